Source: an optimization exercise on an open RTL-to-GDS flow (aim: small area and a short achievable clock period). Production flows keep margins and buffers that such runs may drop. RTL that was checked went through simulation tests only; none was proved equivalent to the original. Runs are listed by start time; runs that overlapped did not see each other's results, and the first one shown may already differ from the original design. The series may have gaps, and a smaller design here may also do less where the tests do not look. For run 8, only the layout was checked, not whether the RTL still works. Power figures rest on the tool's default switching activity, not on a simulated workload.

<file path="design/flow/constraint.sdc">
create_clock -name core_clock -period 4.5 [get_ports {CLK}]
set_input_delay 0.9000 -clock core_clock [delete_from_list [all_inputs] [get_ports {CLK}]]
set_output_delay 0.9000 -clock core_clock [all_outputs]
set_load 0.01 [all_outputs]
</file>
<file path="design/flow/design.v">
`default_nettype none
module mc_fifo_top (input  wire        CLK,
                    input  wire        RST,
                    input  wire        enq,
                    input  wire [2:0]  enq_idx,
                    input  wire        deq,
                    input  wire [2:0]  deq_idx,
                    input  wire [31:0] din,
                    output wire [31:0] dot,
                    output wire [7:0]  emp,
                    output wire [7:0]  full);
  MULTI_CHANNEL_FIFO #(.C_LOG(3), .FIFO_SIZE(3), .FIFO_WIDTH(32))
  u_fifo (.CLK(CLK), .RST(RST),
          .enq(enq), .enq_idx(enq_idx),
          .deq(deq), .deq_idx(deq_idx),
          .din(din), .dot(dot), .emp(emp), .full(full));
endmodule
`default_nettype wire

`default_nettype none
module BFIFO #(parameter                    FIFO_SIZE  =  4,   
               parameter                    FIFO_WIDTH = 32)   
              (input  wire                  CLK, 
               input  wire                  RST, 
               input  wire                  enq, 
               input  wire                  deq, 
               input  wire [FIFO_WIDTH-1:0] din, 
               output reg  [FIFO_WIDTH-1:0] dot, 
               output wire                  emp, 
               output wire                  full, 
               output reg  [FIFO_SIZE:0]    cnt);
  reg [FIFO_SIZE-1:0]  head, tail;
  reg [FIFO_WIDTH-1:0] mem [(1<<FIFO_SIZE)-1:0];
  assign emp  = (cnt==0);
  assign full = (cnt==(1<<FIFO_SIZE));
  always @(posedge CLK) dot <= mem[head];
  always @(posedge CLK) begin
    if (RST) {cnt, head, tail} <= 0;
    else begin
      case ({enq, deq})
        2'b01: begin                 head<=head+1;               cnt<=cnt-1; end
        2'b10: begin mem[tail]<=din;               tail<=tail+1; cnt<=cnt+1; end
        2'b11: begin mem[tail]<=din; head<=head+1; tail<=tail+1;             end
      endcase
    end
  end
endmodule
module MULTI_CHANNEL_FIFO #(parameter                    C_LOG      = 2,   
                            parameter                    FIFO_SIZE  = 2,   
                            parameter                    FIFO_WIDTH = 32)
                           (input  wire                  CLK,
                            input  wire                  RST,
                            input  wire                  enq,
                            input  wire [C_LOG-1:0]      enq_idx,
                            input  wire                  deq,
                            input  wire [C_LOG-1:0]      deq_idx,
                            input  wire [FIFO_WIDTH-1:0] din,
                            output reg  [FIFO_WIDTH-1:0] dot,
                            output wire [(1<<C_LOG)-1:0] emp,
                            output wire [(1<<C_LOG)-1:0] full);
  (* mem2reg *) reg [FIFO_SIZE:0] head_list [(1<<C_LOG)-1:0];
  (* mem2reg *) reg [FIFO_SIZE:0] tail_list [(1<<C_LOG)-1:0];
  reg [FIFO_WIDTH-1:0] mem [(1<<(C_LOG+FIFO_SIZE))-1:0];
  genvar i;
  generate
    for (i=0; i<(1<<C_LOG); i=i+1) begin: channels
      assign emp[i]  = (head_list[i] == tail_list[i]);
      assign full[i] = (head_list[i] == {~tail_list[i][FIFO_SIZE], tail_list[i][FIFO_SIZE-1:0]});
    end
  endgenerate
  wire [(C_LOG+FIFO_SIZE)-1:0] raddr = {deq_idx, head_list[deq_idx][FIFO_SIZE-1:0]};
  wire [(C_LOG+FIFO_SIZE)-1:0] waddr = {enq_idx, tail_list[enq_idx][FIFO_SIZE-1:0]};
  always @(posedge CLK) dot <= mem[raddr];
  integer p;
  always @(posedge CLK) begin
    if (RST) begin
      for (p=0; p<(1<<C_LOG); p=p+1) begin
        head_list[p] <= 0; 
        tail_list[p] <= 0;
      end
    end else begin
      case ({enq, deq})
        2'b01: begin 
          head_list[deq_idx] <= head_list[deq_idx] + 1;
        end
        2'b10: begin 
          mem[waddr]         <= din;
          tail_list[enq_idx] <= tail_list[enq_idx] + 1; 
        end
        2'b11: begin 
          mem[waddr]         <= din; 
          head_list[deq_idx] <= head_list[deq_idx] + 1; 
          tail_list[enq_idx] <= tail_list[enq_idx] + 1; 
        end
      endcase
    end
  end
endmodule
module DFIFO #(parameter                    FIFO_SIZE  =  4,   
               parameter                    FIFO_WIDTH = 32)   
              (input  wire                  CLK, 
               input  wire                  RST, 
               input  wire                  enq, 
               input  wire                  deq, 
               input  wire [FIFO_WIDTH-1:0] din, 
               output wire [FIFO_WIDTH-1:0] dot, 
               output wire                  emp, 
               output wire                  full, 
               output reg  [FIFO_SIZE:0]    cnt);
  reg [FIFO_SIZE-1:0]  head, tail;
  reg [FIFO_WIDTH-1:0] mem [(1<<FIFO_SIZE)-1:0];
  assign emp  = (cnt==0);
  assign full = (cnt==(1<<FIFO_SIZE));
  assign dot  = mem[head];
  always @(posedge CLK) begin
    if (RST) {cnt, head, tail} <= 0;
    else begin
      case ({enq, deq})
        2'b01: begin                 head<=head+1;               cnt<=cnt-1; end
        2'b10: begin mem[tail]<=din;               tail<=tail+1; cnt<=cnt+1; end
        2'b11: begin mem[tail]<=din; head<=head+1; tail<=tail+1;             end
      endcase
    end
  end
endmodule
module SRL_FIFO #(parameter                    FIFO_SIZE  = 4,    
                  parameter                    FIFO_WIDTH = 32)   
                 (input  wire                  CLK,
                  input  wire                  RST,
                  input  wire                  enq,
                  input  wire                  deq,
                  input  wire [FIFO_WIDTH-1:0] din,
                  output wire [FIFO_WIDTH-1:0] dot,
                  output wire                  emp,
                  output wire                  full,
                  output reg  [FIFO_SIZE:0]    cnt);
  reg  [FIFO_SIZE-1:0]  head;
  reg  [FIFO_WIDTH-1:0] mem [(1<<FIFO_SIZE)-1:0];
  assign emp  = (cnt==0);
  assign full = (cnt==(1<<FIFO_SIZE));
  assign dot  = mem[head];
  always @(posedge CLK) begin
    if (RST) begin
      cnt  <= 0;
      head <= {(FIFO_SIZE){1'b1}};
    end else begin
      case ({enq, deq})
        2'b01: begin cnt <= cnt - 1; head <= head - 1; end
        2'b10: begin cnt <= cnt + 1; head <= head + 1; end
      endcase
    end
  end
  integer i;
  always @(posedge CLK) begin
    if (enq) begin
      mem[0] <= din;
      for (i=1; i<(1<<FIFO_SIZE); i=i+1) mem[i] <= mem[i-1];
    end
  end
endmodule
`default_nettype wire
</file>
<file path="design/flow/run.sh">
#!/bin/bash
# synth_recipe.tcl (not shown) runs the flow's synth.tcl, then flattens the netlist and writes it again
# the make line also repeats each setting of config.mk as NAME=value (left out here)
make -C /OpenROAD-flow-scripts/flow DESIGN_CONFIG=/design/flow/config.mk WORK_HOME=/design/flow/orfs CLKGATE_MAP_FILE= SYNTH_SCRIPT=/design/flow/synth_recipe.tcl finish
</file>
<file path="design/flow/config.mk">
export PLATFORM = sky130hd
export DESIGN_NAME = mc_fifo_top
export DESIGN_NICKNAME = mc_fifo_top
export VERILOG_FILES = /design/flow/design.v
export SDC_FILE = /design/flow/constraint.sdc
export NUM_CORES = 4
export LEC_CHECK = 0
export CAP_MARGIN = 20
export CORE_MARGIN = 2
export CORE_UTILIZATION = 40
export PLACE_DENSITY = 0.6
export SLEW_MARGIN = 20
</file>
==> flow_summary.toml, run 1 <==
[setup_path]
path_cells = "clkdlybuf4s50_1, or2_2, buf_4, o32ai_1, o31a_2, nor2_4, buf_12, a221oi_1, nor3_1, buf_4, o2111ai_1, o31a_1"
critPathArrivalTime_ns = 4.78
worstPathMaxFanout = 21
crit_path_top_delay_cell = "a221oi_1"
slowest_delay_ns = 0.62
cp-end-kind = "flip-flop"
cp_top_family = "compound AO/OA/AOI/OAI gates"
critPathLaunchType = "input port"
cpMostUsedCell = "buf_4"
crit_type = "in -> reg"
path_buf_inv = 4
cp.required_ns = 5.30

[drt]
drtIter0Drc = 6365
ant_nets = 0
wl_um = 253000
drc = 0
avgViaCountPerCell = 5.80
vias = 50700
dr.pass1.iters = 8
avgRoutedWirePerCell_um = 28.9

[sta]
fin_crit_sh_pct = 88.5
report.final.slew_viol_count = 0
fin_crit_ns = 3.98
fmax_mhz = 251
rsz0062_at_grt = "no"
setup_viol = 0
hold_viol_final = 0
holdWs_ns = 0.428
worst_pin_slew_ns = 1.10
finClkSkew_ns = 0.0729
max-slew-margin-rel_pct = 26.9

[logic_synthesis]
syn-cell-area_um2 = 84500
synth_area_per_cell_um2 = 15.8
synth_edf_count = 2048
synth-async-reset-ratio_pct = 0
ys_warn_count = 1
syn_inst = 5361
yosysSeqAreaShare_pct = 75.1
synth_cell_types = 72
synth_ff_type = "edfxtp_1"
ys_seq_elements = 2144

[cts]
cts_num_sinks = 2144
root_buffer = "clkbuf_16"
cts_resized = 0
cts_buffer_depth = 3
hold_buffers = 0
clk_pin_slew_worst_paths_ns = 0.06
clkLatencyLatePin_ns = 0.88
htree_levels = 4
cts_tree = "built"
cts_buffers = 213
cts_setup_buffers = 0

[final_layout]
n_fill_cell = 17800
seqCellArea_um2 = 63400
final_cell_area_um2 = 99800
drive_gt1_share_pct = 16.8
syn_to_final_growth_pct = 18.1
final_cell_mix = "edfxtp_1, nand2_1, mux2i_1"
layout_commonest_cell = "edfxtp_1"
final_nets = 5792
multi_input_comb_area_um2 = 19900

[global_routing]
grt_usage_pct = 23.1
grt_first_pass_wirelength_um = 361000
overflow = 0
grt_pass1_vias = 49000
grt_max_degree = 68
antenna_found_initial = 13

[power]
p_leak_nw = 33.3
power_mw = 42.5
vdd_drop_max_mv = 0.405
p_sw_share_pct = 22.9
p_int_mw = 32.8
comb_power_share_pct = 7.2
p_per_area_nw_per_um2 = 426
power_frac_seq_pct = 51.8
pwr-share-clk_pct = 41.0
power.switching_mw = 9.75

[die]
die_area_um2 = 215000
io_pins = 90
start_util_pct = 40.3
fp.dieW_um = 464
std_cell_rows = 168
coreArea_um2 = 210000
die_h_um = 464

[flow_run]
drv_cap = 0

[placed_design]
portBuffers = 89
dp_hpwl_um = 153000
place.gp.congestion = 0.842
placed_cell_area_um2 = 92900

[hold_path]
hold_class = "in -> reg"

[run_status]
status = "complete, no violations"
power by group through the flow:
| stage | registers, mW | clock network (mW) | logic, mW |
|---|---|---|---|
| floorplan | 22.4 | 0 | 1.51 |
| global placement | 22.5 | 0 | 3.00 |
| detailed placement | 22.5 | 0 | 3.04 |
| CTS | 22.1 | 17.7 | 3.04 |
| global route | 22.0 | 18.5 | 3.25 |
| finish | 22.1 | 17.4 | 3.05 |
state kept, by name, summed over array words and instances, names as in the netlist:
name              cells
u_fifo.head_list     32
u_fifo.mem         2048
u_fifo.dot           32
u_fifo.tail_list     32
cell families after synthesis:
family	Yosys count	synth area share, %
buf+inv	375	2.01
xor+xnor	37	0.384
fa+ha+maj	2	0.0296
mux	594	8.98
flops	2144	75.1
compound gates	701	6.00
simple gates	1508	7.53
stage by stage:
stage	setup slack, ns	util, %	instances	TNS (ns)
final	0.516	47.6	8743	0
after global placement	-0.300	44.3	8337	-3.30
after CTS	0.635	47.5	8741	0
after global routing	0.485	47.6	8742	0
after detailed placement	-0.276	44.3	8338	-3.91
after floorplan	-0.00756	-	5361	-1.21
final cells by class:
class / instances / share of cell area (%)
sequential: 2144 / 63.5
clock buffer: 266 / 5.65
timing repair buffer: 519 / 5.92
antenna: 2 / 0.00501
multi-input combinational: 2842 / 20.0
inverter: 28 / 0.129
tap: 2805 / 3.52
clock inverter: 137 / 1.24
synthesized netlist by cell type (all sizes together) (13+ instances only):
master | instances | area share (%)
nor2 | 158 | 0.72
buf | 201 | 1.2
a2111oi | 63 | 0.65
nand2 | 885 | 3.9
a21oi | 166 | 0.98
o2111ai | 48 | 0.50
a211oi | 79 | 0.70
o211a | 26 | 0.31
edfxtp | 2048 | 73
nand2b | 16 | 0.12
o31a | 13 | 0.13
a22oi | 13 | 0.12
a311oi | 15 | 0.16
nor3 | 19 | 0.11
o21ai | 54 | 0.32
a32oi | 37 | 0.38
clkbuf | 146 | 0.65
dfxtp | 96 | 2.3
nand3 | 369 | 2.2
nor2b | 18 | 0.13
mux4 | 130 | 3.5
inv | 28 | 0.13
mux2i | 453 | 5.4
nand4 | 16 | 0.12
o211ai | 18 | 0.16
xnor2 | 27 | 0.28
o22ai | 15 | 0.11
a31oi | 57 | 0.42
a221oi | 28 | 0.30
path summary, 6_finish.rpt:
path,cells past startpoint,endpoint,slack [ns],start
hold / removal,1,u_fifo.mem[27][20],0.43,din[20]
setup reg to reg,10,u_fifo.dot[2],0.75,u_fifo.head_list[2][1]
hold reg to reg,2,u_fifo.head_list[4][1],0.51,u_fifo.head_list[4][1]
setup / recovery,12,u_fifo.dot[2],0.52,deq_idx[0]
per-layer routing:
layer	vias up	wire length (um)	GRT usage, %
li1	21600	-	-
met1	26300	102000	31.4
met2	2326	121000	37.6
met3	438	20700	4.20
met4	8	8470	7.63
met5	-	84	0
==> inputs of run 2 (changes only) <==
==> design/flow/design.v (replaced) <==
`default_nettype none
module mc_fifo_top (input  wire        CLK,
                    input  wire        RST,
                    input  wire        enq,
                    input  wire [2:0]  enq_idx,
                    input  wire        deq,
                    input  wire [2:0]  deq_idx,
                    input  wire [31:0] din,
                    output wire [31:0] dot,
                    output wire [7:0]  emp,
                    output wire [7:0]  full);
  MULTI_CHANNEL_FIFO #(.C_LOG(3), .FIFO_SIZE(3), .FIFO_WIDTH(32))
  u_fifo (.CLK(CLK), .RST(RST),
          .enq(enq), .enq_idx(enq_idx),
          .deq(deq), .deq_idx(deq_idx),
          .din(din), .dot(dot), .emp(emp), .full(full));
endmodule
`default_nettype wire

`default_nettype none
module MULTI_CHANNEL_FIFO #(parameter                    C_LOG      = 2,   
                            parameter                    FIFO_SIZE  = 2,   
                            parameter                    FIFO_WIDTH = 32)
                           (input  wire                  CLK,
                            input  wire                  RST,
                            input  wire                  enq,
                            input  wire [C_LOG-1:0]      enq_idx,
                            input  wire                  deq,
                            input  wire [C_LOG-1:0]      deq_idx,
                            input  wire [FIFO_WIDTH-1:0] din,
                            output wire [FIFO_WIDTH-1:0] dot,
                            output wire [(1<<C_LOG)-1:0] emp,
                            output wire [(1<<C_LOG)-1:0] full);
  localparam NCH = 1 << C_LOG;
  localparam DEP = 1 << FIFO_SIZE;
  localparam W   = FIFO_WIDTH;
  reg ph;
  always @(posedge CLK) ph <= RST ? 1'b0 : ~ph;
  wire [W-1:0] dinx = din ^ {W{ph}};
  reg  [NCH*DEP*W-1:0] mem;    
  reg  [NCH*DEP-1:0]   occ;    
  reg  [W-1:0] rd;
  wire [W-1:0] head [0:NCH-1];
  genvar c, k;
  generate
    for (c = 0; c < NCH; c = c + 1) begin: ch
      wire pop  = deq & (deq_idx == c);
      wire push = enq & (enq_idx == c);
      assign emp[c]  = ~occ[c*DEP];
      assign full[c] = occ[c*DEP+DEP-1];
      assign head[c] = mem[(c*DEP)*W +: W] & {W{deq_idx == c}};
      for (k = 0; k < DEP; k = k + 1) begin: pos
        wire occ_k  = occ[c*DEP+k];
        wire occ_up = (k == DEP-1) ? 1'b0 : occ[c*DEP+k+1];
        wire occ_dn = (k == 0)     ? 1'b1 : occ[c*DEP+k-1];
        wire nx = pop & occ_up;
        wire hd = ~pop & occ_k;
        wire wr = ~(nx | hd);
        wire [W-1:0] q  = mem[(c*DEP+k)*W +: W];
        wire [W-1:0] qn = (k == DEP-1) ? {W{1'b0}} : mem[(c*DEP+k+1)*W +: W];
        wire [W-1:0] d;
        AOI222_BANK #(.W(W)) u_sel (.s0(nx), .a0(qn), .s1(wr), .a1(dinx), .s2(hd), .a2(q), .y(d));
        always @(posedge CLK) mem[(c*DEP+k)*W +: W] <= d;
        always @(posedge CLK) begin
          if (RST)               occ[c*DEP+k] <= 1'b0;
          else if (push & ~pop)  occ[c*DEP+k] <= occ_dn;
          else if (pop & ~push)  occ[c*DEP+k] <= occ_up;
        end
      end
    end
  endgenerate
  integer i;
  reg [W-1:0] sel;
  always @* begin
    sel = {W{1'b0}};
    for (i = 0; i < NCH; i = i + 1) sel = sel | head[i];
  end
  reg ph_d;
  always @(posedge CLK) begin
    rd   <= sel;
    ph_d <= ph;
  end
  assign dot = rd ^ {W{ph_d}};
endmodule
module AOI222_BANK #(parameter W = 32)
                    (input  wire         s0,
                     input  wire [W-1:0] a0,
                     input  wire         s1,
                     input  wire [W-1:0] a1,
                     input  wire         s2,
                     input  wire [W-1:0] a2,
                     output wire [W-1:0] y);
  assign y = ~(({W{s0}} & a0) | ({W{s1}} & a1) | ({W{s2}} & a2));
endmodule
`default_nettype wire
--- a/design/flow/config.mk
+++ b/design/flow/config.mk
@@ -10,3 +10,5 @@
 export CORE_UTILIZATION = 40
 export PLACE_DENSITY = 0.6
 export SLEW_MARGIN = 20
+export SYNTH_HIERARCHICAL = 1
+export SYNTH_MINIMUM_KEEP_SIZE = 0
==> flow_summary.toml, run 2 <==
[run_status]
status = "complete, no violations"

[sta]
hold_viol_final = 0
fin_crit_sh_pct = 82.2
report.final.slew_viol_count = 0
worst_slack_ns = 0.799
fmax_mhz = 270
setup_viol = 0
worst_pin_slew_ns = 1.18
rsz0062_at_grt = "no"
setup_tns_ns = 0
holdWs_ns = 0.435
fin_crit_ns = 3.70
finClkSkew_ns = 0.0244
max-slew-margin-rel_pct = 21.0

[drt]
vias = 58100
avgRoutedWirePerCell_um = 29.1
ant_nets = 0
avgViaCountPerCell = 7.02
wl_um = 241000
drtIter0Drc = 18500
dr.pass1.iters = 22
drc = 0

[cts]
htree_levels = 4
hold_buffers = 0
root_buffer = "clkbuf_16"
cts_tree = "built"
cts_resized = 0
cts_buffer_depth = 3
cts_num_sinks = 2146
cts_buffers = 198
clkLatencyLatePin_ns = 0.82
cts_setup_buffers = 0
clk_pin_slew_worst_paths_ns = 0.06

[die]
coreArea_um2 = 186000
die_h_um = 436
fp.dieW_um = 436
io_pins = 90
die_area_um2 = 190000
std_cell_rows = 158
start_util_pct = 40.3

[logic_synthesis]
post-synth-top-count-cell = "dfxtp_1"
yosysSeqAreaShare_pct = 57.5
yosys.area.top_type_share_pct = 57.5
syn-cell-area_um2 = 74800
synth-async-reset-ratio_pct = 0
synthTopCellsByCount = "dfxtp_1, a222oi_1, buf_6"
synth.area.top_cells = "dfxtp_1, a222oi_1, buf_6"
synth_area_per_cell_um2 = 13.8
synth_top_area_cell = "dfxtp_1"
synth_cell_types = 29
synth_ff_type = "dfxtp_1"
synth_edf_count = 0
syn_inst = 5428
ys_warn_count = 7
ys_seq_elements = 2146

[hold_path]
hold_class = "reg -> reg"

[setup_path]
crit_path_top_delay_cell = "dfxtp_2"
critPathLaunchType = "flip-flop"
worstPathMaxFanout = 32
crit_type = "reg -> out"
cp_top_family = "flip-flops"
path_buf_inv = 1
cp-end-kind = "primary output"
critPathArrivalTime_ns = 2.80
cp.required_ns = 3.60
path_cells = "xor2_1, clkdlybuf4s50_1"
slowest_delay_ns = 1.09

[power]
p_per_area_nw_per_um2 = 566
vdd_drop_max_mv = 0.321
p_leak_nw = 30.6
power_mw = 47.7

[final_layout]
regMostFlops = "u_fifo.mem"
largest_registers = "u_fifo.mem (2048), u_fifo.occ (64), u_fifo.rd (32)"
final_cell_mix = "dfxtp_1, a222oi_1, conb_1"
final_nets = 5672
drive_gt1_share_pct = 13.2
layout_commonest_cell = "dfxtp_1"
multi_input_comb_area_um2 = 28000
n_fill_cell = 16300
syn_to_final_growth_pct = 12.7
finalNonFillerCells = 8267
final_cell_area_um2 = 84300
largest_reg_flops = 2048
seqCellArea_um2 = 43000
utilization_pct = 45.4

[placed_design]
place.gp.congestion = 1.07
portBuffers = 89
dp_hpwl_um = 139000
placed_cell_area_um2 = 77400
dp_slack_ns = 0.892
place_inst = 7901

[global_routing]
grt_pass1_vias = 50900
antenna_found_initial = 5
grt_max_degree = 66
grt_first_pass_wirelength_um = 353000
overflow = 0
grt_usage_pct = 23.7

[flow_run]
drv_cap = 0
run 2: changes by cell type in the layout (fill, tap and decap cells not counted), moves of 74 or more:
cell	before	now
a21oi_1	166	8
a222oi_1	0	2048
and2_1	1	84
buf_12	152	35
buf_4	301	227
conb_1	0	296
dfxtp_1	96	2144
edfxtp_1	2048	0
mux2i_1	453	48
mux4_2	130	18
nand2_1	884	14
nand3_1	369	0
nor2_1	87	7
run 2: cell type report:
| class | count | share of cell area (%) |
|---|---|---|
| clock buffers | 287 | 6.94 |
| multi-input cells | 2902 | 33.3 |
| diodes | 3 | 0.00891 |
| repair buffers | 350 | 3.89 |
| inverters | 24 | 0.107 |
| flip-flops and latches | 2146 | 51.0 |
| well taps | 2480 | 3.68 |
| clock inverters | 75 | 1.13 |
run 2: worst register-to-register path, delay by kind of cell (launching register included):
family | cells | cell delay [ns]
flops | 1 | 0.73
compound gates | 1 | 0.25
xor+xnor | 1 | 0.79
buf+inv | 2 | 0.84
run 2: per-layer routing:
metal / part of all wire (%) / global-route usage (%)
met5: 0 / 0
met3: 12 / 4.22
met4: 5.2 / 12.1
met1: 44 / 37.2
met2: 39 / 30.2
run 2: final timing paths:
check / from / end / slack [ns] / depth (start not counted)
worst max-delay path: u_fifo.ph_d / dot[20] / 0.80 / 2
worst min-delay path: u_fifo.mem[19] / u_fifo.mem[19] / 0.43 / 1
worst max register to register: u_fifo.ph / u_fifo.mem[1121] / 1.74 / 4
worst min register to register: u_fifo.mem[19] / u_fifo.mem[19] / 0.43 / 1
run 2: logic make-up after synthesis:
kind of cell,share of synthesized area (%)
compound gates,28.0
xor+xnor,0.750
fa+ha+maj,0.134
buf+inv,7.75
flops,57.5
mux,4.03
other cells,0.00502
simple gates,1.82
run 2: report_power, final:
group	switching, mW	leakage [nW]	internal [mW]
Combinational	3.17	9.19	2.48
Clock	7.28	3.36	10.3
Sequential	2.42	18.1	22.1
==> inputs of run 3 (changes only) <==
--- a/design/flow/design.v
+++ b/design/flow/design.v
@@ -28,7 +28,7 @@
                             input  wire                  deq,
                             input  wire [C_LOG-1:0]      deq_idx,
                             input  wire [FIFO_WIDTH-1:0] din,
-                            output wire [FIFO_WIDTH-1:0] dot,
+                            output reg  [FIFO_WIDTH-1:0] dot,
                             output wire [(1<<C_LOG)-1:0] emp,
                             output wire [(1<<C_LOG)-1:0] full);
   localparam NCH = 1 << C_LOG;
@@ -39,48 +39,43 @@
   wire [W-1:0] dinx = din ^ {W{ph}};
   reg  [NCH*DEP*W-1:0] mem;    
   reg  [NCH*DEP-1:0]   occ;    
-  reg  [W-1:0] rd;
-  wire [W-1:0] head [0:NCH-1];
+  wire [NCH-1:0]   rsel;       
+  wire [NCH*W-1:0] heads;      
   genvar c, k;
   generate
     for (c = 0; c < NCH; c = c + 1) begin: ch
       wire pop  = deq & (deq_idx == c);
       wire push = enq & (enq_idx == c);
-      assign emp[c]  = ~occ[c*DEP];
+      assign emp[c]  = occ[c*DEP];
       assign full[c] = occ[c*DEP+DEP-1];
-      assign head[c] = mem[(c*DEP)*W +: W] & {W{deq_idx == c}};
+      assign rsel[c] = (deq_idx == c);
+      assign heads[c*W +: W] = mem[(c*DEP)*W +: W];
       for (k = 0; k < DEP; k = k + 1) begin: pos
-        wire occ_k  = occ[c*DEP+k];
-        wire occ_up = (k == DEP-1) ? 1'b0 : occ[c*DEP+k+1];
-        wire occ_dn = (k == 0)     ? 1'b1 : occ[c*DEP+k-1];
+        wire occ_k  = (k == 0)     ? ~occ[c*DEP] : occ[c*DEP+k];
+        wire occ_up = (k == DEP-1) ? 1'b0 : (k == DEP-2) ? occ[c*DEP+k+1] : occ[c*DEP+k+1];
+        wire occ_dn = (k == 0)     ? 1'b1 : (k == 1) ? ~occ[c*DEP] : occ[c*DEP+k-1];
         wire nx = pop & occ_up;
         wire hd = ~pop & occ_k;
         wire wr = ~(nx | hd);
-        wire [W-1:0] q  = mem[(c*DEP+k)*W +: W];
-        wire [W-1:0] qn = (k == DEP-1) ? {W{1'b0}} : mem[(c*DEP+k+1)*W +: W];
+        wire [W-1:0] q = mem[(c*DEP+k)*W +: W];
         wire [W-1:0] d;
-        AOI222_BANK #(.W(W)) u_sel (.s0(nx), .a0(qn), .s1(wr), .a1(dinx), .s2(hd), .a2(q), .y(d));
+        if (k == DEP-1) begin: last
+          AOI22_BANK #(.W(W)) u_sel (.s0(wr), .a0(dinx), .s1(hd), .a1(q), .y(d));
+        end else begin: mid
+          AOI222_BANK #(.W(W)) u_sel (.s0(nx), .a0(mem[(c*DEP+k+1)*W +: W]),
+                                      .s1(wr), .a1(dinx), .s2(hd), .a2(q), .y(d));
+        end
         always @(posedge CLK) mem[(c*DEP+k)*W +: W] <= d;
-        always @(posedge CLK) begin
-          if (RST)               occ[c*DEP+k] <= 1'b0;
-          else if (push & ~pop)  occ[c*DEP+k] <= occ_dn;
-          else if (pop & ~push)  occ[c*DEP+k] <= occ_up;
-        end
+        wire occ_nx = RST                ? 1'b0   :
+                      (push & ~pop)      ? occ_dn :
+                      (pop & ~push)      ? occ_up : occ_k;
+        always @(posedge CLK) occ[c*DEP+k] <= (k == 0) ? ~occ_nx : occ_nx;
       end
     end
   endgenerate
-  integer i;
-  reg [W-1:0] sel;
-  always @* begin
-    sel = {W{1'b0}};
-    for (i = 0; i < NCH; i = i + 1) sel = sel | head[i];
-  end
-  reg ph_d;
-  always @(posedge CLK) begin
-    rd   <= sel;
-    ph_d <= ph;
-  end
-  assign dot = rd ^ {W{ph_d}};
+  wire [W-1:0] rdata;
+  AO8_BANK #(.W(W)) u_rd (.s(rsel), .a(heads), .y(rdata));
+  always @(posedge CLK) dot <= rdata ^ {W{ph}};
 endmodule
 module AOI222_BANK #(parameter W = 32)
                     (input  wire         s0,
@@ -92,4 +87,21 @@
                      output wire [W-1:0] y);
   assign y = ~(({W{s0}} & a0) | ({W{s1}} & a1) | ({W{s2}} & a2));
 endmodule
+module AOI22_BANK #(parameter W = 32)
+                   (input  wire         s0,
+                    input  wire [W-1:0] a0,
+                    input  wire         s1,
+                    input  wire [W-1:0] a1,
+                    output wire [W-1:0] y);
+  assign y = ~(({W{s0}} & a0) | ({W{s1}} & a1));
+endmodule
+module AO8_BANK #(parameter W = 32)
+                 (input  wire [7:0]     s,
+                  input  wire [8*W-1:0] a,
+                  output wire [W-1:0]   y);
+  assign y = ({W{s[0]}} & a[0*W +: W]) | ({W{s[1]}} & a[1*W +: W]) |
+             ({W{s[2]}} & a[2*W +: W]) | ({W{s[3]}} & a[3*W +: W]) |
+             ({W{s[4]}} & a[4*W +: W]) | ({W{s[5]}} & a[5*W +: W]) |
+             ({W{s[6]}} & a[6*W +: W]) | ({W{s[7]}} & a[7*W +: W]);
+endmodule
 `default_nettype wire
--- a/design/flow/config.mk
+++ b/design/flow/config.mk
@@ -6,9 +6,12 @@
 export NUM_CORES = 4
 export LEC_CHECK = 0
 export CAP_MARGIN = 20
+export CELL_PAD_IN_SITES_DETAIL_PLACEMENT = 1
+export CELL_PAD_IN_SITES_GLOBAL_PLACEMENT = 2
 export CORE_MARGIN = 2
 export CORE_UTILIZATION = 40
-export PLACE_DENSITY = 0.6
+export PLACE_DENSITY = 0.5
+export SETUP_SLACK_MARGIN = 2.2
 export SLEW_MARGIN = 20
 export SYNTH_HIERARCHICAL = 1
 export SYNTH_MINIMUM_KEEP_SIZE = 0
==> flow_summary.toml, run 3 <==
[cts]
cts_tree = "built"
root_buffer = "clkbuf_16"
htree_levels = 4
clkLatencyLatePin_ns = 0.87
cts_buffers = 225
cts_buffer_depth = 3
cts_num_sinks = 2145
clk_pin_slew_worst_paths_ns = 0.06

[setup_path]
ff2ff_setup_slack_ns = 2.26
cp_num_cells = 1
cp_top_family = "flip-flops"
path_buf_inv = 1
r2r_start = "u_fifo.ph"
rr_endpoint = "u_fifo.mem[108]"
crit_type = "reg -> out"
crit_path_top_delay_cell = "dfxtp_4"
cp.required_ns = 3.60
cp-end-kind = "primary output"
crit_path_end = "dot[30]"
critPathLaunchType = "flip-flop"
reg2reg_depth = 5
startpoint = "u_fifo.dot[30]"
critPathArrivalTime_ns = 1.40
worstPathMaxFanout = 1
slowest_delay_ns = 0.41
path_cells = "buf_6"

[die]
die_area_um2 = 186000
die_h_um = 431
fp.dieW_um = 431
coreArea_um2 = 181000
std_cell_rows = 156
start_util_pct = 40.3
io_pins = 90

[final_layout]
largest_registers = "u_fifo.mem (2048), u_fifo.occ (64), u_fifo.dot (32)"
syn_to_final_growth_pct = 13.8
drive_gt1_share_pct = 16.5
final_cell_mix = "dfxtp_1, a222oi_1, a22oi_1"
regMostFlops = "u_fifo.mem"
final_nets = 5542
largest_reg_flops = 2048
layout_commonest_cell = "dfxtp_1"
n_fill_cell = 18000

[logic_synthesis]
yosys.area.top_type_share_pct = 58.9
synth_mux_area_share_pct = 1.15
synth_cell_types = 40
synth-async-reset-ratio_pct = 0
yosysSeqAreaShare_pct = 58.9
synth_compound_area_share_pct = 29.0
synth_ff_type = "dfxtp_1"
ys_seq_elements = 2145
syn_inst = 5505
synth_edf_count = 0
post-synth-top-count-cell = "dfxtp_1"
synth_top_area_cell = "dfxtp_1"
synthTopCellsByCount = "dfxtp_1, a222oi_1, a22oi_1"
synth_area_per_cell_um2 = 13.2
ys_warn_count = 7
syn-cell-area_um2 = 72900
synth_top_family_by_area = "compound AO/OA/AOI/OAI gates"
synth_xor_area_share_pct = 0.769
synth.area.top_cells = "dfxtp_1, a222oi_1, buf_6"
synthSimpleGateAreaFrac_pct = 2.33
synthAdderAreaFrac_pct = 0.275

[drt]
drc = 0
avgRoutedWirePerCell_um = 35.2
wl_um = 283000
avgViaCountPerCell = 7.21
dr.pass1.iters = 13
vias = 57900
ant_nets = 0
drtIter0Drc = 13700

[sta]
fmax_mhz = 436
setup_viol = 0
report.final.slew_viol_count = 0
fin_crit_sh_pct = 51.0
max-slew-margin-rel_pct = 30.7
setup_tns_ns = 0
finClkSkew_ns = 0.0228
worst_pin_slew_ns = 1.04
hold_viol_final = 0
rsz0062_at_grt = "yes"
fin_crit_ns = 2.30

[placed_design]
portBuffers = 89
dp_hpwl_um = 161000
place.gp.congestion = 0.861

[power]
vdd_drop_max_mv = 0.354
power_mw = 46.8
p_leak_nw = 30.6
p_per_area_nw_per_um2 = 564

[global_routing]
overflow = 0
grt_max_degree = 66
grt_usage_pct = 28.8
grt_first_pass_wirelength_um = 403000
grt_pass1_vias = 55400
antenna_found_initial = 5

[run_status]
status = "complete, no violations"

[flow_run]
drv_cap = 0

[hold_path]
hold_class = "reg -> reg"
min_from = "u_fifo.mem[503]"
run 3: area by class of cell:
type	count	area, um^2	area share (%)
Inverter	32	134	0.161
Clock buffer	354	6850	8.26
Multi-Input combinational cell	2711	25500	30.7
Clock inverter	55	666	0.802
Sequential cell	2145	43100	52.0
Timing Repair Buffer	369	3780	4.55
Tap cell	2370	2970	3.57
Antenna cell	3	7.51	0.00905
run 3: repair_timing:
item	in CTS	in global routing
pin swaps	11	3
endpoints found under the setup margin	2181	1263
buffers inserted	30	6
hold buffers	0	0
gates resized for setup	402	38
cloned	5	2
run 3: metal layers:
layer / track usage (%) / share of wire (%)
met2: 44.0 / 45
met4: 12.0 / 3.8
met1: 40.8 / 44
met5: 0 / 0
met3: 4.05 / 7.3
run 3: metrics by stage:
step | util, % | cell area [um^2] | hold slack [ns] | setup WS (ns) | cells
after floorplan | - | 73500 | 0.413 | 1.74 | 5505
after global placement | 41.1 | 74400 | 0.423 | 0.350 | 7580
after detailed placement | 41.2 | 74500 | 0.429 | 0.386 | 7583
after CTS | 45.7 | 82800 | 0.441 | 2.15 | 8027
after global routing | 45.9 | 83000 | 0.449 | 2.17 | 8037
final | 45.9 | 83000 | 0.437 | 2.20 | 8039
run 3: how the worst min path moves through the flow:
| stage | depth (start not counted) | to |
|---|---|---|
| CTS | 1 | u_fifo.mem[2028] |
| detailed placement | 1 | u_fifo.mem[737] |
| global route | 1 | u_fifo.mem[502] |
| global placement | 1 | u_fifo.mem[1267] |
| floorplan | 1 | u_fifo.mem[224] |
| finish | 1 | u_fifo.mem[503] |
run 3: cells by family after synthesis:
group | Yosys count
muxes | 80
and+or+nand+nor | 320
adders and majority gates | 16
AOI/OAI and AO/OA | 2224
buffers and inverters | 656
xor gates and xnor gates | 64
DFF | 2145
run 3: report_power, final:
part,internal (mW),switching (mW),leakage (nW)
logic,1.85,2.30,8.78
clock network,11.2,7.83,3.71
registers,21.5,2.17,18.1
==> inputs of run 4 (changes only) <==
--- a/design/flow/config.mk
+++ b/design/flow/config.mk
@@ -10,6 +10,8 @@
 export CELL_PAD_IN_SITES_GLOBAL_PLACEMENT = 2
 export CORE_MARGIN = 2
 export CORE_UTILIZATION = 40
+export CTS_CLUSTER_DIAMETER = 80
+export CTS_CLUSTER_SIZE = 30
 export PLACE_DENSITY = 0.5
 export SETUP_SLACK_MARGIN = 2.2
 export SLEW_MARGIN = 20
==> flow_summary.toml, run 4 <==
[final_layout]
final_nets = 5459
largest_reg_flops = 2048
layout_commonest_cell = "dfxtp_1"
regMostFlops = "u_fifo.mem"
utilization_pct = 44.4
n_fill_cell = 18200
final_cell_mix = "dfxtp_1, a222oi_1, a22oi_1"
largest_registers = "u_fifo.mem (2048), u_fifo.occ (64), u_fifo.dot (32)"
seqCellArea_um2 = 43100
drive_gt1_share_pct = 15.3
syn_to_final_growth_pct = 10.2
multi_input_comb_area_um2 = 25500

[global_routing]
overflow = 0
grt_pass1_vias = 54300
antenna_found_initial = 9
grt_first_pass_wirelength_um = 398000
grt_usage_pct = 28.5
grt_max_degree = 66

[power]
comb_power_share_pct = 9.9
p_sw_share_pct = 28.4
p_leak_nw = 29.2
vdd_drop_max_mv = 0.292
p_per_area_nw_per_um2 = 522
p_int_mw = 30.0
power_frac_seq_pct = 56.4
power.switching_mw = 11.9
pwr-share-clk_pct = 33.7

[drt]
dr.pass1.iters = 14
ant_nets = 0
wl_um = 281000
drtIter0Drc = 14100
vias = 57400
drc = 0
avgRoutedWirePerCell_um = 35.7
avgViaCountPerCell = 7.29

[sta]
finClkSkew_ns = 0.0397
holdWs_ns = 0.441
fin_crit_sh_pct = 51.2
fin_crit_ns = 2.30
rsz0062_at_grt = "yes"
setup_viol = 0
worst_pin_slew_ns = 1.03
report.final.slew_viol_count = 0
hold_viol_final = 0
fmax_mhz = 434
setup_tns_ns = 0
max-slew-margin-rel_pct = 31.3

[logic_synthesis]
yosys.area.top_type_share_pct = 58.9
synth_area_per_cell_um2 = 13.2
synth-async-reset-ratio_pct = 0
yosysSeqAreaShare_pct = 58.9
post-synth-top-count-cell = "dfxtp_1"
ys_warn_count = 7
synth_edf_count = 0
ys_seq_elements = 2145
synth.area.top_cells = "dfxtp_1, a222oi_1, buf_6"
synth_ff_type = "dfxtp_1"
synthTopCellsByCount = "dfxtp_1, a222oi_1, a22oi_1"
synth_top_area_cell = "dfxtp_1"
syn-cell-area_um2 = 72900
syn_inst = 5505
synth_cell_types = 40

[setup_path]
worstPathMaxFanout = 32
critPathLaunchType = "input port"
crit_type = "in -> reg"
cp.required_ns = 5.19
cp-end-kind = "flip-flop"
critPathArrivalTime_ns = 2.99

[cts]
cts_tree = "built"
cts_num_sinks = 2145
cts_buffers = 132
clkLatencyLatePin_ns = 0.83
htree_levels = 4
clk_pin_slew_worst_paths_ns = 0.09
root_buffer = "clkbuf_16"
cts_buffer_depth = 3

[die]
die_h_um = 431
std_cell_rows = 156
die_area_um2 = 186000
coreArea_um2 = 181000
fp.dieW_um = 431
io_pins = 90
start_util_pct = 40.3

[placed_design]
dp_hpwl_um = 161000
place.gp.congestion = 0.861
portBuffers = 89

[run_status]
status = "complete, no violations"

[flow_run]
drv_cap = 0

[hold_path]
hold_class = "reg -> reg"
[run 4: cell counts after synthesis]
No cell type changed its count.
[run 4: path summary, 6_finish.rpt]
check | end | slack (ns) | cells after the start | startpoint
max reg2reg | u_fifo.mem[1281] | 2.26 | 5 | u_fifo.ph
min | u_fifo.mem[1507] | 0.44 | 1 | u_fifo.mem[1507]
max | u_fifo.dot[4] | 2.20 | 6 | deq_idx[1]
min reg2reg | u_fifo.mem[1507] | 0.44 | 1 | u_fifo.mem[1507]
[run 4: cell families (layout without fill, tap and decap cells)]
kind of cell / Yosys count / in the layout / synth area share [%]
muxes: 80 / 80 / 1.15
xor gates and xnor gates: 64 / 64 / 0.769
DFF: 2145 / 2145 / 58.9
adders and majority gates: 16 / 16 / 0.275
other: 0 / 1 / 0
AOI/OAI and AO/OA: 2224 / 2225 / 29.0
and+or+nand+nor: 320 / 329 / 2.33
buffers and inverters: 656 / 649 / 7.62
[run 4: worst max-delay path, stage by stage]
cell	delay [ns]
clkdlybuf4s15_2	0.28
buf_4	0.21
and3b_2	0.45
a22oi_1	0.69
nand4_1	0.22
xor2_1	0.19
[run 4: cell type report]
cell class              instances  share of cell area, %
flip-flops and latches       2145                   53.7
multi-input cells            2714                   31.8
repair buffers                376                   4.71
clock buffers                 151                   4.53
well taps                    2370                   3.69
clock inverters                90                   1.42
inverters                      32                  0.171
diodes                          1                0.00312
[run 4: metal layers]
| metal | track usage, % | vias to the layer above | routed length [um] |
|---|---|---|---|
| li1 | - | 24300 | - |
| met1 | 40.6 | 30200 | 123000 |
| met2 | 44.3 | 2500 | 128000 |
| met3 | 3.66 | 374 | 20300 |
| met4 | 10.0 | 6 | 9360 |
| met5 | 0 | - | 41 |
[run 4: timing repair]
| action | CTS | global route |
|---|---|---|
| hold endpoints to repair | 0 | 0 |
| setup endpoints to repair | 2186 | 1156 |
| setup buffers | 34 | 9 |
| pin swaps | 8 | 14 |
| gates cloned | 4 | 6 |
| hold buffers | 0 | 0 |
| resized for setup | 395 | 53 |
[run 4: per-stage QoR]
| step | power (mW) | std cells | area (um^2) | worst slack [ns] |
|---|---|---|---|---|
| 5_1_grt | 43.3 | 7879 | 80300 | 2.14 |
| 3_3_place_gp | 27.8 | 7580 | 74400 | 0.350 |
| 3_5_place_dp | 27.9 | 7583 | 74500 | 0.386 |
| 6_report | 41.9 | 7879 | 80300 | 2.20 |
| 2_1_floorplan | 25.2 | 5505 | 73500 | 1.74 |
| 4_1_cts | 42.0 | 7862 | 80000 | 2.17 |
[run 4: power groups by stage]
stage,Clock (mW),Sequential (mW),Combinational [mW]
floorplan,0,22.8,2.42
global placement,0,23.9,3.90
detailed placement,0,23.9,4.04
CTS,14.4,23.5,4.07
global route,15.1,23.8,4.38
finish,14.1,23.6,4.13
==> inputs of run 5 (changes only) <==
==> design/flow/flow/run.sh (new file) <==
#!/bin/bash
# The standard layout (standard.sh), with clock tree synthesis told not to add
# dummy loads to balance the tree. Everything else is the standard flow's own flow.
set -euo pipefail
export CTS_ARGS="-sink_clustering_enable -repair_clock_nets -dont_use_dummy_load -sink_clustering_size 30 -sink_clustering_max_diameter 80"
bash standard.sh > standard.log 2>&1
==> design/flow/standard.sh (new file) <==
#!/bin/bash
# synth_recipe.tcl (not shown) runs the flow's synth.tcl, then flattens the netlist and writes it again
# the make line also repeats each setting of config.mk as NAME=value (left out here)
make -C /OpenROAD-flow-scripts/flow DESIGN_CONFIG=/design/flow/config.mk WORK_HOME=/design/flow/orfs CLKGATE_MAP_FILE= SYNTH_SCRIPT=/design/flow/synth_recipe.tcl "${@:-finish}"
removed: design/flow/run.sh
==> flow_summary.toml, run 5 <==
[die]
io_pins = 90
die_area_um2 = 186000
die_h_um = 431
fp.dieW_um = 431
std_cell_rows = 156
start_util_pct = 40.3
coreArea_um2 = 181000

[sta]
rsz0062_at_grt = "yes"
hold_viol_final = 0
finClkSkew_ns = 0.0528
fin_crit_sh_pct = 51.6
setup_viol = 0
max-slew-margin-rel_pct = 28.6
worst_pin_slew_ns = 1.07
setup_tns_ns = 0
fmax_mhz = 431
fin_crit_ns = 2.32
report.final.slew_viol_count = 0

[power]
p_sw_share_pct = 27.5
pwr-share-clk_pct = 29.5
p_int_mw = 28.5
power_frac_seq_pct = 60.2
vdd_drop_max_mv = 0.273
comb_power_share_pct = 10.3
power.switching_mw = 10.8
p_per_area_nw_per_um2 = 499
p_leak_nw = 28.4

[logic_synthesis]
yosysSeqAreaShare_pct = 58.9
ys_seq_elements = 2145
synth.area.top_cells = "dfxtp_1, a222oi_1, buf_6"
synth-async-reset-ratio_pct = 0
synth_ff_type = "dfxtp_1"
syn_inst = 5505
synth_area_per_cell_um2 = 13.2
ys_warn_count = 7
yosys.area.top_type_share_pct = 58.9
syn-cell-area_um2 = 72900
post-synth-top-count-cell = "dfxtp_1"
synthTopCellsByCount = "dfxtp_1, a222oi_1, a22oi_1"
synth_cell_types = 40
synth_edf_count = 0
synth_top_area_cell = "dfxtp_1"

[final_layout]
drive_gt1_share_pct = 13.5
final_cell_mix = "dfxtp_1, a222oi_1, a22oi_1"
final_nets = 5453
layout_commonest_cell = "dfxtp_1"
syn_to_final_growth_pct = 7.92
largest_reg_flops = 2048
largest_registers = "u_fifo.mem (2048), u_fifo.occ (64), u_fifo.dot (32)"
regMostFlops = "u_fifo.mem"
final_cell_area_um2 = 78700

[setup_path]
startpoint = "deq_idx[1]"
critPathArrivalTime_ns = 2.98
cp.required_ns = 5.16
rr_endpoint = "u_fifo.mem[1745]"
critPathLaunchType = "input port"
ff2ff_setup_slack_ns = 2.23
r2r_start = "u_fifo.ph"
worstPathMaxFanout = 32
crit_type = "in -> reg"
cp-end-kind = "flip-flop"
reg2reg_depth = 5

[cts]
root_buffer = "clkbuf_16"
hold_buffers = 0
clk_pin_slew_worst_paths_ns = 0.11
htree_levels = 4
clkLatencyLatePin_ns = 0.82
cts_buffer_depth = 3
cts_tree = "built"
cts_buffers = 132
cts_num_sinks = 2145

[run_status]
status = "complete, no violations"

[drt]
ant_nets = 0
wl_um = 280000
vias = 57100
avgViaCountPerCell = 7.35
avgRoutedWirePerCell_um = 36.1
dr.pass1.iters = 14
drc = 0
drtIter0Drc = 13900

[placed_design]
placed_cell_area_um2 = 74500
place.gp.congestion = 0.861
dp_hpwl_um = 161000
portBuffers = 89

[global_routing]
grt_max_degree = 66
grt_pass1_vias = 54200
grt_first_pass_wirelength_um = 397000
grt_usage_pct = 28.4
antenna_found_initial = 7
overflow = 0

[flow_run]
drv_cap = 0

[hold_path]
min_to = "u_fifo.mem[1681]"
min_from = "u_fifo.mem[1713]"
hold_class = "reg -> reg"
min_path_cells = 1
==> run 5: cell families after synthesis <==
logic type	count (synthesis)	share of synthesized area, %
mux	80	1.15
flops	2145	58.9
simple gates	320	2.33
fa+ha+maj	16	0.275
xor+xnor	64	0.769
buf+inv	656	7.62
compound gates	2224	29.0
==> run 5: power by group through the flow <==
stage                     clock network, mW  registers, mW  logic [mW]
after global placement                    0           23.9        3.90
final                                  11.6           23.6        4.06
after floorplan                           0           22.8        2.42
after global routing                   12.5           23.8        4.31
after CTS                              11.9           23.5        4.01
after detailed placement                  0           23.9        4.04
==> run 5: worst max-delay path, cell delays in order <==
cell and delay, ns:
clkdlybuf4s15_2 0.29, buf_6 0.20, and3b_2 0.45, a22oi_1 0.70
nand4_1 0.21, xor2_1 0.19
==> run 5: cell type report <==
| type | instances | area, um^2 |
|---|---|---|
| fillers | 18200 | 102000 |
| flip-flops and latches | 2145 | 43100 |
| multi-input cells | 2713 | 25500 |
| repair buffers | 370 | 3620 |
| clock buffers | 132 | 3300 |
| well taps | 2370 | 2970 |
| inverters | 32 | 138 |
| diodes | 3 | 7.51 |
| repair inverters | 1 | 5.00 |
==> run 5: routing by layer <==
metal / routed length, um / track usage (%) / share of wire [%]
met3: 19900 / 3.46 / 7.1
met4: 9950 / 10.3 / 3.6
met1: 123000 / 40.5 / 44
met2: 127000 / 44.1 / 45
met5: 13 / 0 / 0.0046
==> run 5: worst max-delay path by stage <==
| stage | to | cells after the start |
|---|---|---|
| after floorplan | u_fifo.mem[1046] | 4 |
| after global placement | u_fifo.mem[1367] | 5 |
| after detailed placement | u_fifo.mem[1497] | 8 |
| after CTS | dot[22] | 1 |
| after global routing | u_fifo.mem[5] | 7 |
| final | u_fifo.dot[9] | 6 |
==> run 5: metrics by stage <==
step / hold WS, ns / setup WS [ns] / power (mW) / std cells / util, %
final: 0.425 / 2.18 / 39.3 / 7766 / 43.5
after global routing: 0.454 / 2.14 / 40.6 / 7764 / 43.5
after CTS: 0.427 / 2.19 / 39.4 / 7743 / 43.3
after detailed placement: 0.429 / 0.386 / 27.9 / 7583 / 41.2
after global placement: 0.423 / 0.350 / 27.8 / 7580 / 41.1
after floorplan: 0.413 / 1.74 / 25.2 / 5505 / -
==> run 5: what timing repair did <==
action	4_1_cts	5_1_grt
pin swaps	11	9
buffers inserted	24	13
endpoints found under the setup margin	2187	1100
gates resized for setup	371	56
cloned	4	6
==> inputs of run 6 (changes only) <==
==> design/flow/run.sh (new file) <==
#!/bin/bash
# synth_recipe.tcl (not shown) runs the flow's synth.tcl, then flattens the netlist and writes it again
# the make line also repeats each setting of config.mk as NAME=value (left out here)
make -C /OpenROAD-flow-scripts/flow DESIGN_CONFIG=/design/flow/config.mk WORK_HOME=/design/flow/orfs CLKGATE_MAP_FILE= SYNTH_SCRIPT=/design/flow/synth_recipe.tcl finish
==> design/flow/config.mk (replaced) <==
export PLATFORM = sky130hd
export DESIGN_NAME = mc_fifo_top
export DESIGN_NICKNAME = mc_fifo_top
export VERILOG_FILES = /design/flow/design.v
export SDC_FILE = /design/flow/constraint.sdc
export NUM_CORES = 4
export LEC_CHECK = 0
export CAP_MARGIN = 20
export CELL_PAD_IN_SITES_DETAIL_PLACEMENT = 1
export CELL_PAD_IN_SITES_GLOBAL_PLACEMENT = 1
export CORE_MARGIN = 2
export CORE_UTILIZATION = 52
export CTS_CLUSTER_DIAMETER = 80
export CTS_CLUSTER_SIZE = 30
export PLACE_DENSITY = 0.62
export SETUP_SLACK_MARGIN = 2.3
export SLEW_MARGIN = 20
export SYNTH_HIERARCHICAL = 1
export SYNTH_MINIMUM_KEEP_SIZE = 0
removed: design/flow/flow/run.sh
removed: design/flow/standard.sh
==> flow_summary.toml, run 6 <==
[setup_path]
crit_type = "in -> reg"
r2r_start = "u_fifo.ph"
path_cells = "clkbuf_2, clkbuf_16, and3_4, buf_4, a22oi_1, nand4_1, xor2_2"
worstPathMaxFanout = 13
cp-end-kind = "flip-flop"
crit_path_top_delay_cell = "xor2_2"
slowest_delay_ns = 0.41
crit_path_end = "u_fifo.dot[30]"
path_buf_inv = 3
critPathLaunchType = "input port"
cp_top_family = "buffers and inverters"
cp_num_cells = 7
cp.required_ns = 5.11
rr_endpoint = "u_fifo.mem[2042]"
ff2ff_setup_slack_ns = 2.33
reg2reg_depth = 4
critPathArrivalTime_ns = 2.88
startpoint = "deq_idx[1]"

[die]
std_cell_rows = 137
fp.dieW_um = 378
io_pins = 90
coreArea_um2 = 139000
die_h_um = 378
start_util_pct = 52.3
die_area_um2 = 143000

[logic_synthesis]
syn-cell-area_um2 = 72900
synth_edf_count = 0
synthAdderAreaFrac_pct = 0.275
synth_ff_type = "dfxtp_1"
ys_seq_elements = 2145
yosys.area.top_type_share_pct = 58.9
synth.area.top_cells = "dfxtp_1, a222oi_1, buf_6"
yosysSeqAreaShare_pct = 58.9
synth_mux_area_share_pct = 1.15
synth_compound_area_share_pct = 29.0
ys_warn_count = 7
synth_cell_types = 40
synth_top_family_by_area = "compound AO/OA/AOI/OAI gates"
synthTopCellsByCount = "dfxtp_1, a222oi_1, a22oi_1"
synth_xor_area_share_pct = 0.769
post-synth-top-count-cell = "dfxtp_1"
syn_inst = 5505
synth-async-reset-ratio_pct = 0
synthSimpleGateAreaFrac_pct = 2.33
synth_area_per_cell_um2 = 13.2
synth_top_area_cell = "dfxtp_1"

[sta]
hold_viol_final = 0
fin_crit_ns = 2.27
setup_tns_ns = 0
rsz0062_at_grt = "yes"
max-slew-margin-rel_pct = 26.7
finClkSkew_ns = 0.0282
report.final.slew_viol_count = 0
worst_pin_slew_ns = 1.10
fmax_mhz = 440
fin_crit_sh_pct = 50.5
setup_viol = 0

[hold_path]
hold_class = "reg -> reg"

[drt]
wl_um = 269000
drc = 0
ant_nets = 0
avgRoutedWirePerCell_um = 36.4
drtIter0Drc = 14900
vias = 58900
avgViaCountPerCell = 7.96
dr.pass1.iters = 14

[cts]
clk_pin_slew_worst_paths_ns = 0.11
cts_tree = "built"
cts_buffers = 95
hold_buffers = 0
htree_levels = 3
cts_buffer_depth = 3
cts_num_sinks = 2145
clkLatencyLatePin_ns = 0.76
root_buffer = "clkbuf_16"

[final_layout]
layout_commonest_cell = "dfxtp_1"
finalNonFillerCells = 7399
syn_to_final_growth_pct = 9.90
utilization_pct = 57.5
drive_gt1_share_pct = 17.0
regMostFlops = "u_fifo.mem"
largest_registers = "u_fifo.mem (2048), u_fifo.occ (64), u_fifo.dot (32)"
final_cell_mix = "dfxtp_1, a222oi_1, a22oi_1"
n_fill_cell = 13400
final_nets = 5522
largest_reg_flops = 2048

[placed_design]
place_inst = 7064
place.gp.congestion = 0.908
portBuffers = 89
dp_hpwl_um = 147000

[global_routing]
grt_usage_pct = 35.3
grt_pass1_vias = 55700
grt_max_degree = 66
met2_usage_pct = 55.2
antenna_found_initial = 11
grt_util_met1_pct = 47.9
grt_util_met3_pct = 7.82
overflow = 0
grt_first_pass_wirelength_um = 385000
grt_most_used_layer = "met2"

[power]
vdd_drop_max_mv = 0.488
p_leak_nw = 29.3
p_per_area_nw_per_um2 = 481

[run_status]
status = "complete, no violations"

[flow_run]
drv_cap = 0
==> run 6: cell counts after synthesis <==
No cell type changed its count.
==> run 6: final cells by class <==
class | count | area [um^2] | share of cell area (%)
antenna | 4 | 10.0 | 0.0125
clock buffer | 107 | 2510 | 3.14
clock inverter | 45 | 588 | 0.734
inverter | 32 | 163 | 0.203
multi-input combinational | 2742 | 26600 | 33.2
sequential | 2145 | 43000 | 53.7
tap | 1876 | 2350 | 2.93
timing repair buffer | 448 | 4840 | 6.04
==> run 6: how the worst min path moves through the flow <==
stage / slack [ns] / startpoint / endpoint / cells past startpoint
floorplan: 0.41 / u_fifo.mem[1000] / u_fifo.mem[1000] / 1
global placement: 0.42 / u_fifo.mem[1271] / u_fifo.mem[1271] / 1
detailed placement: 0.43 / u_fifo.mem[2047] / u_fifo.mem[2047] / 1
CTS: 0.45 / u_fifo.mem[497] / u_fifo.mem[497] / 1
global route: 0.45 / u_fifo.mem[1783] / u_fifo.mem[1783] / 1
finish: 0.44 / u_fifo.mem[1006] / u_fifo.mem[1006] / 1
==> run 6: per-layer routing <==
| metal | routed length, um | up-vias |
|---|---|---|
| li1 | - | 24300 |
| met1 | 108000 | 30800 |
| met2 | 122000 | 3336 |
| met3 | 28700 | 454 |
| met4 | 9950 | 14 |
| met5 | 94 | - |
==> run 6: repair_timing <==
item	CTS	global route
gates resized for setup	490	70
cloned	38	6
setup endpoints to repair	2186	1054
pin swaps	55	20
buffers inserted	111	24
==> run 6: cell families (layout without fill, tap and decap cells) <==
family,count (synthesis),after routing
AOI/OAI and AO/OA,2224,2224
and+or+nand+nor,320,357
other,0,4
muxes,80,80
buffers and inverters,656,632
xor gates and xnor gates,64,65
DFF,2145,2145
adders and majority gates,16,16
==> run 6: report_power, final <==
| group | leakage (nW) | internal (mW) | switching, mW | total (mW) |
|---|---|---|---|---|
| clock | 1.52 | 4.43 | 6.53 | 11.0 |
| combinational | 9.70 | 1.85 | 2.45 | 4.30 |
| sequential | 18.1 | 21.4 | 1.87 | 23.3 |
| total | 29.3 | 27.7 | 10.9 | 38.6 |
==> run 6: metrics by stage <==
step           hold slack [ns]  setup WS [ns]  total power, mW  cell area (um^2)
2_1_floorplan            0.414           2.03             25.2             74200
3_5_place_dp             0.429          0.471             27.5             73900
5_1_grt                  0.455           2.23             39.7             80100
6_report                 0.443           2.23             38.6             80100
3_3_place_gp             0.423          0.602             27.4             73800
4_1_cts                  0.447           2.16             38.4             79500
==> run 6: worst register-to-register path: cells and delay by family (launching register included) <==
| family | cells | cell delay, ns |
|---|---|---|
| flops | 1 | 0.46 |
| compound gates | 1 | 0.19 |
| xor+xnor | 1 | 0.72 |
| buf+inv | 2 | 0.67 |
==> inputs of run 7 (changes only) <==
==> design/flow/flow/run.sh (new file) <==
#!/bin/bash
# The standard layout (standard.sh) with two changes: clock tree synthesis adds
# no dummy loads to balance the tree, and the port buffers are plain buf_4
# cells rather than the resizer's default pick.
set -euo pipefail
export CTS_ARGS="-sink_clustering_enable -repair_clock_nets -dont_use_dummy_load -sink_clustering_size 30 -sink_clustering_max_diameter 80"
export BUFFER_PORTS_ARGS="-buffer_cell sky130_fd_sc_hd__buf_4"
bash standard.sh > standard.log 2>&1
==> design/flow/standard.sh (new file) <==
#!/bin/bash
# synth_recipe.tcl (not shown) runs the flow's synth.tcl, then flattens the netlist and writes it again
# the make line also repeats each setting of config.mk as NAME=value (left out here)
make -C /OpenROAD-flow-scripts/flow DESIGN_CONFIG=/design/flow/config.mk WORK_HOME=/design/flow/orfs CLKGATE_MAP_FILE= SYNTH_SCRIPT=/design/flow/synth_recipe.tcl "${@:-finish}"
removed: design/flow/run.sh
==> flow_summary.toml, run 7 <==
[sta]
setup_tns_ns = 0
fmax_mhz = 402
setup_viol = 0
finClkSkew_ns = 0.0643
hold_viol_final = 0
fin_crit_ns = 2.49
report.final.slew_viol_count = 0
max-slew-margin-rel_pct = 21.7
rsz0062_at_grt = "yes"
worst_pin_slew_ns = 1.17
fin_crit_sh_pct = 55.3

[setup_path]
crit_type = "in -> reg"
critPathArrivalTime_ns = 3.03
crit_path_top_delay_cell = "xor2_1"
cp.required_ns = 5.05
cp-end-kind = "flip-flop"
worstPathMaxFanout = 32
critPathLaunchType = "input port"
rr_endpoint = "u_fifo.mem[1067]"
cp_top_family = "XOR/XNOR gates"
r2r_start = "u_fifo.ph"
ff2ff_setup_slack_ns = 2.30
slowest_delay_ns = 0.69
reg2reg_depth = 4
path_buf_inv = 1
path_cells = "buf_4, and3b_4, a22oi_1, nand4_1, xor2_1"

[logic_synthesis]
syn-cell-area_um2 = 72900
synth_top_area_cell = "dfxtp_1"
ys_warn_count = 7
post-synth-top-count-cell = "dfxtp_1"
synth_edf_count = 0
synth.area.top_cells = "dfxtp_1, a222oi_1, buf_6"
synthTopCellsByCount = "dfxtp_1, a222oi_1, a22oi_1"
yosys.area.top_type_share_pct = 58.9
ys_seq_elements = 2145
synth_cell_types = 40
yosysSeqAreaShare_pct = 58.9
synth-async-reset-ratio_pct = 0
synth_area_per_cell_um2 = 13.2
syn_inst = 5505
synth_ff_type = "dfxtp_1"

[cts]
root_buffer = "clkbuf_16"
cts_buffer_depth = 3
cts_num_sinks = 2145
cts_tree = "built"
htree_levels = 3
clkLatencyLatePin_ns = 0.75
cts_buffers = 95
clk_pin_slew_worst_paths_ns = 0.10

[final_layout]
syn_to_final_growth_pct = 6.93
regMostFlops = "u_fifo.mem"
multi_input_comb_area_um2 = 26300
final_nets = 5450
seqCellArea_um2 = 43000
largest_registers = "u_fifo.mem (2048), u_fifo.occ (64), u_fifo.dot (32)"
drive_gt1_share_pct = 14.3
largest_reg_flops = 2048
layout_commonest_cell = "dfxtp_1"
final_cell_mix = "dfxtp_1, a222oi_1, a22oi_1"
n_fill_cell = 13500

[run_status]
status = "complete, no violations"

[die]
die_area_um2 = 143000
fp.dieW_um = 378
io_pins = 90
die_h_um = 378
start_util_pct = 52.3
std_cell_rows = 137
coreArea_um2 = 139000

[drt]
avgViaCountPerCell = 8.01
vias = 58300
wl_met3_um = 28200
routedLengthMet1_um = 108000
dr.pass1.iters = 13
wl_met2_um = 118000
drtIter0Drc = 14800
avgRoutedWirePerCell_um = 36.6
ant_nets = 0
drc = 0
wl_um = 266000
top_layer_used = "met5"

[global_routing]
grt_max_degree = 66
grt_usage_pct = 34.7
antenna_found_initial = 13
grt_first_pass_wirelength_um = 379000
overflow = 0
grt_pass1_vias = 54500

[hold_path]
min_to = "u_fifo.mem[743]"
min_path_cells = 1
min_from = "u_fifo.mem[743]"
hold_class = "reg -> reg"

[power]
power_mw = 37.3
p_leak_nw = 28.4
vdd_drop_max_mv = 0.372
p_per_area_nw_per_um2 = 478

[placed_design]
dp_hpwl_um = 150000
place.gp.congestion = 0.893
portBuffers = 89

[flow_run]
drv_cap = 0
==> run 7: changes by cell type in the layout (fill, tap and decap cells not counted), sizes merged, moves of 2 or more <==
| cell | change |
|---|---|
| clkdlybuf4s50 | -33 |
| buf | -39 |
| clkbuf | -16 |
| inv | -26 |
| bufinv | -3 |
| nor2 | +19 |
| and2 | -8 |
| clkinvlp | -2 |
| clkinv | -14 |
| bufbuf | -3 |
| and4bb | -2 |
==> run 7: layout make-up <==
cell class                 instances  area share (%)
antenna                            5          0.0160
clock buffer                      95            3.05
inverter                          32           0.204
multi-input combinational       2750            33.7
sequential                      2145            55.1
tap                             1876            3.01
timing repair buffer             368            4.85
==> run 7: metrics by stage <==
stage / util (%) / hold WS, ns / cell area, um^2 / instances / setup slack (ns)
6_report: 55.9 / 0.439 / 78000 / 7271 / 2.01
2_1_floorplan: - / 0.414 / 74200 / 5505 / 2.03
3_3_place_gp: 52.6 / 0.423 / 73400 / 7030 / 1.17
4_1_cts: 55.3 / 0.440 / 77000 / 7213 / 2.27
3_5_place_dp: 52.7 / 0.429 / 73400 / 7032 / 1.06
5_1_grt: 55.9 / 0.446 / 78000 / 7269 / 2.19
==> run 7: how the worst max path moves through the flow <==
| stage | from | to | slack, ns | cells after the start |
|---|---|---|---|---|
| floorplan | deq_idx[0] | u_fifo.occ[6] | 2.03 | 8 |
| global placement | deq_idx[0] | u_fifo.mem[1599] | 1.17 | 6 |
| detailed placement | deq_idx[0] | u_fifo.mem[1575] | 1.06 | 6 |
| CTS | u_fifo.ph | u_fifo.mem[1806] | 2.27 | 6 |
| global route | deq_idx[1] | u_fifo.dot[11] | 2.19 | 5 |
| finish | deq_idx[1] | u_fifo.dot[11] | 2.01 | 5 |
==> run 7: metal layers <==
metal / global-route usage, % / vias to the layer above
li1: - / 24100
met1: 48.3 / 30300
met2: 53.2 / 3408
met3: 6.76 / 470
met4: 13.4 / 12
met5: 0 / -
==> run 7: cells by family after synthesis <==
family	share of synthesized area [%]
adders and majority gates	0.275
AOI/OAI and AO/OA	29.0
and+or+nand+nor	2.33
buffers and inverters	7.62
DFF	58.9
xor gates and xnor gates	0.769
muxes	1.15
==> run 7: where the power goes <==
group | switching [mW] | leakage, nW | total (mW) | internal (mW)
sequential | 1.87 | 18.1 | 23.3 | 21.4
combinational | 2.43 | 9.15 | 4.27 | 1.84
clock | 5.89 | 1.17 | 9.68 | 3.79
==> run 7: worst reg2reg max path, cell delays in order (launching register included) <==
cell	delay (ns)
dfxtp_4	0.47
buf_12	0.27
xor2_4	0.82
buf_12	0.33
a222oi_1	0.13
==> run 7: what timing repair did <==
action,4_1_cts,5_1_grt
buffers inserted,50,42
resized for setup,118,55
setup endpoints to repair,2023,1022
pin swaps,51,40
cloned,36,11
hold buffers,0,0
==> inputs of run 8 (changes only) <==
--- a/design/flow/design.v
+++ b/design/flow/design.v
@@ -28,7 +28,7 @@
                             input  wire                  deq,
                             input  wire [C_LOG-1:0]      deq_idx,
                             input  wire [FIFO_WIDTH-1:0] din,
-                            output reg  [FIFO_WIDTH-1:0] dot,
+                            output wire [FIFO_WIDTH-1:0] dot,
                             output wire [(1<<C_LOG)-1:0] emp,
                             output wire [(1<<C_LOG)-1:0] full);
   localparam NCH = 1 << C_LOG;
@@ -46,10 +46,10 @@
     for (c = 0; c < NCH; c = c + 1) begin: ch
       wire pop  = deq & (deq_idx == c);
       wire push = enq & (enq_idx == c);
-      assign emp[c]  = occ[c*DEP];
-      assign full[c] = occ[c*DEP+DEP-1];
       assign rsel[c] = (deq_idx == c);
       assign heads[c*W +: W] = mem[(c*DEP)*W +: W];
+      wire [DEP-1:0] occ_nx;    
+      OUTREG #(.W(2)) u_flags (.CLK(CLK), .d({occ_nx[DEP-1], ~occ_nx[0]}), .q({full[c], emp[c]}));
       for (k = 0; k < DEP; k = k + 1) begin: pos
         wire occ_k  = (k == 0)     ? ~occ[c*DEP] : occ[c*DEP+k];
         wire occ_up = (k == DEP-1) ? 1'b0 : (k == DEP-2) ? occ[c*DEP+k+1] : occ[c*DEP+k+1];
@@ -66,16 +66,26 @@
                                       .s1(wr), .a1(dinx), .s2(hd), .a2(q), .y(d));
         end
         always @(posedge CLK) mem[(c*DEP+k)*W +: W] <= d;
-        wire occ_nx = RST                ? 1'b0   :
-                      (push & ~pop)      ? occ_dn :
-                      (pop & ~push)      ? occ_up : occ_k;
-        always @(posedge CLK) occ[c*DEP+k] <= (k == 0) ? ~occ_nx : occ_nx;
+        assign occ_nx[k] = RST                ? 1'b0   :
+                           (push & ~pop)      ? occ_dn :
+                           (pop & ~push)      ? occ_up : occ_k;
+        always @(posedge CLK) occ[c*DEP+k] <= (k == 0) ? ~occ_nx[k] : occ_nx[k];
       end
     end
   endgenerate
   wire [W-1:0] rdata;
   AO8_BANK #(.W(W)) u_rd (.s(rsel), .a(heads), .y(rdata));
-  always @(posedge CLK) dot <= rdata ^ {W{ph}};
+  reg  [W-1:0] rd;
+  wire [W-1:0] rph;
+  always @(posedge CLK) rd <= rdata;
+  OUTREG #(.W(W)) u_rph (.CLK(CLK), .d({W{ph}}), .q(rph));
+  assign dot = rd ^ rph;
+endmodule
+module OUTREG #(parameter W = 1)
+               (input  wire         CLK,
+                input  wire [W-1:0] d,
+                output reg  [W-1:0] q);
+  always @(posedge CLK) q <= d;
 endmodule
 module AOI222_BANK #(parameter W = 32)
                     (input  wire         s0,
==> design/flow/flow/run.sh (replaced) <==
#!/bin/bash
# The standard layout (standard.sh), with clock tree synthesis told not to add
# dummy loads to balance the tree. Everything else is the standard flow's own flow.
set -euo pipefail
export CTS_ARGS="-sink_clustering_enable -repair_clock_nets -dont_use_dummy_load -sink_clustering_size 30 -sink_clustering_max_diameter 80"
bash standard.sh > standard.log 2>&1
==> flow_summary.toml, run 8 <==
[logic_synthesis]
yosys.area.top_type_share_pct = 59.4
synth_cell_types = 40
synth_ff_type = "dfxtp_1"
synth_area_per_cell_um2 = 13.3
synth.area.top_cells = "dfxtp_1, a222oi_1, buf_6"
yosysSeqAreaShare_pct = 59.4
syn_inst = 5550
synth_edf_count = 0
ys_warn_count = 9
syn-cell-area_um2 = 73900
synth_top_area_cell = "dfxtp_1"
synth-async-reset-ratio_pct = 0
synthTopCellsByCount = "dfxtp_1, a222oi_1, a22oi_1"
ys_seq_elements = 2193
post-synth-top-count-cell = "dfxtp_1"

[drt]
wl_met2_um = 119000
drtIter0Drc = 15000
wl_met3_um = 28200
wl_um = 265000
avgRoutedWirePerCell_um = 36.2
dr.pass1.iters = 17
avgViaCountPerCell = 7.95
top_layer_used = "met5"
vias = 58300
drc = 0
ant_nets = 0
routedLengthMet1_um = 108000

[sta]
fin_crit_ns = 2.40
rsz0062_at_grt = "yes"
holdWs_ns = 0.438
fin_crit_sh_pct = 53.4
report.final.slew_viol_count = 0
finClkSkew_ns = 0.0688
max-slew-margin-rel_pct = 39.6
worst_pin_slew_ns = 0.904
hold_viol_final = 0
setup_viol = 0
setup_tns_ns = 0
fmax_mhz = 416

[final_layout]
regMostFlops = "u_fifo.mem"
n_fill_cell = 13700
utilization_pct = 55.7
multi_input_comb_area_um2 = 26200
final_cell_mix = "dfxtp_1, a222oi_1, a22oi_1"
drive_gt1_share_pct = 14.0
final_nets = 5499
seqCellArea_um2 = 44000
layout_commonest_cell = "dfxtp_1"
largest_registers = "u_fifo.mem (2048), u_fifo.occ (64)"
syn_to_final_growth_pct = 6.37
largest_reg_flops = 2048

[setup_path]
crit_path_top_delay_cell = "dfxtp_4"
slowest_delay_ns = 0.43
cp-end-kind = "primary output"
reg2reg_depth = 4
rr_endpoint = "u_fifo.mem[524]"
path_cells = "xor2_2, buf_2"
critPathArrivalTime_ns = 1.50
cp.required_ns = 3.60
ff2ff_setup_slack_ns = 2.33
critPathLaunchType = "flip-flop"
crit_type = "reg -> out"
r2r_start = "u_fifo.ph"
worstPathMaxFanout = 1

[hold_path]
min_path_cells = 1
min_from = "u_fifo.mem[447]"
hold_class = "reg -> reg"
min_to = "u_fifo.mem[415]"

[global_routing]
grt_max_degree = 65
grt_first_pass_wirelength_um = 384000
antenna_found_initial = 9
overflow = 0
grt_pass1_vias = 55600
grt_usage_pct = 34.5

[die]
coreArea_um2 = 141000
io_pins = 90
die_area_um2 = 145000
start_util_pct = 52.3
die_h_um = 381
std_cell_rows = 138
fp.dieW_um = 381

[placed_design]
portBuffers = 89
dp_hpwl_um = 153000
place.gp.congestion = 0.917

[cts]
cts_num_sinks = 2193
clkLatencyLatePin_ns = 0.77
htree_levels = 3
cts_buffer_depth = 3
cts_tree = "built"
root_buffer = "clkbuf_16"
cts_buffers = 100
clk_pin_slew_worst_paths_ns = 0.11

[flow_run]
drv_cap = 0

[power]
p_per_area_nw_per_um2 = 482
p_leak_nw = 28.6
vdd_drop_max_mv = 0.374

[run_status]
status = "complete, no violations"
==> run 8: changes by cell type after synthesis, sizes merged, moves of 4 or more <==
| cell | delta |
|---|---|
| dfxtp | +48 |
| clkbuf | -4 |
| nor2 | +8 |
| nand2 | -7 |
| ha | +8 |
| nand3b | -8 |
| inv | -4 |
| nor3b | +8 |
| clkinv | +4 |
| buf | -8 |
==> run 8: how the worst max path moves through the flow <==
stage,start,end,cells past startpoint
2_1_floorplan,deq_idx[0],u_fifo.occ[3],8
3_3_place_gp,deq_idx[0],u_fifo.mem[1112],6
3_5_place_dp,deq_idx[0],u_fifo.mem[844],6
4_1_cts,u_fifo.rd[19],dot[19],2
5_1_grt,u_fifo.rd[12],dot[12],2
6_report,u_fifo.rd[19],dot[19],2
==> run 8: power by group <==
| group | switching (mW) | internal, mW |
|---|---|---|
| clock | 6.02 | 3.98 |
| combinational | 2.29 | 1.78 |
| sequential | 1.96 | 21.9 |
==> run 8: layout make-up <==
type / instances / area share [%]
Inverter: 32 / 0.234
Tap cell: 1890 / 3.01
Timing Repair inverter: 1 / 0.00955
Antenna cell: 5 / 0.0159
Timing Repair Buffer: 368 / 4.21
Sequential cell: 2193 / 56.0
Multi-Input combinational cell: 2737 / 33.3
Clock buffer: 100 / 3.18
==> run 8: cells by family (layout without fill, tap and decap cells) <==
kind of cell               count (synthesis)  count (layout)  synth area share, %
other                                      0               5                    0
xor gates and xnor gates                  64              64                0.758
buffers and inverters                    644             501                 7.42
and+or+nand+nor                          321             345                 2.31
adders and majority gates                 24              24                0.406
AOI/OAI and AO/OA                       2224            2224                 28.6
DFF                                     2193            2193                 59.4
muxes                                     80              80                 1.14
==> run 8: what timing repair did <==
| action | CTS | global route |
|---|---|---|
| setup buffers | 48 | 7 |
| endpoints found under the setup margin | 2208 | 949 |
| hold buffers | 0 | 0 |
| pin swaps | 68 | 16 |
| gates cloned | 24 | 1 |
| resized for setup | 339 | 46 |
==> run 8: worst max-delay path, delay by kind of cell, from the launching register on <==
family	cells	cell delay (ns)
xor+xnor	1	0.17
buf+inv	1	0.15
flops	1	0.43
==> run 8: per-stage QoR <==
stage	std cells	total power, mW	worst slack [ns]	area [um^2]
3_3_place_gp	7140	27.9	0.584	75000
4_1_cts	7313	37.8	2.07	78400
2_1_floorplan	5550	25.6	2.05	75300
6_report	7326	37.9	2.10	78600
3_5_place_dp	7141	28.0	0.579	75100
5_1_grt	7323	39.1	2.05	78600
==> run 8: per-layer routing <==
metal  vias up  global-route usage, %
met3       440                   6.79
met5         -                      0
met1     30300                   48.4
met4         8                   11.9
met2      3251                   53.0
li1      24200                      -
==> inputs of run 9 (changes only) <==
--- a/design/flow/design.v
+++ b/design/flow/design.v
@@ -28,7 +28,7 @@
                             input  wire                  deq,
                             input  wire [C_LOG-1:0]      deq_idx,
                             input  wire [FIFO_WIDTH-1:0] din,
-                            output wire [FIFO_WIDTH-1:0] dot,
+                            output reg  [FIFO_WIDTH-1:0] dot,
                             output wire [(1<<C_LOG)-1:0] emp,
                             output wire [(1<<C_LOG)-1:0] full);
   localparam NCH = 1 << C_LOG;
@@ -75,11 +75,7 @@
   endgenerate
   wire [W-1:0] rdata;
   AO8_BANK #(.W(W)) u_rd (.s(rsel), .a(heads), .y(rdata));
-  reg  [W-1:0] rd;
-  wire [W-1:0] rph;
-  always @(posedge CLK) rd <= rdata;
-  OUTREG #(.W(W)) u_rph (.CLK(CLK), .d({W{ph}}), .q(rph));
-  assign dot = rd ^ rph;
+  always @(posedge CLK) dot <= rdata ^ {W{ph}};
 endmodule
 module OUTREG #(parameter W = 1)
                (input  wire         CLK,
--- a/design/flow/config.mk
+++ b/design/flow/config.mk
@@ -13,7 +13,7 @@
 export CTS_CLUSTER_DIAMETER = 80
 export CTS_CLUSTER_SIZE = 30
 export PLACE_DENSITY = 0.62
-export SETUP_SLACK_MARGIN = 2.3
+export SETUP_SLACK_MARGIN = 2.5
 export SLEW_MARGIN = 20
 export SYNTH_HIERARCHICAL = 1
 export SYNTH_MINIMUM_KEEP_SIZE = 0
==> flow_summary.toml, run 9 <==
[logic_synthesis]
ys_seq_elements = 2161
syn-cell-area_um2 = 73300
synth_area_per_cell_um2 = 13.3
synth-async-reset-ratio_pct = 0
ys_warn_count = 8
yosys.area.top_type_share_pct = 59.0
synth.area.top_cells = "dfxtp_1, a222oi_1, buf_6"
synth_ff_type = "dfxtp_1"
synthTopCellsByCount = "dfxtp_1, a222oi_1, a22oi_1"
synth_top_area_cell = "dfxtp_1"
synth_cell_types = 41
syn_inst = 5521
synth_edf_count = 0
post-synth-top-count-cell = "dfxtp_1"
yosysSeqAreaShare_pct = 59.0

[placed_design]
dp_hpwl_um = 154000
place_inst = 7088
place.gp.congestion = 0.978
portBuffers = 89

[setup_path]
reg2reg_depth = 7
rr_endpoint = "u_fifo.mem[1131]"
cpMostUsedCell = "buf_12"
crit_type = "in -> reg"
critPathArrivalTime_ns = 2.89
cp-end-kind = "flip-flop"
worstPathMaxFanout = 8
slowest_delay_ns = 0.49
crit_path_top_delay_cell = "a22oi_2"
ff2ff_setup_slack_ns = 2.44
cp.required_ns = 5.14
path_cells = "buf_12, buf_16, and3b_2, buf_6, buf_12, a22oi_2, nand4_1, xor2_4"
r2r_start = "u_fifo.ph"
critPathLaunchType = "input port"

[drt]
avgRoutedWirePerCell_um = 37.8
wl_um = 285000
drc = 0
dr.pass1.iters = 22
vias = 60500
drtIter0Drc = 15000
ant_nets = 0
avgViaCountPerCell = 8.03

[final_layout]
utilization_pct = 58.9
multi_input_comb_area_um2 = 27300
syn_to_final_growth_pct = 12.3
drive_gt1_share_pct = 19.9
final_nets = 5722
seqCellArea_um2 = 43300
final_cell_mix = "dfxtp_1, a222oi_1, a22oi_1"
n_fill_cell = 13300
regMostFlops = "u_fifo.mem"
finalNonFillerCells = 7532
layout_commonest_cell = "dfxtp_1"
largest_registers = "u_fifo.mem (2048), u_fifo.occ (64), u_fifo.dot (32)"
largest_reg_flops = 2048

[die]
std_cell_rows = 137
start_util_pct = 52.5
die_h_um = 379
die_area_um2 = 144000
io_pins = 90
fp.dieW_um = 379
coreArea_um2 = 140000

[global_routing]
grt_usage_pct = 36.3
antenna_found_initial = 23
grt_max_degree = 65
grt_pass1_vias = 57300
overflow = 0
grt_first_pass_wirelength_um = 391000

[sta]
setup_viol = 0
fin_crit_ns = 2.26
setup_tns_ns = 0
rsz0062_at_grt = "yes"
max-slew-margin-rel_pct = 39.7
finClkSkew_ns = 0.0478
fmax_mhz = 443
report.final.slew_viol_count = 0
worst_pin_slew_ns = 0.904
fin_crit_sh_pct = 50.1
hold_viol_final = 0

[cts]
root_buffer = "clkbuf_16"
cts_tree = "built"
htree_levels = 3
cts_buffer_depth = 3
clkLatencyLatePin_ns = 0.75
clk_pin_slew_worst_paths_ns = 0.12
cts_buffers = 97
cts_num_sinks = 2161

[flow_run]
drv_cap = 0

[hold_path]
hold_class = "reg -> reg"
min_to = "u_fifo.mem[616]"
min_from = "u_fifo.mem[648]"
min_path_cells = 1

[power]
vdd_drop_max_mv = 0.338
power_mw = 38.3
p_per_area_nw_per_um2 = 465
p_leak_nw = 30.2

[run_status]
status = "complete, no violations"
## run 9: cell count changes in the layout (fill, tap and decap cells not counted), moves of 16 or more
cell | previous run | this run
xor2_1 | 24 | 5
and2_1 | 51 | 3
a22oi_1 | 376 | 338
and2_4 | 18 | 81
a22oi_2 | 8 | 46
buf_12 | 42 | 105
buf_4 | 224 | 289
buf_6 | 14 | 89
and2_2 | 24 | 52
buf_16 | 0 | 16
xor2_2 | 8 | 25
buf_2 | 47 | 17
dfxtp_4 | 22 | 4
dfxtp_1 | 2146 | 2126
## run 9: worst max-delay path: cells and delay by family
kind | cells | cell delay [ns]
buffers and inverters | 4 | 0.52
AOI/OAI and AO/OA | 1 | 0.49
xor gates and xnor gates | 1 | 0.37
and+or+nand+nor | 2 | 0.59
## run 9: worst max path at each step
stage / slack [ns] / from / end / cells after the start
2_1_floorplan: 2.05 / deq_idx[0] / u_fifo.occ[3] / 8
3_3_place_gp: 0.77 / deq / u_fifo.mem[1887] / 7
3_5_place_dp: 0.69 / deq / u_fifo.mem[1856] / 7
4_1_cts: 2.32 / u_fifo.ch[0].u_flags.q[0] / emp[0] / 1
5_1_grt: 2.31 / u_fifo.ch[0].u_flags.q[0] / emp[0] / 1
6_report: 2.24 / deq_idx[2] / u_fifo.dot[27] / 8
## run 9: cell families (layout without fill, tap and decap cells)
| logic type | count (synthesis) | in the layout | share of synthesized area (%) |
|---|---|---|---|
| AOI/OAI and AO/OA | 2224 | 2225 | 28.8 |
| xor gates and xnor gates | 64 | 65 | 0.765 |
| adders and majority gates | 24 | 24 | 0.410 |
| buffers and inverters | 647 | 710 | 7.50 |
| DFF | 2161 | 2161 | 59.0 |
| muxes | 80 | 80 | 1.15 |
| other | 0 | 2 | 0 |
| and+or+nand+nor | 321 | 389 | 2.32 |
## run 9: final cells by class
class	instances	area share (%)
Antenna cell	2	0.00608
Clock buffer	97	2.95
Inverter	32	0.248
Multi-Input combinational cell	2783	33.2
Sequential cell	2161	52.6
Tap cell	1876	2.85
Timing Repair Buffer	577	8.09
Timing Repair inverter	4	0.0380
## run 9: power breakdown
part / leakage [nW] / internal (mW) / switching (mW)
sequential: 18.2 / 21.6 / 1.91
combinational: 10.8 / 2.21 / 2.71
clock: 1.20 / 3.86 / 5.97
## run 9: timing repair
action / in CTS / in global routing
pin swaps: 76 / 73
setup endpoints to repair: 2208 / 807
hold buffers: 0 / 0
gates resized for setup: 478 / 144
cloned: 72 / 27
buffers inserted: 165 / 81
hold endpoints to repair: 0 / 0
## run 9: stage by stage
stage	hold slack (ns)	area [um^2]	worst slack [ns]
5_1_grt	0.453	82300	2.31
3_3_place_gp	0.423	75000	0.774
6_report	0.436	82300	2.24
4_1_cts	0.435	80600	2.32
2_1_floorplan	0.413	75100	2.05
3_5_place_dp	0.429	75100	0.693
## run 9: routing by layer
layer,track usage (%),routed length [um]
met5,1.10,145
met4,15.5,11800
met3,8.52,28900
met2,60.8,138000
met1,44.4,106000
==> inputs of run 10 (changes only) <==
==> design/flow/run.sh (new file) <==
#!/bin/bash
# synth_recipe.tcl (not shown) runs the flow's synth.tcl, then flattens the netlist and writes it again
# the make line also repeats each setting of config.mk as NAME=value (left out here)
make -C /OpenROAD-flow-scripts/flow DESIGN_CONFIG=/design/flow/config.mk WORK_HOME=/design/flow/orfs CLKGATE_MAP_FILE= SYNTH_SCRIPT=/design/flow/synth_recipe.tcl finish
--- a/design/flow/config.mk
+++ b/design/flow/config.mk
@@ -13,7 +13,7 @@
 export CTS_CLUSTER_DIAMETER = 80
 export CTS_CLUSTER_SIZE = 30
 export PLACE_DENSITY = 0.62
-export SETUP_SLACK_MARGIN = 2.5
+export SETUP_SLACK_MARGIN = 2.3
 export SLEW_MARGIN = 20
 export SYNTH_HIERARCHICAL = 1
 export SYNTH_MINIMUM_KEEP_SIZE = 0
removed: design/flow/flow/run.sh
removed: design/flow/standard.sh
==> flow_summary.toml, run 10 <==
[sta]
finClkSkew_ns = 0.0286
report.final.slew_viol_count = 0
setup_tns_ns = 0
rsz0062_at_grt = "yes"
fin_crit_ns = 2.25
fmax_mhz = 445
worst_slack_ns = 2.25
max-slew-margin-rel_pct = 30.6
setup_viol = 0
fin_crit_sh_pct = 50.0
hold_viol_final = 0
worst_pin_slew_ns = 1.04

[placed_design]
portBuffers = 89
dp_hpwl_um = 149000
dp_slack_ns = 0.363
place.gp.congestion = 0.910

[logic_synthesis]
synth_top_area_cell = "dfxtp_1"
synthSimpleGateAreaFrac_pct = 2.32
synth_ff_type = "dfxtp_1"
synth_edf_count = 0
ys_warn_count = 8
yosys.area.top_type_share_pct = 59.0
yosysSeqAreaShare_pct = 59.0
syn-cell-area_um2 = 73300
synth_top_family_by_area = "compound AO/OA/AOI/OAI gates"
ys_seq_elements = 2161
synth_mux_area_share_pct = 1.15
synthTopCellsByCount = "dfxtp_1, a222oi_1, a22oi_1"
synth-async-reset-ratio_pct = 0
synth_cell_types = 41
post-synth-top-count-cell = "dfxtp_1"
synth_area_per_cell_um2 = 13.3
synthAdderAreaFrac_pct = 0.410
synth_xor_area_share_pct = 0.765
syn_inst = 5521
synth.area.top_cells = "dfxtp_1, a222oi_1, buf_6"
synth_compound_area_share_pct = 28.8

[die]
coreArea_um2 = 140000
fp.dieW_um = 379
std_cell_rows = 137
die_h_um = 379
start_util_pct = 52.5
io_pins = 90
die_area_um2 = 144000

[cts]
cts_buffer_depth = 3
cts_buffers = 100
cts_tree = "built"
cts_num_sinks = 2161
htree_levels = 3
root_buffer = "clkbuf_16"
clkLatencyLatePin_ns = 0.77
clk_pin_slew_worst_paths_ns = 0.11

[setup_path]
cp.required_ns = 5.12
critPathArrivalTime_ns = 2.87
startpoint = "deq_idx[0]"
ff2ff_setup_slack_ns = 2.37
slowest_delay_ns = 0.43
cp-end-kind = "flip-flop"
reg2reg_depth = 5
crit_path_top_delay_cell = "a22oi_1"
path_cells = "buf_2, buf_8, and3b_1, buf_4, a22oi_1, nand4_1, xor2_1"
r2r_start = "u_fifo.ph"
worstPathMaxFanout = 32
rr_endpoint = "u_fifo.mem[822]"
crit_type = "in -> reg"
critPathLaunchType = "input port"

[global_routing]
grt_max_degree = 65
grt_usage_pct = 34.9
antenna_found_initial = 4
grt_pass1_vias = 55800
overflow = 0
grt_first_pass_wirelength_um = 381000

[final_layout]
layout_commonest_cell = "dfxtp_1"
drive_gt1_share_pct = 15.0
n_fill_cell = 13500
regMostFlops = "u_fifo.mem"
largest_reg_flops = 2048
final_nets = 5472
final_cell_mix = "dfxtp_1, a222oi_1, a22oi_1"
largest_registers = "u_fifo.mem (2048), u_fifo.occ (64), u_fifo.dot (32)"
syn_to_final_growth_pct = 8.14

[drt]
vias = 58500
avgRoutedWirePerCell_um = 36.1
dr.pass1.iters = 13
drtIter0Drc = 14400
avgViaCountPerCell = 7.96
wl_um = 265000
drc = 0
ant_nets = 0

[hold_path]
min_path_cells = 1
min_from = "u_fifo.mem[1532]"
hold_class = "reg -> reg"
min_to = "u_fifo.mem[1532]"

[power]
p_per_area_nw_per_um2 = 495
vdd_drop_max_mv = 0.392
p_leak_nw = 28.9

[flow_run]
drv_cap = 0

[run_status]
status = "complete, no violations"
[run 10: cell count changes in the layout (fill, tap and decap cells not counted), sizes merged, moves of 2 or more]
cell           change
bufinv             +4
clkdlybuf4s15      -2
clkinv            +19
inv               +35
diode              +2
dlygate4sd2        -2
and2              -30
clkdlybuf4s50      +5
buf              -208
[run 10: per-layer routing]
metal | GRT usage, % | share of wire (%)
met1 | 46.0 | 40
met2 | 56.4 | 47
met3 | 6.78 | 9.5
met4 | 14.2 | 4.0
met5 | 0 | 0.047
[run 10: area by class of cell]
class	count	area, um^2	area share (%)
sequential	2161	43300	54.6
inverter	32	184	0.232
timing repair buffer	358	3520	4.44
multi-input combinational	2752	26500	33.4
antenna	4	10.0	0.0126
tap	1876	2350	2.96
timing repair inverter	1	7.51	0.00947
clock inverter	61	817	1.03
clock buffer	107	2590	3.27
[run 10: what timing repair did]
item | 4_1_cts | 5_1_grt
gates cloned | 38 | 2
buffers inserted | 58 | 10
gates resized for setup | 315 | 29
endpoints found under the setup margin | 2208 | 635
hold buffers | 0 | 0
pin swaps | 45 | 13
[run 10: worst max path at each step]
stage	to	cells past startpoint
3_5_place_dp	u_fifo.mem[1064]	6
2_1_floorplan	u_fifo.mem[1025]	2
3_3_place_gp	u_fifo.mem[1327]	6
4_1_cts	u_fifo.occ[0]	8
6_report	u_fifo.dot[28]	7
5_1_grt	u_fifo.occ[6]	8
[run 10: where the power goes]
| group | leakage [nW] | switching [mW] | total, mW | internal [mW] |
|---|---|---|---|---|
| sequential | 18.2 | 1.93 | 23.5 | 21.6 |
| combinational | 9.02 | 2.38 | 4.17 | 1.79 |
| clock | 1.65 | 6.78 | 11.5 | 4.71 |
[run 10: cell families (layout without fill, tap and decap cells)]
kind of cell,after synthesis,after routing
AOI/OAI and AO/OA,2224,2224
xor gates and xnor gates,64,65
adders and majority gates,24,24
buffers and inverters,647,559
DFF,2161,2161
muxes,80,80
other,0,4
and+or+nand+nor,321,359
[run 10: critical path, delay by kind of cell]
family                    cells  cell delay, ns
AOI/OAI and AO/OA             1            0.43
xor gates and xnor gates      1            0.28
buffers and inverters         3            0.65
and+or+nand+nor               2            0.59
[run 10: through the flow]
step,hold WS [ns],utilization (%),area [um^2],std cells,power (mW)
2_1_floorplan,0.414,-,74700,5521,25.4
3_3_place_gp,0.423,53.3,74500,7071,27.7
3_5_place_dp,0.429,53.4,74500,7072,27.8
4_1_cts,0.447,56.5,79000,7336,39.1
5_1_grt,0.458,56.7,79200,7348,40.3
6_report,0.442,56.7,79200,7352,39.2
==> inputs of run 11 (changes only) <==
--- a/design/flow/config.mk
+++ b/design/flow/config.mk
@@ -9,10 +9,10 @@
 export CELL_PAD_IN_SITES_DETAIL_PLACEMENT = 1
 export CELL_PAD_IN_SITES_GLOBAL_PLACEMENT = 1
 export CORE_MARGIN = 2
-export CORE_UTILIZATION = 52
+export CORE_UTILIZATION = 58
 export CTS_CLUSTER_DIAMETER = 80
 export CTS_CLUSTER_SIZE = 30
-export PLACE_DENSITY = 0.62
+export PLACE_DENSITY = 0.66
 export SETUP_SLACK_MARGIN = 2.3
 export SLEW_MARGIN = 20
 export SYNTH_HIERARCHICAL = 1
==> flow_summary.toml, run 11 <==
[run_status]
status = "complete, no violations"

[final_layout]
final_cell_area_um2 = 78500
drive_gt1_share_pct = 15.1
antennaDiodeCount = 0
final_nets = 5478
n_fill_cell = 11800
largest_registers = "u_fifo.mem (2048), u_fifo.occ (64), u_fifo.dot (32)"
regMostFlops = "u_fifo.mem"
layout_commonest_cell = "dfxtp_1"
final_cell_mix = "dfxtp_1, a222oi_1, a22oi_1"
syn_to_final_growth_pct = 7.19
largest_reg_flops = 2048

[power]
p_per_area_nw_per_um2 = 483
p_int_mw = 27.4
vdd_drop_max_mv = 0.346
pwr-share-clk_pct = 26.9
power_frac_seq_pct = 62.0
p_leak_nw = 28.7
p_sw_share_pct = 27.7
power.switching_mw = 10.5
comb_power_share_pct = 11.0

[cts]
root_buffer = "clkbuf_16"
clkLatencyLatePin_ns = 0.75
htree_levels = 3
cts_buffers = 89
cts_tree = "built"
cts_buffer_depth = 3
cts_num_sinks = 2161
hold_buffers = 0
clk_pin_slew_worst_paths_ns = 0.11

[drt]
avgViaCountPerCell = 8.30
ant_nets = 0
dr.pass1.iters = 17
wl_um = 259000
drc = 0
vias = 58900
avgRoutedWirePerCell_um = 36.4
drtIter0Drc = 15900

[sta]
report.final.slew_viol_count = 0
rsz0062_at_grt = "yes"
hold_viol_final = 0
fin_crit_ns = 2.36
worst_pin_slew_ns = 0.927
setup_viol = 0
fin_crit_sh_pct = 52.5
finClkSkew_ns = 0.0306
setup_tns_ns = 0
holdWs_ns = 0.443
max-slew-margin-rel_pct = 38.1
fmax_mhz = 423

[logic_synthesis]
synth_compound_area_share_pct = 28.8
synth_xor_area_share_pct = 0.765
synth_top_family_by_area = "compound AO/OA/AOI/OAI gates"
synth_mux_area_share_pct = 1.15
ys_seq_elements = 2161
syn-cell-area_um2 = 73300
yosysSeqAreaShare_pct = 59.0
syn_inst = 5521
synth_area_per_cell_um2 = 13.3
synthSimpleGateAreaFrac_pct = 2.32
synth_ff_type = "dfxtp_1"
synthTopCellsByCount = "dfxtp_1, a222oi_1, a22oi_1"
synthAdderAreaFrac_pct = 0.410
synth_cell_types = 41
synth.area.top_cells = "dfxtp_1, a222oi_1, buf_6"
synth_top_area_cell = "dfxtp_1"
post-synth-top-count-cell = "dfxtp_1"
synth_edf_count = 0
synth-async-reset-ratio_pct = 0
ys_warn_count = 8
yosys.area.top_type_share_pct = 59.0

[setup_path]
r2r_start = "u_fifo.ph"
crit_type = "in -> reg"
critPathLaunchType = "input port"
reg2reg_depth = 5
cp-end-kind = "flip-flop"
path_cells = "buf_2, buf_12, nor3_2, buf_4, a22oi_2, nand4_1, xor2_1"
ff2ff_setup_slack_ns = 2.32
worstPathMaxFanout = 32
rr_endpoint = "u_fifo.mem[2001]"
critPathArrivalTime_ns = 2.98
cp.required_ns = 5.12
crit_path_top_delay_cell = "nand4_1"
slowest_delay_ns = 0.54

[hold_path]
min_to = "u_fifo.mem[2036]"
min_path_cells = 1
min_from = "u_fifo.mem[2036]"
hold_class = "reg -> reg"

[die]
coreArea_um2 = 126000
io_pins = 90
die_area_um2 = 129000
std_cell_rows = 130
die_h_um = 359
start_util_pct = 58.4
fp.dieW_um = 359

[global_routing]
grt_max_degree = 65
grt_pass1_vias = 56300
overflow = 0
grt_usage_pct = 37.6
antenna_found_initial = 8
grt_first_pass_wirelength_um = 376000

[placed_design]
placed_cell_area_um2 = 74100
portBuffers = 89
place.gp.congestion = 0.942
dp_hpwl_um = 147000

[flow_run]
drv_cap = 0
-- run 11: cell count changes in the layout (fill, tap and decap cells not counted), sizes merged, moves of 2 or more --
cell,before,now
clkdlybuf4s50,36,34
buf,320,342
bufinv,4,2
clkinv,23,13
and2,106,104
clkbuf,109,101
nor2,146,140
diode,4,0
inv,61,40
-- run 11: critical path: cells and delay by family --
kind / cells / cell delay (ns)
AO/OA/AOI/OAI: 1 / 0.45
AND/OR/NAND/NOR: 2 / 0.59
buffers and inverters: 3 / 0.66
XOR/XNOR: 1 / 0.32
-- run 11: cells by family after synthesis --
logic type / count (synthesis)
AO/OA/AOI/OAI: 2224
flip-flops: 2161
buffers and inverters: 647
AND/OR/NAND/NOR: 321
multiplexers: 80
XOR/XNOR: 64
adder cells (fa/ha/maj): 24
-- run 11: per-layer routing --
metal | global-route usage, % | vias up | share of wire, %
met2 | 59.1 | 3755 | 46
li1 | - | 24200 | -
met5 | 0.629 | - | 0.061
met1 | 50.8 | 30400 | 39
met3 | 8.48 | 506 | 12
met4 | 13.6 | 12 | 3.6
-- run 11: timing repair --
item                                    CTS  global route
pin swaps                                44            25
buffers inserted                         55            29
cloned                                   30             3
setup endpoints to repair              2202          1033
resized for setup                       366            47
endpoints found under the hold margin     0             0
-- run 11: cell type report --
cell class              instances  area, um^2  share of cell area, %
repair buffers                383        3780                   4.82
clock buffers                  96        2340                   2.98
inverters                      32         184                  0.234
multi-input cells            2744       26500                   33.7
clock inverters                28         359                  0.457
repair inverters                1        7.51                0.00956
well taps                    1650        2060                   2.63
flip-flops and latches       2161       43300                   55.1
-- run 11: how the worst max path moves through the flow --
stage | startpoint | end | slack (ns) | depth (start not counted)
finish | deq_idx[2] | u_fifo.dot[28] | 2.14 | 7
global route | u_fifo.dot[26] | dot[26] | 2.28 | 1
CTS | u_fifo.dot[22] | dot[22] | 2.29 | 1
detailed placement | deq_idx[0] | u_fifo.mem[1425] | 0.66 | 9
global placement | deq_idx[2] | u_fifo.mem[1418] | 0.73 | 9
floorplan | din[1] | u_fifo.mem[1025] | 1.91 | 2
-- run 11: power groups by stage --
| stage | combinational, mW | sequential, mW | clock [mW] |
|---|---|---|---|
| floorplan | 2.43 | 22.9 | 0 |
| global placement | 3.76 | 23.7 | 0 |
| detailed placement | 3.95 | 23.7 | 0 |
| CTS | 4.01 | 23.3 | 10.3 |
| global route | 4.39 | 23.6 | 10.9 |
| finish | 4.19 | 23.5 | 10.2 |
-- run 11: per-stage QoR --
step / cells / power (mW) / util, % / setup WS (ns)
global placement: 6852 / 27.5 / 59.0 / 0.731
floorplan: 5521 / 25.4 / - / 1.91
CTS: 7063 / 37.6 / 62.1 / 2.29
finish: 7095 / 37.9 / 62.6 / 2.14
global route: 7095 / 38.9 / 62.6 / 2.28
detailed placement: 6854 / 27.7 / 59.0 / 0.655

## separate check: timing with driven ports
How much do the figures lean on ideal ports? The routed layouts below were timed once more, with nothing changed but the port constraints. Step 1 (the two cells are an assumption about what drives the block):
set clk [get_ports {CLK}]
set_driving_cell -lib_cell sky130_fd_sc_hd__clkbuf_16 $clk
set_driving_cell -lib_cell sky130_fd_sc_hd__buf_2 [delete_from_list [all_inputs] $clk]
Step 2 also shifts input and output timing later by t, the mid clock arrival at the registers, as if the neighbouring blocks saw the same clock. Three values: ideal, step 1, step 2; two values: the first two.
run | shift t [ns] | setup slack, ns | worst hold slack (ns) | pins driven straight from the clock port
run 1 | 0.933 | 0.516 / 0.578 / -0.355 | 0.428 / 0.372 / 0.507 | 1
run 2 | 0.886 | 0.799 / 0.718 / 0.852 | 0.435 / 0.435 / 0.435 | 1
run 3 | 0.956 | 2.205 / 2.108 / 1.264 | 0.437 / 0.437 / 0.437 | 1
run 4 | 0.899 | 2.197 / 2.137 / 1.261 | 0.441 / 0.441 / 0.441 | 1
run 5 | 0.875 | 2.179 / 2.140 / 1.265 | 0.425 / 0.425 / 0.425 | 1
run 6 | 0.824 | 2.229 / 2.191 / 1.459 | 0.443 / 0.443 / 0.443 | 1
run 7 | 0.809 | 2.012 / 2.062 / 1.253 | 0.439 / 0.439 / 0.439 | 1
run 8 | 0.813 | 2.097 / 2.015 / 1.380 | 0.438 / 0.438 / 0.438 | 1
run 9 | 0.813 | 2.244 / 2.258 / 1.445 | 0.436 / 0.436 / 0.436 | 1
run 10 | 0.837 | 2.251 / 2.250 / 1.452 | 0.442 / 0.442 / 0.442 | 1
run 11 | 0.819 | 2.138 / 2.191 / 1.372 | 0.443 / 0.443 / 0.443 | 1
With both steps, setup timing fails in run 1, where it was met with ideal ports. For run 3, which loses most, drivers alone change the setup slack by -0.097 ns; drivers and shift together by -0.941 ns.
